This is an optimization exercise on Yosys and OpenROAD, whose aim is small area, not a production implementation. At most, simulation tests tie the RTL to the original design; equivalence was not proved. Runs are listed by start time; runs that overlapped did not see each other's results, and the first one shown may already differ from the original design. Some runs may be left out. An edit can pass the tests and still lose a function that they never use. Only the layout flow was run in run 1; the RTL was not checked for function there.

$ cat design/flow/design.v
module button(Fg_CLK,RESETn,ExtBTN,IntBTN);
    input Fg_CLK;
    input RESETn;
    input  ExtBTN;
    output reg IntBTN;
    reg D1;
    reg D2;
    reg D3;
    reg [25:0] counter;
    reg enable_counter;
      parameter [25:0] time_counter_limit = 300 ;  
always @(posedge Fg_CLK or negedge RESETn) begin
    if(~RESETn)begin
            D1 <= 0;
            D2 <= 0;
            D3 <= 0;
            IntBTN <= 0;
    end
    else begin
        D1 <= ExtBTN;
        D2 <= D1;
        D3 <= D2;
        if(~enable_counter) IntBTN <= (~D2 & D3 &(counter == 0));
    end
end
always @(posedge Fg_CLK or negedge RESETn) begin
    if(~RESETn)begin
        counter <= 0;
    end
    else if(counter < time_counter_limit && (enable_counter == 1))begin
        counter <= counter + 1;
    end
    else begin  
        counter <= 0;
    end
end
always @(posedge Fg_CLK or negedge RESETn) begin
    if(~RESETn)begin
        enable_counter <= 0 ;
    end
    else if(IntBTN)begin
        enable_counter <= 1;
    end
    else if(~(counter < time_counter_limit && (enable_counter == 1)))begin
        enable_counter <= 0;
    end
end
endmodule
module sampling_control(Fg_CLK,RESETn,IntBTN,Ready,Enable,Mode);
    input Fg_CLK;
    input RESETn;
    input IntBTN;
    output reg Ready;
    output reg Enable;
    output reg [3:0] Mode;  
    reg [14:0] counter_Enable;
    reg [6:0] counter_Ready;
    reg reg_pulse; 
    function automatic signed [31:0] pow10(input [3:0] e);
        case (e)
            4'd0: pow10 = 32'h00000001;
            4'd1: pow10 = 32'h0000000A;
            4'd2: pow10 = 32'h00000064;
            4'd3: pow10 = 32'h000003E8;
            4'd4: pow10 = 32'h00002710;
            4'd5: pow10 = 32'h000186A0;
            4'd6: pow10 = 32'h000F4240;
            4'd7: pow10 = 32'h00989680;
            4'd8: pow10 = 32'h05F5E100;
            4'd9: pow10 = 32'h3B9ACA00;
            4'd10: pow10 = 32'h540BE400;
            4'd11: pow10 = 32'h4876E800;
            4'd12: pow10 = 32'hD4A51000;
            4'd13: pow10 = 32'h4E72A000;
            4'd14: pow10 = 32'h107A4000;
            4'd15: pow10 = 32'hA4C68000;
            default: pow10 = 32'h00000001;
        endcase
    endfunction
    always @(posedge Fg_CLK or negedge RESETn)begin 
        if(~RESETn)begin
            Mode <= 0;
        end
        else if (reg_pulse && Enable)begin
            if(Mode < 4 )begin
                Mode <= Mode +1;
            end
            else begin
                Mode <= 0;
            end
        end
    end
    always @(posedge Fg_CLK or negedge RESETn)begin 
        if(~RESETn)begin
            Enable <= 1;
            counter_Enable <= 0;
        end
        else begin
            counter_Enable <= counter_Enable + 1;
            if(counter_Enable >= pow10(Mode)-1) begin
                Enable <= 1;
                counter_Enable <= 0;
            end
            else begin
                Enable <= 0;
            end
        end
    end
    always @(posedge Fg_CLK or negedge RESETn)begin
        if(~RESETn)counter_Ready <= 0;
        else if (counter_Ready < 80) counter_Ready <= counter_Ready + 1;
    end
    always @(posedge Fg_CLK or negedge RESETn)begin
        if(~RESETn) Ready <= 0;
        else if(counter_Ready == 79) Ready <= 1;
        else Ready <= 0;
    end
    always @(posedge Fg_CLK or negedge RESETn)begin
        if(~RESETn)begin
            reg_pulse <= 0;
        end
        else if (reg_pulse && Enable)begin
            reg_pulse <= 0;
        end
        else if (IntBTN) begin
            reg_pulse <= 1;
        end
    end
endmodule
module rotary(Fg_CLK, RESETn, Rot_A, Rot_B, Rot_C, Address, FreqChng);
    input Fg_CLK;
    input RESETn;
    input Rot_A;
    input Rot_B;
    input Rot_C;
    output reg [10:0] Address;  
    output reg FreqChng;
    reg [11:0] count;  
    reg [1:0] step_exp;  
    reg [1:0] state;  
    reg A1;
    reg A2;
    reg A3;
    reg A_pulse;
    reg B1;
    reg B2;
    reg B3;
    reg B_pulse;
    reg [21:0] counter;
    reg counter_pulse;
      parameter counter_100ms = 3000; 
    function automatic signed [31:0] pow10(input [1:0] e);
        case (e)
            2'd0: pow10 = 32'h00000001;
            2'd1: pow10 = 32'h0000000A;
            2'd2: pow10 = 32'h00000064;
            2'd3: pow10 = 32'h000003E8;
            default: pow10 = 32'h00000001;
        endcase
    endfunction
    always @(posedge Fg_CLK or negedge RESETn) begin
        if(~RESETn) begin
            A1 <= 0;
            A2 <= 0;
            A3 <= 0;
            A_pulse <= 0;
        end
        else begin 
            A1 <= Rot_A;
            A2 <= A1;
            A3 <= A2;
            A_pulse <= (~A2 & A3);
        end
    end 
    always @(posedge Fg_CLK or negedge RESETn) begin
        if(~RESETn) begin
            B1 <= 0;
            B2 <= 0;
            B3 <= 0;
            B_pulse <= 0;
        end
        else begin 
            B1 <= Rot_B;
            B2 <= B1;
            B3 <= B2;
            B_pulse <= (~B2 & B3);
        end
    end 
    always @(posedge Fg_CLK or negedge RESETn) begin
        if(~RESETn) begin
            state <= 2'b00;
            count <= 0;
        end
        else begin
            case (state)
                2'b10 : begin  
                    if (B_pulse) begin 
                        state <= 2'b00;
                        if ($signed(count - pow10(step_exp)) >= 0) count <= count - pow10(step_exp);
                        else                                    count <= 0;
                    end
                end
                2'b00 : begin  
                    if (A_pulse) state <= 2'b10;
                    if (B_pulse) state <= 2'b01;
                end
                2'b01 : begin  
                    if (A_pulse) begin 
                        state <= 2'b00;
                        if (count + pow10(step_exp) <= 1800) count <= count + pow10(step_exp);
                        else count <= 1800; 
                    end
                end
                default : state <= 2'b00;
            endcase
        end
    end
    always @(posedge Fg_CLK or negedge RESETn) begin
        if(~RESETn) step_exp <= 0;
        else if(Rot_C) begin 
            if(step_exp < 2) step_exp <= step_exp + 1;
            else step_exp <= 0;
        end
    end
    always @(posedge Fg_CLK or negedge RESETn) begin
        if(~RESETn) begin 
            counter <= 0;
            counter_pulse <= 0;
        end
        else begin
            counter <= counter + 1; 
            if      (counter == counter_100ms -1)   counter_pulse <= 1;
            else if (counter >= counter_100ms) begin
                counter <= 0;
                counter_pulse <= 0; 
            end
        end
    end
    always @(posedge Fg_CLK or negedge RESETn) begin
        if      (~RESETn)       Address <= 0; 
        else if (counter_pulse) Address <= count[10:0];
    end
    always @(posedge Fg_CLK or negedge RESETn) begin
        if(~RESETn)                                     FreqChng <= 0;
        else if ((Address != count[10:0]) & counter_pulse )   FreqChng <= 1;
        else                                            FreqChng <= 0;
    end
endmodule
module oscillator (Fg_CLK, RESETn, Enable, Ready, init1, init2, Mode, freqchange, out1, out2);
    input Fg_CLK;
    input RESETn;
    input Enable;
    input Ready;
    input [31:0] init1; 
    input [31:0] init2; 
    input [3:0]Mode;
    input freqchange;
    output reg [31:0] out1;
    output reg [31:0] out2;
    reg [31:0] a;
    reg [31:0] b;
    reg [63:0] c;
    reg [31:0] out;
    reg [31:0] out1_a;
    reg zcross;
    reg dir;
    reg do_update;
    reg update_wait;
    always @(*)begin  
        c       <=  $signed(a)*$signed(out1);
        out1_a  <=  c[60:29];
    end
    always @(*)begin  
        out     <= out1_a-out2;
    end
    always @(posedge Fg_CLK or negedge RESETn)begin  
        if      (~RESETn)   out1 <= 0;
        else if (Ready | do_update)     begin
            if (dir) out1 <= init1;
            else     out1 <= ~init1 + 1;
        end
        else if (Enable)    out1 <= out;
    end
    always @(posedge Fg_CLK or negedge RESETn)begin  
        if      (~RESETn)   out2 <= 0;
        else if (Ready | do_update)     out2 <= 32'h000000AB;
        else if (Enable)    out2 <= out1;
    end
    always @(posedge Fg_CLK or negedge RESETn)begin  
        if      (~RESETn)   a <= 0;
        else if (Ready | do_update)     a <= init2;
    end
    always @(*)begin 
            if (Mode == 4) begin  
            if((out1 [31:23] == 9'd0)||(out1 [31:23] == {9{1'b1}})) zcross <= 1;
            else zcross <= 0;
        end
        else begin  
            if((out1 [31:22] == 10'd0)||(out1 [31:22] == {10{1'b1}})) zcross <= 1;
            else zcross <= 0;
        end
    end
    always @(*)begin 
        if (out2[31]) dir <= 1;  
        else          dir <= 0;  
    end
    always @(posedge Fg_CLK or negedge RESETn)begin 
        if      (~RESETn)    update_wait <= 0;
        else if (freqchange) update_wait <= 1;
        else if (do_update)     update_wait <= 0;
    end
    always @(*)begin  
        if(zcross & update_wait) do_update <= 1;
        else do_update <= 0;
    end
endmodule
module interpolator(Fg_CLK, RESETn, out1, out2, Mode, Enable, osc_out);
    input Fg_CLK;
    input RESETn;
    input [31:0] out1;
    input [31:0] out2;
    input [3:0] Mode;
    input Enable;
    output wire [11:0] osc_out;  
    reg Enable_delay;
    reg [31:0] delta_y;
    reg [31:0] interpOut_buffer;
    reg [31:0] delta_y_buffer;
    reg [11:0] interpOut;  
    assign osc_out =  {~interpOut[11], interpOut[10:0]};  
    function automatic signed [31:0] pow10(input [3:0] e);
        case (e)
            4'd0: pow10 = 32'h00000001;
            4'd1: pow10 = 32'h0000000A;
            4'd2: pow10 = 32'h00000064;
            4'd3: pow10 = 32'h000003E8;
            4'd4: pow10 = 32'h00002710;
            4'd5: pow10 = 32'h000186A0;
            4'd6: pow10 = 32'h000F4240;
            4'd7: pow10 = 32'h00989680;
            4'd8: pow10 = 32'h05F5E100;
            4'd9: pow10 = 32'h3B9ACA00;
            4'd10: pow10 = 32'h540BE400;
            4'd11: pow10 = 32'h4876E800;
            4'd12: pow10 = 32'hD4A51000;
            4'd13: pow10 = 32'h4E72A000;
            4'd14: pow10 = 32'h107A4000;
            4'd15: pow10 = 32'hA4C68000;
            default: pow10 = 32'h00000001;
        endcase
    endfunction
    always @(*)begin  
        delta_y_buffer <=  $signed(out1-out2)/$signed(pow10(Mode));
    end
    always@(posedge Fg_CLK or negedge RESETn)begin
        if(~RESETn) Enable_delay <= 0;
        else        Enable_delay <= Enable;
    end
    always@(posedge Fg_CLK or negedge RESETn)begin
        if(~RESETn) delta_y <= 0;
        else        delta_y <= delta_y_buffer; 
    end
    always @(posedge Fg_CLK or negedge RESETn)begin
        if(~RESETn) begin
            interpOut_buffer <= 0;  
            interpOut <= 0;
        end
        else if (Enable_delay) begin
            interpOut_buffer <= out2;
            interpOut <= interpOut_buffer[29:18];
        end
        else begin
            interpOut_buffer <= interpOut_buffer + delta_y;
            interpOut <= interpOut_buffer[29:18]; 
        end
    end
endmodule
module dds_core(
    input  wire        clk,
    input  wire        rst_n,
    input  wire        btn_mode,
    input  wire        rot_a,
    input  wire        rot_b,
    input  wire        btn_step,
    output wire [10:0] rom_addr,
    input  wire [47:0] rom_data,
    output wire [11:0] dac_out
);
    wire wire_rot_c;
    wire [10:0] wire_address;
    wire wire_btn_simp;
    wire wire_ready;
    wire wire_enable;
    wire [3:0] wire_mode;
    wire wire_feqchange;
    wire [31:0] wire_cos2x;
    wire [31:0] wire_sin1x;
    wire [31:0] wire_out1;
    wire [31:0] wire_out2;
    button MODE_BTN_module(
        .Fg_CLK(clk),
        .RESETn(rst_n),
        .ExtBTN(btn_mode),
        .IntBTN(wire_btn_simp)
    );
    sampling_control SAMP_module(
        .Fg_CLK(clk),
        .RESETn(rst_n),
        .IntBTN(wire_btn_simp),
        .Ready(wire_ready),
        .Enable(wire_enable),
        .Mode(wire_mode)
    );
    button STEP_BTN_module(
        .Fg_CLK(clk),
        .RESETn(rst_n),
        .ExtBTN(btn_step),
        .IntBTN(wire_rot_c)
    );
    rotary ROTARY_module (
        .Fg_CLK (clk),
        .RESETn (rst_n),
        .Rot_B  (rot_a),
        .Rot_A  (rot_b),
        .Rot_C  (wire_rot_c),
        .Address    (wire_address),
        .FreqChng   (wire_feqchange)
    );
    assign rom_addr = wire_address;
    assign wire_sin1x = {4'b0000  , rom_data[47:24], 4'b0000};
    assign wire_cos2x = {6'b001111, rom_data[23: 0], 2'b00  };
    oscillator OSC_module(
        .Fg_CLK(clk),
        .RESETn(rst_n),
        .Enable(wire_enable),
        .Ready(wire_ready),
        .init1(wire_sin1x),
        .init2(wire_cos2x),
        .Mode(wire_mode),
        .freqchange(wire_feqchange),
        .out1(wire_out1),
        .out2(wire_out2)
    );
    interpolator INTERPOLATOR_module(
        .Fg_CLK(clk),
        .RESETn(rst_n),
        .out1(wire_out1),
        .out2(wire_out2),
        .Mode(wire_mode),
        .Enable(wire_enable),
        .osc_out(dac_out)
    );
endmodule
$ cat design/flow/run.sh
#!/bin/bash
# synth_recipe.tcl (not shown) runs the flow's synth.tcl, then flattens the netlist and writes it again
# the make line also repeats each setting of config.mk as NAME=value (left out here)
make -C /OpenROAD-flow-scripts/flow DESIGN_CONFIG=/design/flow/config.mk WORK_HOME=/design/flow/orfs CLKGATE_MAP_FILE= SYNTH_SCRIPT=/design/flow/synth_recipe.tcl finish
$ cat design/flow/config.mk
export PLATFORM = sky130hd
export DESIGN_NAME = dds_core
export DESIGN_NICKNAME = dds_core
export VERILOG_FILES = /design/flow/design.v
export SDC_FILE = /design/flow/constraint.sdc
export NUM_CORES = 4
export LEC_CHECK = 0
export CAP_MARGIN = 20
export CORE_MARGIN = 2
export CORE_UTILIZATION = 40
export SLEW_MARGIN = 20
$ cat design/flow/constraint.sdc
create_clock -name core_clock -period 80.0 [get_ports {clk}]
set_input_delay 16.0000 -clock core_clock [delete_from_list [all_inputs] [get_ports {clk}]]
set_output_delay 16.0000 -clock core_clock [all_outputs]
set_load 0.01 [all_outputs]
==> summary.md, run 1 <==
| Metric | Value |
|---|---|
| Status | complete, no violations |
| Fmax | 13.09 MHz |
| CP endpoint kind | register |
| Synth Warn # | 5 |
| Clock tree buffer depth | 3 |
| Reg2Reg Setup Slack | 3.59 ns |
| Post-route minimum period | 76.41 ns |
| Post-synth top area cell | fa_1 |
| Hold Vio Cnt, Final | 0 |
| Die W | 441.2 um |
| Met3 usage | 3.535% |
| Clock H-tree levels | 2 |
| DIE HEIGHT | 441.2 um |
| Top-count cell post-synth | nand2_1 |
| Synth top area share | 24.46% |
| Synth Cell Area | 76,450 sq um |
| Root Buffer Master | clkbuf_16 |
| #FFs+latches synth | 313 |
| Tcrit/Tclk final | 95.51% |
| Worst Setup Path Type | register to register |
| Routed Wire Length | 266,400 um |
| Final Non-Filler Cells | 12,110 |
| Rows | 160 |
| Core area | 190,000 sq um |
| Yosys cell types | 104 |
| Layout net count | 11,400 |
| Largest net degree at the start of global routing | 132 |
| Top Ports | 77 |
| Dpl hpwl | 205,300 um |
| Vias in the first global route | 70,497 |
| Total CTS buffers | 39 |
| Setup crit start kind | register |
| Asr flop ratio synth | 100.0% |
| Post-Syn Instances | 9,369 |
| Post-synth EDFFs | 0 |
| Starting Density | 40.24% |
| Worst skew pair latency | 0.62 ns |
| Slew HR | 20.59% |
| Layout cells sized above 1 | 9.046% |
| Final ANT Viol Nets | 0 |
| Skew final | 0.03342 ns |
| Mean Syn Cell Area | 8.160 sq um |
| Clk sinks | 313 |
| Critical Path RT | 80.47 ns |
| Avg Vias per Cell | 5.735 |
| Buffers on Ports | 76 |
| First-pass GRT wire length | 413,400 um |
| Top post-synthesis cells by area | fa_1 24%, ha_1 14%, dfrtp_1 10% |
| Met2 usage | 45.33% |
| Hold crit path type | register to register |
| Slew Viols, Final | 0 |
| Area Growth Syn to Fin | 11.20% |
| Clock-pin slew on the worst setup and hold paths | 0.06 ns |
| Die area | 194,600 sq um |
| Drt drc | 0 |
| Final Wtd Congestion | 0.9749 |
| Slew @ Worst Pin | 1.182 ns |
| CP peak stage delay | 0.54 ns |
| Commonest cells in the netlist | 1,234 x nand2_1, 1,126 x inv_1, 934 x fa_1 |
| Sequential fraction of the synthesis area | 10.25% |
| CTS tree | yes |
| Crit-path max FO | 31 |
| Top_reg_cell synth | dfrtp_1 |
| Slowest CP cell | or4bb_4 |
| Crit-path most repeated cell | ha_1 |
| Initial antenna violation count | 5 |
| M1 GR Usage | 35.30% |
| Total track usage | 27.26% |
| Fillers | 18,738 |
| Via count | 69,451 |
| Final setup vio count | 0 |
| Crit path DAT | 76.88 ns |
| Iteration-0 DRC Markers | 5,673 |
| Inst Count DP | 11,969 |
| Drt wl/cell | 22.00 um |
| Grt total ovfl | 0 |
| Max cap viols | 0 |
| DRT Pass-1 Iters | 6 |
| Gr busiest metal | met2 |
[metrics by stage]
stage / cell area, sq um / TNS (ns) / utilization (%) / hold WS [ns] / setup WS [ns]
6_report: 85020 / 0 / 44.75 / 0.3471 / 3.590
5_1_grt: 85010 / -4.402 / 44.75 / 0.3666 / -0.3333
4_1_cts: 83610 / 0 / 44.01 / 0.3507 / 0.01451
3_5_place_dp: 82000 / -46.08 / 43.16 / 0.3404 / -2.334
3_3_place_gp: 81990 / -9.462 / 43.16 / 0.3347 / -1.055
2_1_floorplan: 76730 / 0 / - / 0.3312 / 0.01408
[cell type report]
class	count	area (sq um)	share of cell area [%]
Sequential cell	313	7841	9.223
Timing Repair Buffer	495	3979	4.680
Timing Repair inverter	1	7.507	0.008830
Antenna cell	4	10.01	0.01177
Inverter	1129	4245	4.994
Multi-Input combinational cell	7586	64410	75.76
Clock inverter	20	270.3	0.3179
Tap cell	2511	3142	3.695
Clock buffer	51	1111	1.307
[sequential cells by signal (all words and copies together), names as in the netlist, 11 cells and up]
register	count
OSC_module.out1	32
OSC_module.out2	32
INTERPOLATOR_module.delta_y	30
INTERPOLATOR_module.interpOut_buffer	30
MODE_BTN_module.counter	26
STEP_BTN_module.counter	26
OSC_module.a	25
ROTARY_module.counter	22
SAMP_module.counter_Enable	15
INTERPOLATOR_module.interpOut	12
ROTARY_module.count	12
ROTARY_module.Address	11
[path summary, 6_finish.rpt]
check,from,end,cells after the start
max,OSC_module.out2[14]$_DFFE_PN0P_,INTERPOLATOR_module.delta_y[21]$_DFF_PN0_,363
min reg2reg,STEP_BTN_module.D1$_DFF_PN0_,STEP_BTN_module.D2$_DFF_PN0_,0
max in group asynchronous,rst_n,ROTARY_module.count[4]$_DFFE_PN0P_,2
max reg2reg,OSC_module.out2[14]$_DFFE_PN0P_,INTERPOLATOR_module.delta_y[21]$_DFF_PN0_,363
min,STEP_BTN_module.D1$_DFF_PN0_,STEP_BTN_module.D2$_DFF_PN0_,0
min in group asynchronous,rst_n,ROTARY_module.B1$_DFF_PN0_,1
[routing by layer]
| metal | share of wire, % | vias to the layer above |
|---|---|---|
| met5 | 0 | - |
| met4 | 5.3 | 0 |
| met3 | 7.1 | 646 |
| met2 | 47 | 2644 |
| met1 | 41 | 34345 |
| li1 | - | 31816 |
[layout by cell type, fill, tap and decap left out, types with 309 or more instances in the layout]
cell and n:
dfrtp_1 309, ha_1 842, o21ai_0 329, nand2_1 1229, a21oi_1 443, fa_1 933
buf_4 406, xnor2_1 322, inv_1 1124, nor2_1 721
[critical path: cells and delay by family (launching register included)]
family / cells / cell delay [ns]
muxes: 5 / 1.66
and+or+nand+nor: 83 / 14.25
AOI/OAI and AO/OA: 209 / 44.63
xor gates and xnor gates: 1 / 0.23
adders and majority gates: 33 / 9.63
DFF: 1 / 0.45
buffers and inverters: 32 / 5.22
[logic make-up after synthesis]
kind of cell,after synthesis,share of synthesized area (%)
buf+inv,1513,7.535
xor+xnor,540,6.186
other cells,2,0.009823
simple gates,3126,18.76
mux,157,2.203
flops,313,10.25
compound gates,1937,16.74
fa+ha+maj,1781,38.32
[timing repair]
item	in CTS	in global routing
hold buffers	0	0
setup endpoints to repair	30	30
resized for setup	36	227
pin swaps	2	71
setup buffers	6	58
cloned	1	1
Power of run 1 is not shown: default switching activity piles up to over one toggle a cycle in this logic, so the estimate is an artifact.
## Run 2: large edit since run 1, in outline
design/flow/design.v: 453 -> 2139 lines; modules unchanged: 0
  button: edited, 48 -> 37 lines
  sampling_control: edited, 81 -> 46 lines
  rotary: edited, 119 -> 80 lines
  oscillator: edited, 68 -> 70 lines
  rca: new, 9 lines
  inc: new, 9 lines
  booth_mul: new, 1808 lines, shown in part
  interpolator: edited, 61 -> 40 lines
  dds_core: edited, 76 -> 40 lines
==> module button as of run 2 <==
module button(Fg_CLK,RESETn,ExtBTN,IntBTN);
    input Fg_CLK;
    input RESETn;
    input  ExtBTN;
    output reg IntBTN;
    reg D1;
    reg D2;
    reg D3;
    reg [8:0] counter;
    reg enable_counter;
    localparam [8:0] time_counter_limit = 300;
    wire counting = (counter < time_counter_limit) & enable_counter;
    always @(posedge Fg_CLK or negedge RESETn) begin
        if(~RESETn)begin
            D1 <= 0;
            D2 <= 0;
            D3 <= 0;
            IntBTN <= 0;
        end
        else begin
            D1 <= ExtBTN;
            D2 <= D1;
            D3 <= D2;
            if(~enable_counter) IntBTN <= (~D2 & D3 &(counter == 0));
        end
    end
    always @(posedge Fg_CLK or negedge RESETn) begin
        if(~RESETn)        counter <= 0;
        else if (counting) counter <= counter + 1'b1;
        else               counter <= 0;
    end
    always @(posedge Fg_CLK or negedge RESETn) begin
        if(~RESETn)         enable_counter <= 0;
        else if(IntBTN)     enable_counter <= 1;
        else if(~counting)  enable_counter <= 0;
    end
endmodule
==> module sampling_control as of run 2 <==
module sampling_control(Fg_CLK,RESETn,IntBTN,Tick,Ready,Enable,Mode);
    input Fg_CLK;
    input RESETn;
    input IntBTN;
    input Tick;             
    output wire Ready;
    output reg Enable;
    output reg [2:0] Mode;  
    reg [13:0] counter_Enable;  
    reg reg_pulse;
    reg ready_done;
    assign Ready = Tick & ~ready_done;
    always @(posedge Fg_CLK or negedge RESETn)begin
        if(~RESETn)    ready_done <= 0;
        else if (Tick) ready_done <= 1;
    end
    always @(posedge Fg_CLK or negedge RESETn)begin
        if(~RESETn) Mode <= 0;
        else if (reg_pulse && Enable) Mode <= (Mode == 3'd4) ? 3'd0 : Mode + 1'b1;
    end
    reg last;
    always @(*) begin
        case (Mode)
            3'd1:    last = (counter_Enable == 14'd9);
            3'd2:    last = (counter_Enable == 14'd99);
            3'd3:    last = (counter_Enable == 14'd999);
            3'd4:    last = (counter_Enable == 14'd9999);
            default: last = 1'b1;
        endcase
    end
    always @(posedge Fg_CLK or negedge RESETn)begin
        if(~RESETn)begin
            Enable <= 1;
            counter_Enable <= 0;
        end
        else begin
            Enable <= last;
            counter_Enable <= last ? 14'd0 : counter_Enable + 1'b1;
        end
    end
    always @(posedge Fg_CLK or negedge RESETn)begin
        if(~RESETn)                   reg_pulse <= 0;
        else if (reg_pulse && Enable) reg_pulse <= 0;
        else if (IntBTN)              reg_pulse <= 1;
    end
endmodule
==> module rotary as of run 2 <==
module rotary(Fg_CLK, RESETn, Rot_A, Rot_B, Rot_C, Address, FreqChng, Tick);
    input Fg_CLK;
    input RESETn;
    input Rot_A;
    input Rot_B;
    input Rot_C;
    output reg [10:0] Address;  
    output reg FreqChng;
    output wire Tick;           
    reg [10:0] count;  
    reg [1:0] step_exp;  
    reg [1:0] state;  
    reg A1, A2, A3, A_pulse;
    reg B1, B2, B3, B_pulse;
    reg [11:0] counter;
    wire counter_pulse = (counter == 12'd3000);
    assign Tick = (counter == 12'd80);
    wire [6:0] step = (step_exp == 2'd0) ? 7'd1 : (step_exp == 2'd1) ? 7'd10 : 7'd100;
    wire [11:0] cnt_minus = {1'b0, count} - {5'b0, step};
    wire [11:0] cnt_plus  = {1'b0, count} + {5'b0, step};
    always @(posedge Fg_CLK or negedge RESETn) begin
        if(~RESETn) begin
            A1 <= 0; A2 <= 0; A3 <= 0; A_pulse <= 0;
            B1 <= 0; B2 <= 0; B3 <= 0; B_pulse <= 0;
        end
        else begin
            A1 <= Rot_A; A2 <= A1; A3 <= A2; A_pulse <= (~A2 & A3);
            B1 <= Rot_B; B2 <= B1; B3 <= B2; B_pulse <= (~B2 & B3);
        end
    end
    always @(posedge Fg_CLK or negedge RESETn) begin
        if(~RESETn) begin
            state <= 2'b00;
            count <= 0;
        end
        else begin
            case (state)
                2'b10 : begin  
                    if (B_pulse) begin
                        state <= 2'b00;
                        if (~cnt_minus[11]) count <= cnt_minus[10:0];
                        else                count <= 0;
                    end
                end
                2'b00 : begin  
                    if (A_pulse) state <= 2'b10;
                    if (B_pulse) state <= 2'b01;
                end
                2'b01 : begin  
                    if (A_pulse) begin
                        state <= 2'b00;
                        if (cnt_plus <= 12'd1800) count <= cnt_plus[10:0];
                        else count <= 11'd1800;
                    end
                end
                default : state <= 2'b00;
            endcase
        end
    end
    always @(posedge Fg_CLK or negedge RESETn) begin
        if(~RESETn) step_exp <= 0;
        else if(Rot_C) begin
            if(step_exp < 2) step_exp <= step_exp + 1'b1;
            else step_exp <= 0;
        end
    end
    always @(posedge Fg_CLK or negedge RESETn) begin
        if(~RESETn)             counter <= 0;
        else if (counter_pulse) counter <= 0;
        else                    counter <= counter + 1'b1;
    end
    always @(posedge Fg_CLK or negedge RESETn) begin
        if      (~RESETn)       Address <= 0;
        else if (counter_pulse) Address <= count;
    end
    always @(posedge Fg_CLK or negedge RESETn) begin
        if(~RESETn) FreqChng <= 0;
        else        FreqChng <= (Address != count) & counter_pulse;
    end
endmodule
==> module oscillator as of run 2 <==
module oscillator (Fg_CLK, RESETn, Enable, Ready, rom_data, Mode, freqchange, out1, out2, delta, delta_neg);
    input Fg_CLK;
    input RESETn;
    input Enable;
    input Ready;
    input [47:0] rom_data;
    input [2:0] Mode;
    input freqchange;
    output reg [31:0] out1;
    output reg [31:0] out2;
    output reg [29:0] delta;       
    output wire delta_neg;         
    reg aval;
    reg [23:0] ad;
    reg update_wait;
    wire [31:0] x;
    rca #(32) SUB (.a(out1), .b(~out2), .ci(1'b1), .s(x));
    reg [30:0] magic;
    always @(*) begin
        case (Mode)
            3'd1:    magic = 31'h66666667;
            3'd2:    magic = 31'h51EB851F;
            3'd3:    magic = 31'h10624DD3;
            default: magic = 31'h68DB8BAD;
        endcase
    end
    wire [30:0] mA = Enable ? {1'b0, aval, aval, aval, aval, ad, 2'b00} : magic;
    wire [31:0] mB = Enable ? out1 : x;
    wire [62:29] P;
    booth_mul MUL (.A(mA), .B(mB), .E(~out2 & {32{Enable}}), .e0(Enable), .P(P));
    wire [31:0] out = P[60:29];
    wire sg = P[62];
    always @(*) begin
        case (Mode)
            3'd0:    delta = x[29:0];
            3'd1:    delta = {sg, P[62:34]};
            3'd2:    delta = {{4{sg}}, P[62:37]};
            3'd3:    delta = {{5{sg}}, P[62:38]};
            default: delta = {{11{sg}}, P[62:44]};
        endcase
    end
    assign delta_neg = (Mode != 3'd0) & x[31];
    wire zcross = (Mode == 3'd4) ? ((out1[31:23] == 9'd0) || (out1[31:23] == {9{1'b1}}))
                                 : ((out1[31:22] == 10'd0) || (out1[31:22] == {10{1'b1}}));
    wire dir = out2[31];
    wire do_update = zcross & update_wait;
    wire load = Ready | do_update;
    wire [27:0] init1 = {4'b0000, rom_data[47:24]};
    wire [27:0] ninit1;
    inc #(28) NEG (.a(~init1), .s(ninit1));
    always @(posedge Fg_CLK or negedge RESETn)begin
        if      (~RESETn) out1 <= 0;
        else if (load)    out1 <= {dir ? init1 : ninit1, 4'b0000};
        else if (Enable)  out1 <= out;
    end
    always @(posedge Fg_CLK or negedge RESETn)begin
        if      (~RESETn) out2 <= 0;
        else if (load)    out2 <= 32'h000000AB;
        else if (Enable)  out2 <= out1;
    end
    always @(posedge Fg_CLK or negedge RESETn)begin
        if      (~RESETn) begin aval <= 0; ad <= 0; end
        else if (load)    begin aval <= 1; ad <= rom_data[23:0]; end
    end
    always @(posedge Fg_CLK or negedge RESETn)begin
        if      (~RESETn)    update_wait <= 0;
        else if (freqchange) update_wait <= 1;
        else if (do_update)  update_wait <= 0;
    end
endmodule
==> module rca as of run 2 <==
module rca #(parameter W = 32) (input [W-1:0] a, input [W-1:0] b, input ci, output [W-1:0] s);
    wire [W:0] c;
    assign c[0] = ci;
    genvar i;
    generate for (i = 0; i < W; i = i + 1) begin : g
        assign s[i] = a[i] ^ b[i] ^ c[i];
        assign c[i+1] = (a[i] & b[i]) | (a[i] & c[i]) | (b[i] & c[i]);
    end endgenerate
endmodule
==> module inc as of run 2 <==
module inc #(parameter W = 28) (input [W-1:0] a, output [W-1:0] s);
    wire [W:0] c;
    assign c[0] = 1'b1;
    genvar i;
    generate for (i = 0; i < W; i = i + 1) begin : g
        assign s[i] = a[i] ^ c[i];
        assign c[i+1] = a[i] & c[i];
    end endgenerate
endmodule
==> module booth_mul as of run 2, first 32 of 1808 lines <==
module booth_mul(input [30:0] A, input [31:0] B, input [31:0] E, input e0, output [62:29] P);
    wire [32:0] Ax = {1'b0, A, 1'b0};
    wire one0 = Ax[1] ^ Ax[0];
    wire two0 = (Ax[2] & ~Ax[1] & ~Ax[0]) | (~Ax[2] & Ax[1] & Ax[0]);
    wire neg0 = Ax[2];
    wire n1 = (one0 & B[0]) ^ neg0;
    wire n2 = ((one0 & B[1]) | (two0 & B[0])) ^ neg0;
    wire n3 = ((one0 & B[2]) | (two0 & B[1])) ^ neg0;
    wire n4 = ((one0 & B[3]) | (two0 & B[2])) ^ neg0;
    wire n5 = ((one0 & B[4]) | (two0 & B[3])) ^ neg0;
    wire n6 = ((one0 & B[5]) | (two0 & B[4])) ^ neg0;
    wire n7 = ((one0 & B[6]) | (two0 & B[5])) ^ neg0;
    wire n8 = ((one0 & B[7]) | (two0 & B[6])) ^ neg0;
    wire n9 = ((one0 & B[8]) | (two0 & B[7])) ^ neg0;
    wire n10 = ((one0 & B[9]) | (two0 & B[8])) ^ neg0;
    wire n11 = ((one0 & B[10]) | (two0 & B[9])) ^ neg0;
    wire n12 = ((one0 & B[11]) | (two0 & B[10])) ^ neg0;
    wire n13 = ((one0 & B[12]) | (two0 & B[11])) ^ neg0;
    wire n14 = ((one0 & B[13]) | (two0 & B[12])) ^ neg0;
    wire n15 = ((one0 & B[14]) | (two0 & B[13])) ^ neg0;
    wire n16 = ((one0 & B[15]) | (two0 & B[14])) ^ neg0;
    wire n17 = ((one0 & B[16]) | (two0 & B[15])) ^ neg0;
    wire n18 = ((one0 & B[17]) | (two0 & B[16])) ^ neg0;
    wire n19 = ((one0 & B[18]) | (two0 & B[17])) ^ neg0;
    wire n20 = ((one0 & B[19]) | (two0 & B[18])) ^ neg0;
    wire n21 = ((one0 & B[20]) | (two0 & B[19])) ^ neg0;
    wire n22 = ((one0 & B[21]) | (two0 & B[20])) ^ neg0;
    wire n23 = ((one0 & B[22]) | (two0 & B[21])) ^ neg0;
    wire n24 = ((one0 & B[23]) | (two0 & B[22])) ^ neg0;
    wire n25 = ((one0 & B[24]) | (two0 & B[23])) ^ neg0;
    wire n26 = ((one0 & B[25]) | (two0 & B[24])) ^ neg0;
    wire n27 = ((one0 & B[26]) | (two0 & B[25])) ^ neg0;
==> module interpolator as of run 2 <==
module interpolator(Fg_CLK, RESETn, out2, delta, delta_neg, Enable, osc_out);
    input Fg_CLK;
    input RESETn;
    input [31:0] out2;
    input [29:0] delta;
    input delta_neg;
    input Enable;
    output wire [11:0] osc_out;  
    reg Enable_delay;
    reg [29:0] delta_y;
    reg delta_y_neg;
    reg [29:0] interpOut_buffer;
    reg [11:0] interpOut;
    assign osc_out = {~interpOut[11], interpOut[10:0]};
    wire [29:0] acc;
    rca #(30) ACC (.a(interpOut_buffer), .b(delta_y), .ci(delta_y_neg), .s(acc));
    always@(posedge Fg_CLK or negedge RESETn)begin
        if(~RESETn) begin
            Enable_delay <= 0;
            delta_y <= 0;
            delta_y_neg <= 0;
        end
        else begin
            Enable_delay <= Enable;
            delta_y <= delta;
            delta_y_neg <= delta_neg;
        end
    end
    always @(posedge Fg_CLK or negedge RESETn)begin
        if(~RESETn) begin
            interpOut_buffer <= 0;
            interpOut <= 0;
        end
        else begin
            interpOut <= interpOut_buffer[29:18];
            if (Enable_delay) interpOut_buffer <= out2[29:0];
            else              interpOut_buffer <= acc;
        end
    end
endmodule
==> module dds_core as of run 2 <==
module dds_core(
    input  wire        clk,
    input  wire        rst_n,
    input  wire        btn_mode,
    input  wire        rot_a,
    input  wire        rot_b,
    input  wire        btn_step,
    output wire [10:0] rom_addr,
    input  wire [47:0] rom_data,
    output wire [11:0] dac_out
);
    wire wire_rot_c;
    wire wire_btn_simp;
    wire wire_ready;
    wire wire_enable;
    wire wire_tick;
    wire [2:0] wire_mode;
    wire wire_feqchange;
    wire [31:0] wire_out1;
    wire [31:0] wire_out2;
    wire [29:0] wire_delta;
    wire wire_delta_neg;
    button MODE_BTN_module(
        .Fg_CLK(clk), .RESETn(rst_n), .ExtBTN(btn_mode), .IntBTN(wire_btn_simp));
    sampling_control SAMP_module(
        .Fg_CLK(clk), .RESETn(rst_n), .IntBTN(wire_btn_simp), .Tick(wire_tick),
        .Ready(wire_ready), .Enable(wire_enable), .Mode(wire_mode));
    button STEP_BTN_module(
        .Fg_CLK(clk), .RESETn(rst_n), .ExtBTN(btn_step), .IntBTN(wire_rot_c));
    rotary ROTARY_module (
        .Fg_CLK(clk), .RESETn(rst_n), .Rot_B(rot_a), .Rot_A(rot_b), .Rot_C(wire_rot_c),
        .Address(rom_addr), .FreqChng(wire_feqchange), .Tick(wire_tick));
    oscillator OSC_module(
        .Fg_CLK(clk), .RESETn(rst_n), .Enable(wire_enable), .Ready(wire_ready),
        .rom_data(rom_data), .Mode(wire_mode), .freqchange(wire_feqchange),
        .out1(wire_out1), .out2(wire_out2), .delta(wire_delta), .delta_neg(wire_delta_neg));
    interpolator INTERPOLATOR_module(
        .Fg_CLK(clk), .RESETn(rst_n), .out2(wire_out2), .delta(wire_delta),
        .delta_neg(wire_delta_neg), .Enable(wire_enable), .osc_out(dac_out));
endmodule
--- a/design/flow/config.mk
+++ b/design/flow/config.mk
@@ -5,7 +5,8 @@
 export SDC_FILE = /design/flow/constraint.sdc
 export NUM_CORES = 4
 export LEC_CHECK = 0
+export ABC_AREA = 1
 export CAP_MARGIN = 20
 export CORE_MARGIN = 2
-export CORE_UTILIZATION = 40
+export CORE_UTILIZATION = 60
 export SLEW_MARGIN = 20
==> summary.md, run 2 <==
| Metric | Value |
|---|---|
| Die area | 61,690 sq um |
| Most frequent cells in the layout | 752 x inv_1, 552 x fa_1, 498 x o22ai_1 |
| Top-count cell post-synth | inv_1 |
| Via count | 31,265 |
| Area Growth Syn to Fin | 6.795% |
| Crit-path most repeated cell | fa_1 |
| Sequential fraction of the synthesis area | 18.09% |
| Final Non-Filler Cells | 4,785 |
| Slew @ Worst Pin | 1.232 ns |
| Worst Setup Path Type | register to register |
| Max cap viols | 0 |
| CP peak stage delay | 0.55 ns |
| Total track usage | 44.17% |
| Synth Area in XOR/XNOR | 11.93% |
| Root Buffer Master | clkbuf_16 |
| Hold Vio Cnt, Final | 0 |
| Starting Density | 60.71% |
| Layout net count | 4,705 |
| CP endpoint kind | register |
| Post-synthesis mux area share | 0.05936% |
| Asr flop ratio synth | 100.0% |
| Clock-pin slew on the worst setup and hold paths | 0.07 ns |
| Rows | 89 |
| Buffers on Ports | 76 |
| Post-route minimum period | 31.48 ns |
| Dpl hpwl | 92,520 um |
| Crit path DAT | 31.99 ns |
| First-pass GRT wire length | 200,500 um |
| Biggest regs | OSC_module.out1 x32, OSC_module.out2 x32 |
| Post-CTS Resized | 0 |
| Slowest CP cell | fa_1 |
| Post-Synth Adder-Cell Area | 34.68% |
| Setup crit start kind | register |
| Final setup vio count | 0 |
| Unrepaired setup endpoints after global routing | no |
| Total CTS buffers | 28 |
| Post-Syn Instances | 4,096 |
| Commonest non-fill, non-tap cell in the layout | inv_1 |
| Largest family of logic cells by synthesized area | adder cells |
| Final ANT Viol Nets | 0 |
| Hold crit path type | register to register |
| Slew Viols, Final | 0 |
| Clock H-tree levels | 1 |
| Tcrit/Tclk final | 39.35% |
| Clock tree buffer depth | 3 |
| Top_reg_cell synth | dfrtp_1 |
| Synth Cell Area | 35,830 sq um |
| #FFs+latches synth | 259 |
| Final Hold Slack | 0.3465 ns |
| DIE HEIGHT | 248.4 um |
| Die W | 248.4 um |
| Yosys cell types | 59 |
| Core area | 59,020 sq um |
| Top post-synthesis cells by area | fa_1 31%, dfrtp_1 18%, xor2_1 10% |
| Inst Count DP | 4,731 |
| Final Wtd Congestion | 1.066 |
| Crit-path max FO | 31 |
| Layout cells sized above 1 | 5.935% |
| Commonest cells in the netlist | 752 x inv_1, 552 x fa_1, 498 x o22ai_1 |
| Post-synth EDFFs | 0 |
| Setup_tns | 0 ns |
| Compound-cell area share of the yosys netlist | 15.38% |
| Iteration-0 DRC Markers | 3,638 |
| Fmax | 31.77 MHz |
| DRT Pass-1 Iters | 6 |
| Mean Syn Cell Area | 8.748 sq um |
| Top Ports | 77 |
| Avg Vias per Cell | 6.534 |
| Status | complete, no violations |
| CTS tree | yes |
| Simple-Gate Fraction of Synth Area | 8.325% |
| Clk sinks | 259 |
| Drt drc | 0 |
| Synth Warn # | 5 |
| Largest net degree at the start of global routing | 135 |
| Setup Fix Bufs, Post-CTS | 0 |
| Worst skew pair latency | 0.58 ns |
| Vias in the first global route | 32,440 |
| Hold buffers post-CTS | 0 |
| Critical Path RT | 80.51 ns |
| Skew final | 0.03830 ns |
| Synth top area share | 30.84% |
| Initial antenna violation count | 1 |
| Routed Wire Length | 133,400 um |
| Slew HR | 17.87% |
| Grt total ovfl | 0 |
| Drt wl/cell | 27.89 um |
| Post-synth top area cell | fa_1 |
-- run 2: changes by cell type in the layout (fill, tap and decap cells not counted), moves of 372 or more --
cell / before / now
ha_1: 842 / 110
nor2_1: 721 / 170
o22ai_1: 21 / 498
fa_1: 933 / 552
nand2_1: 1229 / 389
inv_1: 1124 / 752
-- run 2: through the flow --
| step | area (sq um) | util [%] | setup slack (ns) |
|---|---|---|---|
| final | 38270 | 64.84 | 48.52 |
| after global routing | 38260 | 64.83 | 47.54 |
| after CTS | 38230 | 64.77 | 48.64 |
| after detailed placement | 37280 | 63.17 | 48.66 |
| after global placement | 37280 | 63.17 | 48.88 |
| after floorplan | 35830 | - | 50.26 |
-- run 2: cell type report --
| type | instances | area [sq um] |
|---|---|---|
| timing repair buffer | 172 | 1519 |
| sequential | 259 | 6486 |
| inverter | 773 | 2907 |
| clock inverter | 12 | 157.7 |
| clock buffer | 39 | 792.0 |
| antenna | 2 | 5.005 |
| multi-input combinational | 2755 | 25430 |
| tap | 773 | 967.2 |
| fill | 5039 | 20750 |
-- run 2: path summary, 6_finish.rpt --
| kind | start | to | slack, ns | cells past startpoint |
|---|---|---|---|---|
| max reg2reg | OSC_module.out1[0]$_DFFE_PN0P_ | INTERPOLATOR_module.delta_y[27]$_DFF_PN0_ | 48.52 | 86 |
| max | OSC_module.out1[0]$_DFFE_PN0P_ | INTERPOLATOR_module.delta_y[27]$_DFF_PN0_ | 48.52 | 86 |
| max in group asynchronous | rst_n | OSC_module.ad[16]$_DFFE_PN0N_ | 63.57 | 2 |
| min reg2reg | STEP_BTN_module.D1$_DFF_PN0_ | STEP_BTN_module.D2$_DFF_PN0_ | 0.35 | 0 |
| min | STEP_BTN_module.D1$_DFF_PN0_ | STEP_BTN_module.D2$_DFF_PN0_ | 0.35 | 0 |
| min in group asynchronous | rst_n | ROTARY_module.count[10]$_DFFE_PN0P_ | 15.37 | 1 |
-- run 2: layer usage --
metal | share of wire [%] | vias to the layer above | GRT usage (%)
li1 | - | 12930 | -
met1 | 36 | 15384 | 56.10
met2 | 42 | 2286 | 64.66
met3 | 14 | 665 | 14.52
met4 | 8.4 | 0 | 29.20
met5 | 0 | - | 0
-- run 2: cell families (layout without fill, tap and decap cells) --
logic type | Yosys count | count (layout)
other cells | 0 | 2
flops | 259 | 259
buf+inv | 1082 | 996
fa+ha+maj | 662 | 662
xor+xnor | 488 | 488
simple gates | 712 | 712
mux | 2 | 2
compound gates | 891 | 891
-- run 2: worst max-delay path, delay by kind of cell, from the launching register on --
kind / cells / cell delay [ns]
buf+inv: 9 / 1.08
fa+ha+maj: 67 / 28.28
compound gates: 3 / 0.32
simple gates: 5 / 0.86
xor+xnor: 2 / 0.49
flops: 1 / 0.39
Power of run 2 is left out for the same reason.
==> run 3: changes to the inputs <==
--- a/design/flow/config.mk
+++ b/design/flow/config.mk
@@ -6,7 +6,8 @@
 export NUM_CORES = 4
 export LEC_CHECK = 0
 export ABC_AREA = 1
-export CAP_MARGIN = 20
+export CAP_MARGIN = 0
 export CORE_MARGIN = 2
 export CORE_UTILIZATION = 60
-export SLEW_MARGIN = 20
+export CTS_BUF_LIST = sky130_fd_sc_hd__clkbuf_4
+export SLEW_MARGIN = 0
==> summary.md, run 3 <==
| Metric | Value |
|---|---|
| Status | complete, no violations |
| Worst R2R End | INTERPOLATOR_module.delta_y[27]$_DFF_PN0_ |
| Via count | 31,615 |
| Slew HR | 18.44% |
| Initial antenna violation count | 3 |
| Clk sinks | 259 |
| Vias in the first global route | 32,650 |
| Drt wl/cell | 27.52 um |
| Synth Cell Area | 35,830 sq um |
| Inst Count DP | 4,731 |
| CP startpoint | OSC_module.out1[0]$_DFFE_PN0P_ |
| Top post-synthesis cells by area | fa_1 31%, dfrtp_1 18%, xor2_1 10% |
| Top Ports | 77 |
| Layout cells sized above 1 | 7.187% |
| Yosys cell types | 59 |
| Top_reg_cell synth | dfrtp_1 |
| Final Wtd Congestion | 1.066 |
| CP peak stage delay | 0.55 ns |
| Clock-pin slew on the worst setup and hold paths | 0.08 ns |
| Final core utilization | 64.65% |
| Crit path DAT | 32.11 ns |
| Setup Fix Bufs, Post-CTS | 0 |
| Buf+Inv Stages, Crit Path | 9 |
| Slew Viols, Final | 0 |
| Post-route minimum period | 31.43 ns |
| Largest net degree at the start of global routing | 135 |
| Crit-path max FO | 31 |
| Area Growth Syn to Fin | 6.485% |
| Layout net count | 4,745 |
| Post-Syn Instances | 4,096 |
| Commonest non-fill, non-tap cell in the layout | inv_1 |
| Post-synth EDFFs | 0 |
| Top delay family on crit path | adder cells |
| Avg Vias per Cell | 6.517 |
| Grt total ovfl | 0 |
| Clock tree buffer depth | 3 |
| Reg2reg start | OSC_module.out1[0]$_DFFE_PN0P_ |
| Setup_tns | 0 ns |
| Setup crit start kind | register |
| #FFs+latches synth | 259 |
| CTS tree | yes |
| Hold Vio Cnt, Final | 0 |
| Post-Place Cell Area | 37,280 sq um |
| Mean Syn Cell Area | 8.748 sq um |
| Reg2Reg Setup Slack | 48.57 ns |
| Hold Path Stages | 0 |
| Hold buffers post-CTS | 0 |
| Starting Density | 60.71% |
| DIE HEIGHT | 248.4 um |
| Clock H-tree levels | 3 |
| Asr flop ratio synth | 100.0% |
| Slowest CP cell | fa_1 |
| Root Buffer Master | clkbuf_4 |
| Hold crit path type | register to register |
| Total CTS buffers | 69 |
| Sequential fraction of the synthesis area | 18.09% |
| Routed Wire Length | 133,500 um |
| Start point of the worst min-delay path | STEP_BTN_module.D1$_DFF_PN0_ |
| Post-synth top area cell | fa_1 |
| Die W | 248.4 um |
| R2R cell count | 86 |
| Skew final | 0.06816 ns |
| Worst Setup Path Type | register to register |
| Max cap viols | 0 |
| Synth top area share | 30.84% |
| Dpl hpwl | 92,520 um |
| Die area | 61,690 sq um |
| Drt drc | 0 |
| Critical Path RT | 80.68 ns |
| Final setup vio count | 0 |
| Fmax | 31.82 MHz |
| Worst skew pair latency | 0.75 ns |
| Crit-path most repeated cell | fa_1 |
| Post-CTS Resized | 0 |
| Hold EP | STEP_BTN_module.D2$_DFF_PN0_ |
| Commonest cells in the netlist | 752 x inv_1, 552 x fa_1, 498 x o22ai_1 |
| Core area | 59,020 sq um |
| Top-count cell post-synth | inv_1 |
| Unrepaired setup endpoints after global routing | no |
| Slew @ Worst Pin | 1.223 ns |
| Synth Warn # | 5 |
| Final Non-Filler Cells | 4,851 |
| DRT Pass-1 Iters | 7 |
| Buffers on Ports | 76 |
| Tcrit/Tclk final | 39.28% |
| CP endpoint kind | register |
| Rows | 89 |
| Total track usage | 44.28% |
| Final instance area | 38,150 sq um |
| Most frequent cells in the layout | 752 x inv_1, 552 x fa_1, 498 x o22ai_1 |
| Biggest regs | OSC_module.out1 x32, OSC_module.out2 x32 |
| First-pass GRT wire length | 200,300 um |
| Iteration-0 DRC Markers | 3,622 |
| Final ANT Viol Nets | 0 |
## run 3: cell counts after synthesis
Identical to the previous run, type by type.
## run 3: worst max path at each step
stage	cells after the start	endpoint	slack, ns
6_report	86	INTERPOLATOR_module.delta_y[27]$_DFF_PN0_	48.57
2_1_floorplan	86	INTERPOLATOR_module.delta_y[27]$_DFF_PN0_	50.26
3_5_place_dp	86	INTERPOLATOR_module.delta_y[27]$_DFF_PN0_	48.66
5_1_grt	86	INTERPOLATOR_module.delta_y[28]$_DFF_PN0_	47.57
4_1_cts	86	INTERPOLATOR_module.delta_y[27]$_DFF_PN0_	48.66
3_3_place_gp	86	INTERPOLATOR_module.delta_y[27]$_DFF_PN0_	48.88
## run 3: cell type report
type / count / area [sq um]
clock buffer: 96 / 720.7
fill: 5082 / 20870
sequential: 259 / 6486
multi-input combinational: 2755 / 25430
inverter: 773 / 2907
antenna: 1 / 2.502
tap: 773 / 967.2
timing repair buffer: 171 / 1491
clock inverter: 23 / 151.4
## run 3: logic make-up after synthesis
logic type,after synthesis,share of synthesized area (%)
mux,2,0.05936
compound gates,891,15.38
flops,259,18.09
buf+inv,1082,11.53
simple gates,712,8.325
xor+xnor,488,11.93
fa+ha+maj,662,34.68
## run 3: through the flow
step	worst slack (ns)	hold slack [ns]
2_1_floorplan	50.26	0.3312
3_3_place_gp	48.88	0.3365
4_1_cts	48.66	0.3582
6_report	48.57	0.3484
5_1_grt	47.57	0.3673
3_5_place_dp	48.66	0.3402
## run 3: metal layers
layer	global-route usage (%)	wire, um	vias up
li1	-	-	13042
met1	56.88	47840	15546
met2	64.08	56370	2367
met3	13.79	18010	658
met4	30.51	11280	2
met5	0	13	-
Power of run 3 is left out for the same reason.
--- run 4: outline of the changes from run 3 ---
design/flow/design.v: 2139 -> 2009 lines; modules unchanged: 0
  fadd: new, 4 lines
  hadd: new, 4 lines
  dds_core: edited, 40 -> 2001 lines, shown in part
  removed: button, sampling_control, rotary, oscillator, rca, inc, booth_mul, interpolator
==> module fadd as of run 4 <==
module fadd(input a, input b, input c, output s, output co);
    assign s = a ^ b ^ c;
    assign co = (a & b) | (a & c) | (b & c);
endmodule
==> module hadd as of run 4 <==
module hadd(input a, input b, output s, output co);
    assign s = a ^ b;
    assign co = a & b;
endmodule
==> module dds_core, changes in run 4, first 38 of 2022 lines <==
@@ -9,32 +9,1993 @@
     input  wire [47:0] rom_data,
     output wire [11:0] dac_out
 );
-    wire wire_rot_c;
-    wire wire_btn_simp;
-    wire wire_ready;
-    wire wire_enable;
-    wire wire_tick;
-    wire [2:0] wire_mode;
-    wire wire_feqchange;
-    wire [31:0] wire_out1;
-    wire [31:0] wire_out2;
-    wire [29:0] wire_delta;
-    wire wire_delta_neg;
-    button MODE_BTN_module(
-        .Fg_CLK(clk), .RESETn(rst_n), .ExtBTN(btn_mode), .IntBTN(wire_btn_simp));
-    sampling_control SAMP_module(
-        .Fg_CLK(clk), .RESETn(rst_n), .IntBTN(wire_btn_simp), .Tick(wire_tick),
-        .Ready(wire_ready), .Enable(wire_enable), .Mode(wire_mode));
-    button STEP_BTN_module(
-        .Fg_CLK(clk), .RESETn(rst_n), .ExtBTN(btn_step), .IntBTN(wire_rot_c));
-    rotary ROTARY_module (
-        .Fg_CLK(clk), .RESETn(rst_n), .Rot_B(rot_a), .Rot_A(rot_b), .Rot_C(wire_rot_c),
-        .Address(rom_addr), .FreqChng(wire_feqchange), .Tick(wire_tick));
-    oscillator OSC_module(
-        .Fg_CLK(clk), .RESETn(rst_n), .Enable(wire_enable), .Ready(wire_ready),
-        .rom_data(rom_data), .Mode(wire_mode), .freqchange(wire_feqchange),
-        .out1(wire_out1), .out2(wire_out2), .delta(wire_delta), .delta_neg(wire_delta_neg));
-    interpolator INTERPOLATOR_module(
-        .Fg_CLK(clk), .RESETn(rst_n), .out2(wire_out2), .delta(wire_delta),
-        .delta_neg(wire_delta_neg), .Enable(wire_enable), .osc_out(dac_out));
+    localparam [8:0] time_counter_limit = 300;
+    reg       mb_D1, mb_D2, mb_D3, mb_IntBTN, mb_enable_counter;
+    reg [8:0] mb_counter;
+    wire      mb_counting = (mb_counter < time_counter_limit) & mb_enable_counter;
+    always @(posedge clk or negedge rst_n) begin
+        if (~rst_n) begin
--- a/design/flow/config.mk
+++ b/design/flow/config.mk
@@ -11,3 +11,4 @@
 export CORE_UTILIZATION = 60
 export CTS_BUF_LIST = sky130_fd_sc_hd__clkbuf_4
 export SLEW_MARGIN = 0
+export SYNTH_HIERARCHICAL = 1
==> summary.md, run 4 <==
| Metric | Value |
|---|---|
| CTS tree | yes |
| Worst skew pair latency | 0.81 ns |
| Die area | 58,930 sq um |
| Starting Density | 60.66% |
| Post-synth top area cell | fa_1 |
| Fmax | 32.13 MHz |
| Sequential fraction of the synthesis area | 18.95% |
| Commonest non-fill, non-tap cell in the layout | fa_1 |
| Max cap viols | 0 |
| Layout net count | 4,262 |
| Dpl hpwl | 81,790 um |
| Skew final | 0.07596 ns |
| Mean Syn Cell Area | 9.540 sq um |
| Slew Viols, Final | 0 |
| Post-synth EDFFs | 0 |
| Setup crit start kind | register |
| Reg2Reg Setup Slack | 48.88 ns |
| Initial antenna violation count | 3 |
| Setup Fix Bufs, Post-CTS | 0 |
| Iteration-0 DRC Markers | 3,708 |
| Clock-pin slew on the worst setup and hold paths | 0.06 ns |
| CP endpoint kind | register |
| DRT Pass-1 Iters | 14 |
| Layout cells sized above 1 | 8.536% |
| Status | complete, no violations |
| Most frequent cells in the layout | 564 x fa_1, 500 x o22ai_1, 471 x xor2_1 |
| Slew @ Worst Pin | 1.180 ns |
| Worst R2R End | delta_y[25]$_DFF_PN0_ |
| Hold buffers post-CTS | 0 |
| Post-CTS Resized | 0 |
| Vias in the first global route | 31,016 |
| #FFs+latches synth | 259 |
| Via count | 29,114 |
| Synth Cell Area | 34,200 sq um |
| Hold Vio Cnt, Final | 0 |
| Final ANT Viol Nets | 0 |
| Clock H-tree levels | 3 |
| Routed Wire Length | 120,700 um |
| Top post-synthesis cells by area | fa_1 33%, dfrtp_1 19%, xor2_1 12% |
| Slowest CP cell | fa_1 |
| Commonest cells in the netlist | 564 x fa_1, 500 x o22ai_1, 471 x xor2_1 |
| Hold crit path type | register to register |
| Top-count cell post-synth | fa_1 |
| Post-Syn Instances | 3,585 |
| R2R cell count | 75 |
| Drt wl/cell | 27.79 um |
| Total CTS buffers | 75 |
| Largest net degree at the start of global routing | 115 |
| Slew HR | 20.47% |
| Clock tree buffer depth | 3 |
| Hold EP | sb_D2$_DFF_PN0_ |
| Biggest regs | out1 x32, out2 x32 |
| First-pass GRT wire length | 185,800 um |
| CP peak stage delay | 1.02 ns |
| Yosys cell types | 57 |
| DP Worst Slack | 48.97 ns |
| Core area | 56,390 sq um |
| Total track usage | 41.85% |
| Die W | 242.8 um |
| Setup_tns | 0 ns |
| Unrepaired setup endpoints after global routing | no |
| Crit-path most repeated cell | fa_1 |
| Worst Setup Path Type | register to register |
| Area Growth Syn to Fin | 6.457% |
| Post-route minimum period | 31.12 ns |
| Synth Warn # | 7 |
| Start point of the worst min-delay path | sb_D1$_DFF_PN0_ |
| Buffers on Ports | 76 |
| Top_reg_cell synth | dfrtp_1 |
| Final setup vio count | 0 |
| Final Non-Filler Cells | 4,344 |
| Synth top area share | 33.01% |
| DIE HEIGHT | 242.8 um |
| Avg Vias per Cell | 6.702 |
| Tcrit/Tclk final | 38.90% |
| Asr flop ratio synth | 100.0% |
| Clk sinks | 259 |
| Critical Path RT | 80.66 ns |
| Drt drc | 0 |
| Reg2reg start | Enable$_DFF_PN1_ |
| Crit path DAT | 31.78 ns |
| Top Ports | 77 |
| Rows | 87 |
| Hold Path Stages | 0 |
| PnR worst setup slack | 48.88 ns |
| Inst Count DP | 4,209 |
| Crit-path max FO | 30 |
| Root Buffer Master | clkbuf_4 |
| Grt total ovfl | 0 |
| Final Wtd Congestion | 0.9567 |
==> run 4: cell count changes in the layout (fill, tap and decap cells not counted), moves of 8 or more <==
cell | previous run | this run
clkbuf_4 | 96 | 110
fa_1 | 552 | 564
o21bai_2 | 18 | 0
mux2_2 | 1 | 30
inv_1 | 752 | 291
a21oi_1 | 91 | 45
o311ai_0 | 8 | 0
nand2_1 | 389 | 365
o211ai_1 | 18 | 8
o221ai_1 | 8 | 24
xnor2_1 | 67 | 9
o21ai_0 | 134 | 126
nor2_1 | 170 | 187
xor2_1 | 421 | 471
==> run 4: worst max-delay path, delay by kind of cell, from the launching register on <==
family,cells,cell delay (ns)
AOI/OAI and AO/OA,3,0.96
buffers and inverters,2,0.58
DFF,1,0.85
and+or+nand+nor,1,0.13
adders and majority gates,68,28.10
xor gates and xnor gates,1,0.31
==> run 4: worst max path at each step <==
| stage | start | endpoint | slack (ns) |
|---|---|---|---|
| 2_1_floorplan | Enable$_DFF_PN1_ | delta_y[27]$_DFF_PN0_ | 50.22 |
| 3_3_place_gp | Enable$_DFF_PN1_ | delta_y[27]$_DFF_PN0_ | 49.67 |
| 3_5_place_dp | Enable$_DFF_PN1_ | delta_y[27]$_DFF_PN0_ | 48.97 |
| 4_1_cts | Enable$_DFF_PN1_ | delta_y[25]$_DFF_PN0_ | 48.94 |
| 5_1_grt | Enable$_DFF_PN1_ | delta_y[27]$_DFF_PN0_ | 48.10 |
| 6_report | Enable$_DFF_PN1_ | delta_y[25]$_DFF_PN0_ | 48.88 |
==> run 4: cell families after synthesis <==
family	count (synthesis)	synth area share (%)
and+or+nand+nor	707	8.641
other	2	0.02196
AOI/OAI and AO/OA	808	14.79
DFF	259	18.95
adders and majority gates	677	37.15
xor gates and xnor gates	480	12.29
muxes	30	0.9877
buffers and inverters	622	7.167
==> run 4: through the flow <==
stage | area (sq um) | hold slack [ns] | utilization [%]
after detailed placement | 35450 | 0.3355 | 62.87
after floorplan | 34220 | 0.3312 | -
final | 36410 | 0.3431 | 64.57
after CTS | 36390 | 0.3453 | 64.55
after global placement | 35450 | 0.3383 | 62.87
after global routing | 36410 | 0.3539 | 64.57
==> run 4: final cells by class <==
class	count	area, sq um
multi-input combinational	2708	25350
inverter	312	1174
tap	756	945.9
fill	4721	19980
timing repair buffer	175	1509
clock inverter	21	116.4
antenna	3	7.507
sequential	259	6486
clock buffer	110	825.8
==> run 4: Yosys stat by module, one instance, submodules excluded <==
module	cells inside	flops+latches
fadd	1	0
dds_core	2935	259
hadd	1	0
==> run 4: routing by layer <==
| metal | up-vias | global-route usage, % | part of all wire (%) |
|---|---|---|---|
| met5 | - | 0 | 0 |
| met4 | 0 | 24.29 | 7.1 |
| met3 | 614 | 14.25 | 13 |
| met2 | 2126 | 63.75 | 45 |
| met1 | 14426 | 52.15 | 35 |
| li1 | 11948 | - | - |
Power of run 4 is left out for the same reason.
==> run 5: changes to the inputs <==
--- a/design/flow/config.mk
+++ b/design/flow/config.mk
@@ -8,7 +8,7 @@
 export ABC_AREA = 1
 export CAP_MARGIN = 0
 export CORE_MARGIN = 2
-export CORE_UTILIZATION = 60
-export CTS_BUF_LIST = sky130_fd_sc_hd__clkbuf_4
+export CORE_UTILIZATION = 75
+export CTS_BUF_LIST = sky130_fd_sc_hd__clkbuf_2
 export SLEW_MARGIN = 0
 export SYNTH_HIERARCHICAL = 1
==> summary.md, run 5 <==
| Metric | Value |
|---|---|
| Status | complete, no violations |
| Top post-synthesis cells by area | fa_1 33%, dfrtp_1 19%, xor2_1 12% |
| Routed Wire Length | 117,600 um |
| Via count | 30,317 |
| Final setup vio count | 0 |
| Iteration-0 DRC Markers | 5,218 |
| Post-Place Cell Area | 35,210 sq um |
| Post-CTS Resized | 0 |
| Critical Path RT | 80.99 ns |
| Clk sinks | 259 |
| Hold crit path type | register to register |
| Total CTS buffers | 67 |
| PnR worst setup slack | 48.97 ns |
| Total track usage | 51.68% |
| Post-synth top area cell | fa_1 |
| Final instance area | 35,820 sq um |
| Clock H-tree levels | 3 |
| Skew final | 0.1114 ns |
| Setup crit start kind | register |
| Slew @ Worst Pin | 1.394 ns |
| Slew Viols, Final | 0 |
| Vias in the first global route | 32,420 |
| Post-route minimum period | 31.03 ns |
| Reg2Reg Setup Slack | 48.97 ns |
| Most frequent cells in the layout | 564 x fa_1, 499 x o22ai_1, 471 x xor2_1 |
| Starting Density | 75.69% |
| Dpl hpwl | 77,700 um |
| First-pass GRT wire length | 182,500 um |
| DRT Pass-1 Iters | 15 |
| Final ANT Viol Nets | 0 |
| Clock-pin slew on the worst setup and hold paths | 0.12 ns |
| Final Wtd Congestion | 1.036 |
| Die area | 47,330 sq um |
| Hold buffers post-CTS | 0 |
| Top delay family on crit path | adder cells |
| Final core utilization | 79.28% |
| #FFs+latches synth | 259 |
| CP endpoint kind | register |
| Rows | 78 |
| DIE HEIGHT | 217.5 um |
| Mean Syn Cell Area | 9.540 sq um |
| Initial antenna violation count | 4 |
| Post-Syn Instances | 3,585 |
| Synth Warn # | 7 |
| Sequential fraction of the synthesis area | 18.95% |
| Top_reg_cell synth | dfrtp_1 |
| Area Growth Syn to Fin | 4.738% |
| CTS tree | yes |
| Unrepaired setup endpoints after global routing | no |
| Crit path DAT | 32.02 ns |
| Root Buffer Master | clkbuf_2 |
| Crit-path most repeated cell | fa_1 |
| Grt total ovfl | 0 |
| Clock tree buffer depth | 3 |
| Drt wl/cell | 28.21 um |
| Crit-path max FO | 53 |
| Buf+Inv Stages, Crit Path | 2 |
| Avg Vias per Cell | 7.270 |
| Layout net count | 4,247 |
| Top-count cell post-synth | fa_1 |
| Slowest CP cell | fa_1 |
| Buffers on Ports | 76 |
| Asr flop ratio synth | 100.0% |
| Tcrit/Tclk final | 38.78% |
| Setup_tns | 0 ns |
| Synth Cell Area | 34,200 sq um |
| Layout cells sized above 1 | 7.878% |
| Reg2reg start | Enable$_DFF_PN1_ |
| Die W | 217.5 um |
| Worst skew pair latency | 1.10 ns |
| Post-synth EDFFs | 0 |
| Synth top area share | 33.01% |
| Worst Setup Path Type | register to register |
| Drt drc | 0 |
| DP Worst Slack | 49.14 ns |
| Commonest non-fill, non-tap cell in the layout | fa_1 |
| Start point of the worst min-delay path | A1$_DFF_PN0_ |
| CP peak stage delay | 1.01 ns |
| Core area | 45,190 sq um |
| Hold Vio Cnt, Final | 0 |
| Yosys cell types | 57 |
| Top Ports | 77 |
| CP startpoint | Enable$_DFF_PN1_ |
| Biggest regs | out1 x32, out2 x32 |
| Fmax | 32.23 MHz |
| Largest net degree at the start of global routing | 125 |
| Slew HR | 6.063% |
| Max cap viols | 0 |
| Commonest cells in the netlist | 564 x fa_1, 500 x o22ai_1, 471 x xor2_1 |
| Setup Fix Bufs, Post-CTS | 0 |
==> run 5: cell counts after synthesis <==
No cell type changed its count.
==> run 5: Yosys stat by module, one instance, submodules excluded <==
module / area, sq um / copies in the design / cells inside
fadd: 20.02 / 562 / 1
hadd: 12.51 / 88 / 1
dds_core: 21850 / 1 / 2935
==> run 5: layout make-up <==
class / count / area [sq um]
Antenna cell: 3 / 7.507
Clock buffer: 91 / 455.4
Clock inverter: 29 / 147.6
Fill cell: 2926 / 9364
Inverter: 312 / 1174
Multi-Input combinational cell: 2708 / 25340
Sequential cell: 259 / 6486
Tap cell: 600 / 750.7
Timing Repair Buffer: 168 / 1456
==> run 5: metal layers <==
metal / share of wire, % / up-vias / global-route usage, % / routed length, um
met2: 42 / 2870 / 73.25 / 49170
met1: 32 / 14535 / 61.16 / 37730
met4: 9.1 / 6 / 36.69 / 10710
li1: - / 11909 / - / -
met5: 0.064 / - / 1.458 / 75
met3: 17 / 997 / 25.63 / 19970
==> run 5: worst paths after layout <==
path | endpoint | cells after the start
max | delta_y[27]$_DFF_PN0_ | 75
min | A2$_DFF_PN0_ | 0
max reg2reg | delta_y[27]$_DFF_PN0_ | 75
min reg2reg | A2$_DFF_PN0_ | 0
max in group asynchronous | interpOut_buffer[2]$_DFF_PN0_ | 2
min in group asynchronous | count[7]$_DFFE_PN0P_ | 1
==> run 5: kinds of logic (layout without fill, tap and decap cells) <==
family	count (synthesis)	after routing	synth area share (%)
other	2	9	0.02196
and+or+nand+nor	707	707	8.641
xor gates and xnor gates	480	480	12.29
AOI/OAI and AO/OA	808	808	14.79
adders and majority gates	677	677	37.15
muxes	30	30	0.9877
buffers and inverters	622	600	7.167
DFF	259	259	18.95
==> run 5: per-stage QoR <==
step / std cells / hold slack (ns)
3_3_place_gp: 4047 / 0.3356
6_report: 4170 / 0.3486
2_1_floorplan: 3589 / 0.3312
4_1_cts: 4167 / 0.3518
5_1_grt: 4170 / 0.3441
3_5_place_dp: 4047 / 0.3401
Power of run 5 is left out for the same reason.
==> run 6: changes to the inputs <==
--- a/design/flow/design.v
+++ b/design/flow/design.v
@@ -17,33 +17,33 @@
     input  wire [47:0] rom_data,
     output wire [11:0] dac_out
 );
-    localparam [8:0] time_counter_limit = 300;
+    localparam [8:0] L0 = 9'h001, L300 = 9'h0e9;
     reg       mb_D1, mb_D2, mb_D3, mb_IntBTN, mb_enable_counter;
     reg [8:0] mb_counter;
-    wire      mb_counting = (mb_counter < time_counter_limit) & mb_enable_counter;
+    wire      mb_counting = (mb_counter != L300) & mb_enable_counter;
     always @(posedge clk or negedge rst_n) begin
         if (~rst_n) begin
             mb_D1 <= 0; mb_D2 <= 0; mb_D3 <= 0; mb_IntBTN <= 0;
-            mb_counter <= 0; mb_enable_counter <= 0;
+            mb_counter <= L0; mb_enable_counter <= 0;
         end else begin
             mb_D1 <= btn_mode; mb_D2 <= mb_D1; mb_D3 <= mb_D2;
-            if (~mb_enable_counter) mb_IntBTN <= ~mb_D2 & mb_D3 & (mb_counter == 0);
-            mb_counter <= mb_counting ? mb_counter + 1'b1 : 9'd0;
+            if (~mb_enable_counter) mb_IntBTN <= ~mb_D2 & mb_D3 & (mb_counter == L0);
+            mb_counter <= mb_counting ? {mb_counter[7:0], mb_counter[8] ^ mb_counter[4]} : L0;
             if (mb_IntBTN)          mb_enable_counter <= 1;
             else if (~mb_counting)  mb_enable_counter <= 0;
         end
     end
     reg       sb_D1, sb_D2, sb_D3, sb_IntBTN, sb_enable_counter;
     reg [8:0] sb_counter;
-    wire      sb_counting = (sb_counter < time_counter_limit) & sb_enable_counter;
+    wire      sb_counting = (sb_counter != L300) & sb_enable_counter;
     always @(posedge clk or negedge rst_n) begin
         if (~rst_n) begin
             sb_D1 <= 0; sb_D2 <= 0; sb_D3 <= 0; sb_IntBTN <= 0;
-            sb_counter <= 0; sb_enable_counter <= 0;
+            sb_counter <= L0; sb_enable_counter <= 0;
         end else begin
             sb_D1 <= btn_step; sb_D2 <= sb_D1; sb_D3 <= sb_D2;
-            if (~sb_enable_counter) sb_IntBTN <= ~sb_D2 & sb_D3 & (sb_counter == 0);
-            sb_counter <= sb_counting ? sb_counter + 1'b1 : 9'd0;
+            if (~sb_enable_counter) sb_IntBTN <= ~sb_D2 & sb_D3 & (sb_counter == L0);
+            sb_counter <= sb_counting ? {sb_counter[7:0], sb_counter[8] ^ sb_counter[4]} : L0;
             if (sb_IntBTN)          sb_enable_counter <= 1;
             else if (~sb_counting)  sb_enable_counter <= 0;
         end
@@ -55,69 +55,68 @@
     reg [1:0]  state;        
     reg        A1, A2, A3, A_pulse;
     reg        B1, B2, B3, B_pulse;
-    reg [11:0] counter;      
-    wire       counter_pulse = (counter == 12'd3000);
-    wire       tick80 = (counter == 12'd80);
+    reg [11:0] counter;
+    wire       counter_pulse = (counter == 12'hb35);
+    wire       tick80 = (counter == 12'h3ba);
     assign rom_addr = Address;
-    wire [6:0]  step = (step_exp == 2'd0) ? 7'd1 : (step_exp == 2'd1) ? 7'd10 : 7'd100;
-    wire [11:0] cnt_minus = {1'b0, count} - {5'b0, step};
-    wire [11:0] cnt_plus  = {1'b0, count} + {5'b0, step};
+    wire        minus  = state[1];
+    wire [6:0]  step   = (step_exp == 2'd0) ? 7'd1 : (step_exp == 2'd1) ? 7'd10 : 7'd100;
+    wire [11:0] addend = minus ? ~{5'b0, step} : {5'b0, step};
+    wire [11:0] r      = {1'b0, count} + addend + {11'd0, minus};
+    wire        under  = minus & r[11];                
+    wire        over   = ~minus & (r > 12'd1800);
+    wire [10:0] nxt    = under ? 11'd0 : over ? 11'd1800 : r[10:0];
+    wire        fire   = minus ? B_pulse : A_pulse;    
     always @(posedge clk or negedge rst_n) begin
         if (~rst_n) begin
             A1 <= 0; A2 <= 0; A3 <= 0; A_pulse <= 0;
             B1 <= 0; B2 <= 0; B3 <= 0; B_pulse <= 0;
             state <= 2'b00; count <= 0; step_exp <= 0;
-            counter <= 0; Address <= 0; FreqChng <= 0;
+            counter <= 12'h001; Address <= 0; FreqChng <= 0;
         end else begin
             A1 <= rot_b; A2 <= A1; A3 <= A2; A_pulse <= ~A2 & A3;
             B1 <= rot_a; B2 <= B1; B3 <= B2; B_pulse <= ~B2 & B3;
             case (state)
-                2'b10: begin  
-                    if (B_pulse) begin
-                        state <= 2'b00;
-                        count <= cnt_minus[11] ? 11'd0 : cnt_minus[10:0];
-                    end
-                end
                 2'b00: begin  
                     if (A_pulse) state <= 2'b10;
                     if (B_pulse) state <= 2'b01;
                 end
-                2'b01: begin  
-                    if (A_pulse) begin
+                2'b10, 2'b01: begin  
+                    if (fire) begin
                         state <= 2'b00;
-                        count <= (cnt_plus <= 12'd1800) ? cnt_plus[10:0] : 11'd1800;
+                        count <= nxt;
                     end
                 end
                 default: state <= 2'b00;
             endcase
-            if (sb_IntBTN) step_exp <= (step_exp < 2) ? step_exp + 1'b1 : 2'd0;
-            counter <= counter_pulse ? 12'd0 : counter + 1'b1;
+            if (sb_IntBTN) step_exp <= step_exp[1] ? 2'd0 : step_exp + 1'b1;
+            counter <= counter_pulse ? 12'h001 : {counter[10:0], counter[11] ^ counter[10] ^ counter[9] ^ counter[3]};
             if (counter_pulse) Address <= count;
             FreqChng <= (Address != count) & counter_pulse;
         end
     end
     reg        Enable;
     reg [2:0]  Mode;
-    reg [13:0] counter_Enable;   
+    reg [13:0] counter_Enable;
     reg        reg_pulse;
     reg        ready_done;
     wire       Ready = tick80 & ~ready_done;
     reg last;
     always @(*) begin
         case (Mode)
-            3'd1:    last = (counter_Enable == 14'd9);
-            3'd2:    last = (counter_Enable == 14'd99);
-            3'd3:    last = (counter_Enable == 14'd999);
-            3'd4:    last = (counter_Enable == 14'd9999);
+            3'd1:    last = (counter_Enable == 14'h02aa);
+            3'd2:    last = (counter_Enable == 14'h07e6);
+            3'd3:    last = (counter_Enable == 14'h2e6d);
+            3'd4:    last = (counter_Enable == 14'h22df);
             default: last = 1'b1;
         endcase
     end
     always @(posedge clk or negedge rst_n) begin
         if (~rst_n) begin
-            Enable <= 1; counter_Enable <= 0; Mode <= 0; reg_pulse <= 0; ready_done <= 0;
+            Enable <= 1; counter_Enable <= 14'h0001; Mode <= 0; reg_pulse <= 0; ready_done <= 0;
         end else begin
             Enable <= last;
-            counter_Enable <= last ? 14'd0 : counter_Enable + 1'b1;
+            counter_Enable <= last ? 14'h0001 : {counter_Enable[12:0], counter_Enable[13] ^ counter_Enable[12] ^ counter_Enable[11] ^ counter_Enable[1]};
             if (reg_pulse && Enable) Mode <= (Mode == 3'd4) ? 3'd0 : Mode + 1'b1;
             if (reg_pulse && Enable) reg_pulse <= 0;
             else if (mb_IntBTN)      reg_pulse <= 1;
@@ -126,7 +125,6 @@
     end
     reg [31:0] out1;
     reg [31:0] out2;
-    reg        aval;             
     reg [23:0] ad;
     reg        update_wait;
     wire [31:0] x;
@@ -146,7 +144,7 @@
             default: magic = 31'h68DB8BAD;
         endcase
     end
-    wire [30:0] mA = Enable ? {1'b0, aval, aval, aval, aval, ad, 2'b00} : magic;
+    wire [30:0] mA = Enable ? {5'b01111, ad, 2'b00} : magic;
     wire [31:0] mB = x;
     wire [31:0] mE = ~out2 & {32{Enable}};
     wire [62:29] P;
@@ -1971,13 +1969,13 @@
     end endgenerate
     always @(posedge clk or negedge rst_n) begin
         if (~rst_n) begin
-            out1 <= 0; out2 <= 0; aval <= 0; ad <= 0; update_wait <= 0;
+            out1 <= 0; out2 <= 0; ad <= 0; update_wait <= 0;
         end else begin
             if (load)        out1 <= {dir ? init1 : ninit1, 4'b0000};
             else if (Enable) out1 <= out;
             if (load)        out2 <= 32'h000000AB;
             else if (Enable) out2 <= out1;
-            if (load) begin aval <= 1; ad <= rom_data[23:0]; end
+            if (load)        ad <= rom_data[23:0];
             if (FreqChng)       update_wait <= 1;
             else if (do_update) update_wait <= 0;
         end
--- a/design/flow/config.mk
+++ b/design/flow/config.mk
@@ -8,7 +8,7 @@
 export ABC_AREA = 1
 export CAP_MARGIN = 0
 export CORE_MARGIN = 2
-export CORE_UTILIZATION = 75
-export CTS_BUF_LIST = sky130_fd_sc_hd__clkbuf_2
+export CORE_UTILIZATION = 60
+export CTS_BUF_LIST = sky130_fd_sc_hd__clkbuf_4
 export SLEW_MARGIN = 0
 export SYNTH_HIERARCHICAL = 1
==> summary.md, run 6 <==
| Metric | Value |
|---|---|
| Post-synth EDFFs | 0 |
| Drt drc | 0 |
| Worst Setup Path Type | register to register |
| DIE HEIGHT | 240.2 um |
| Crit path DAT | 31.76 ns |
| DRT Pass-1 Iters | 8 |
| Slew @ Worst Pin | 1.017 ns |
| Via count | 28,247 |
| Tcrit/Tclk final | 38.90% |
| Root Buffer Master | clkbuf_4 |
| Fillers | 4,665 |
| CP peak stage delay | 0.98 ns |
| Fmax | 32.14 MHz |
| Buffers on Ports | 76 |
| Clk sinks | 258 |
| Clock tree buffer depth | 3 |
| Crit-path max FO | 56 |
| Setup crit start kind | register |
| First-pass GRT wire length | 181,200 um |
| Post-route minimum period | 31.12 ns |
| CTS tree | yes |
| Top-count cell post-synth | fa_1 |
| Crit-path most repeated cell | fa_1 |
| Total CTS buffers | 69 |
| Layout net count | 4,106 |
| Slew HR | 32.06% |
| Critical Path RT | 80.64 ns |
| Max cap viols | 0 |
| Clock H-tree levels | 3 |
| Synth Cell Area | 33,470 sq um |
| Die W | 240.2 um |
| CP endpoint kind | register |
| Dpl hpwl | 79,240 um |
| Mean Syn Cell Area | 9.687 sq um |
| Setup Fix Bufs, Post-CTS | 0 |
| Clock-pin slew on the worst setup and hold paths | 0.07 ns |
| Synth top area share | 33.68% |
| Final ANT Viol Nets | 0 |
| Iteration-0 DRC Markers | 3,797 |
| Slowest CP cell | dfstp_4 |
| Unrepaired setup endpoints after global routing | no |
| Commonest cells in the netlist | 563 x fa_1, 504 x o22ai_1, 474 x xor2_1 |
| Biggest regs | out1 x32, out2 x32 |
| Post-Syn Instances | 3,455 |
| Top_reg_cell synth | dfrtp_1 |
| Largest net degree at the start of global routing | 124 |
| Hold buffers post-CTS | 0 |
| Rows | 86 |
| Skew final | 0.05784 ns |
| Die area | 57,690 sq um |
| Most frequent cells in the layout | 563 x fa_1, 504 x o22ai_1, 474 x xor2_1 |
| Final Wtd Congestion | 0.9973 |
| Commonest non-fill, non-tap cell in the layout | fa_1 |
| Starting Density | 60.75% |
| Drt wl/cell | 28.63 um |
| #FFs+latches synth | 258 |
| Vias in the first global route | 29,813 |
| Layout cells sized above 1 | 8.547% |
| Yosys cell types | 49 |
| Asr flop ratio synth | 100.0% |
| Status | complete, no violations |
| Synth Warn # | 7 |
| Worst skew pair latency | 0.75 ns |
| Slew Viols, Final | 0 |
| Final setup vio count | 0 |
| Post-synth top area cell | fa_1 |
| Top Ports | 77 |
| Hold crit path type | register to register |
| Routed Wire Length | 119,600 um |
| Sequential fraction of the synthesis area | 19.31% |
| Avg Vias per Cell | 6.763 |
| Grt total ovfl | 0 |
| Area Growth Syn to Fin | 6.172% |
| Core area | 55,090 sq um |
| Total track usage | 42.60% |
| Hold Vio Cnt, Final | 0 |
| Setup_tns | 0 ns |
| Initial antenna violation count | 1 |
| Top post-synthesis cells by area | fa_1 34%, dfrtp_1 19%, xor2_1 12% |
| Post-CTS Resized | 0 |
==> run 6: worst max-delay path, delay by kind of cell (launching register included) <==
family | cells | cell delay [ns]
adders and majority gates | 68 | 28.32
xor gates and xnor gates | 1 | 0.30
buffers and inverters | 2 | 0.53
and+or+nand+nor | 2 | 0.28
AOI/OAI and AO/OA | 3 | 0.59
DFF | 1 | 0.98
==> run 6: per-layer routing <==
metal,track usage (%),routed length [um]
met1,55.71,43720
met2,61.67,51410
met3,16.62,17760
met4,21.70,6696
met5,0,0
==> run 6: kinds of logic after synthesis <==
| family | Yosys count | share of synthesized area (%) |
|---|---|---|
| adder cells (fa/ha/maj) | 671 | 37.71 |
| XOR/XNOR | 485 | 12.69 |
| other | 2 | 0.02244 |
| AO/OA/AOI/OAI | 799 | 14.68 |
| flip-flops | 258 | 19.31 |
| AND/OR/NAND/NOR | 606 | 7.488 |
| buffers and inverters | 604 | 7.081 |
| multiplexers | 30 | 1.009 |
==> run 6: cell type report <==
type                            count  area [sq um]  share of cell area (%)
Tap cell                          748         935.9                   2.634
Inverter                          288          1084                   3.049
Multi-Input combinational cell   2597         24730                   69.59
Sequential cell                   258          6466                   18.20
Clock inverter                     22         148.9                  0.4190
Timing Repair Buffer              167          1449                   4.077
Clock buffer                       96         720.7                   2.028
Antenna cell                        1         2.502                0.007042
==> run 6: path summary, 6_finish.rpt <==
kind	from	cells past startpoint	to	slack, ns
min	mb_D1$_DFF_PN0_	0	mb_D2$_DFF_PN0_	0.35
max reg2reg	Enable$_DFF_PN1_	76	delta_y[26]$_DFF_PN0_	48.88
max	Enable$_DFF_PN1_	76	delta_y[26]$_DFF_PN0_	48.88
min in group asynchronous	rst_n	1	mb_D1$_DFF_PN0_	15.34
max in group asynchronous	rst_n	3	out2[8]$_DFFE_PN0P_	62.18
min reg2reg	mb_D1$_DFF_PN0_	0	mb_D2$_DFF_PN0_	0.35
==> run 6: Yosys stat by module, one instance, submodules excluded <==
| module | times used | flip-flops and latches | cells | cell area, sq um |
|---|---|---|---|---|
| dds_core | 1 | 258 | 2805 | 21120 |
| fadd | 562 | 0 | 1 | 20.02 |
| hadd | 88 | 0 | 1 | 12.51 |
==> run 6: metrics by stage <==
| step | utilization (%) | cells | instance area, sq um | setup WS, ns | hold WS [ns] |
|---|---|---|---|---|---|
| 3_3_place_gp | 62.92 | 4058 | 34660 | 49.26 | 0.3354 |
| 2_1_floorplan | - | 3459 | 33480 | 50.68 | 0.3312 |
| 4_1_cts | 64.49 | 4176 | 35530 | 48.96 | 0.3556 |
| 5_1_grt | 64.50 | 4177 | 35530 | 47.94 | 0.3608 |
| 6_report | 64.50 | 4177 | 35530 | 48.88 | 0.3525 |
| 3_5_place_dp | 62.92 | 4058 | 34660 | 48.87 | 0.3357 |
Power of run 6 is left out for the same reason.
==> run 7: changes to the inputs <==
--- a/design/flow/design.v
+++ b/design/flow/design.v
@@ -1960,18 +1960,18 @@
     wire dir = out2[31];
     wire do_update = zcross & update_wait;
     wire load = Ready | do_update;
-    wire [27:0] init1 = {4'b0000, rom_data[47:24]};
-    wire [27:0] ninit1;
-    wire [28:0] nc;
-    assign nc[0] = 1'b1;
-    generate for (gi = 0; gi < 28; gi = gi + 1) begin : gneg
-        hadd u(.a(~init1[gi]), .b(nc[gi]), .s(ninit1[gi]), .co(nc[gi+1]));
+    wire [23:0] rs = rom_data[47:24];
+    wire [24:0] low;             
+    assign low[0] = 1'b0;
+    generate for (gi = 0; gi < 24; gi = gi + 1) begin : gneg
+        assign low[gi+1] = low[gi] | rs[gi];
     end endgenerate
+    wire [27:0] init1 = {4'b0000, rs} ^ ({{4{low[24]}}, low[23:0]} & {28{~dir}});
     always @(posedge clk or negedge rst_n) begin
         if (~rst_n) begin
             out1 <= 0; out2 <= 0; ad <= 0; update_wait <= 0;
         end else begin
-            if (load)        out1 <= {dir ? init1 : ninit1, 4'b0000};
+            if (load)        out1 <= {init1, 4'b0000};
             else if (Enable) out1 <= out;
             if (load)        out2 <= 32'h000000AB;
             else if (Enable) out2 <= out1;
==> design/flow/flow/run.sh (new file) <==
#!/bin/bash
# Layout flow: the standard ORFS flow (standard.sh, standard synthesis
# unchanged) with three changes to how the layout is made:
#  - the port buffers that ORFS inserts at placement are buf_1 cells;
#  - clock tree synthesis uses clkbuf_8 buffers (sink clusters of up to 14) and
#    inserts no dummy loads;
#  - timing-driven global placement does not keep the resizer's buffering
#    (the design has over 40 ns of setup slack); repair_design after
#    placement still fixes every slew, capacitance and fanout violation
#    (with the default 20% slew and capacitance margins).
# The full make output goes to flow_make.log in this folder; ORFS writes each
# step's log under orfs/logs/.
set -euo pipefail
export BUFFER_PORTS_ARGS="-buffer_cell sky130_fd_sc_hd__buf_1"
export CTS_ARGS="-sink_clustering_enable -repair_clock_nets -dont_use_dummy_load -buf_list sky130_fd_sc_hd__clkbuf_8 -sink_clustering_size 14 -sink_clustering_max_diameter 60"
export GPL_KEEP_OVERFLOW=0
bash standard.sh > flow_make.log 2>&1
==> design/flow/standard.sh (new file) <==
#!/bin/bash
# synth_recipe.tcl (not shown) runs the flow's synth.tcl, then flattens the netlist and writes it again
# the make line also repeats each setting of config.mk as NAME=value (left out here)
make -C /OpenROAD-flow-scripts/flow DESIGN_CONFIG=/design/flow/config.mk WORK_HOME=/design/flow/orfs CLKGATE_MAP_FILE= SYNTH_SCRIPT=/design/flow/synth_recipe.tcl "${@:-finish}"
--- a/design/flow/config.mk
+++ b/design/flow/config.mk
@@ -6,9 +6,8 @@
 export NUM_CORES = 4
 export LEC_CHECK = 0
 export ABC_AREA = 1
-export CAP_MARGIN = 0
+export CAP_MARGIN = 20
 export CORE_MARGIN = 2
 export CORE_UTILIZATION = 60
-export CTS_BUF_LIST = sky130_fd_sc_hd__clkbuf_4
-export SLEW_MARGIN = 0
+export SLEW_MARGIN = 20
 export SYNTH_HIERARCHICAL = 1
removed: design/flow/run.sh
==> summary.md, run 7 <==
| Metric | Value |
|---|---|
| Buffers on Ports | 76 |
| Sequential fraction of the synthesis area | 19.38% |
| Routed Wire Length | 119,100 um |
| Post-route minimum period | 33.25 ns |
| Layout cells sized above 1 | 7.091% |
| Post-synth EDFFs | 0 |
| Final ANT Viol Nets | 0 |
| Slew Viols, Final | 0 |
| Max cap viols | 0 |
| Unrepaired setup endpoints after global routing | no |
| Crit-path most repeated cell | fa_1 |
| DRT Pass-1 Iters | 7 |
| #FFs+latches synth | 258 |
| Top Ports | 77 |
| Drt drc | 0 |
| Dpl hpwl | 84,980 um |
| Die area | 57,490 sq um |
| Top post-synthesis cells by area | fa_1 34%, dfrtp_1 19%, xor2_1 13% |
| Clk sinks | 258 |
| Slew HR | 17.64% |
| Fillers | 4,486 |
| Area Growth Syn to Fin | 5.785% |
| Clock-pin slew on the worst setup and hold paths | 0.09 ns |
| Final Wtd Congestion | 0.9463 |
| Simple-Gate Fraction of Synth Area | 7.222% |
| Synth Cell Area | 33,350 sq um |
| Post-CTS Resized | 0 |
| Top_reg_cell synth | dfrtp_1 |
| Status | complete, no violations |
| Worst skew pair latency | 0.64 ns |
| Starting Density | 60.65% |
| Root Buffer Master | clkbuf_8 |
| Grt total ovfl | 0 |
| Critical Path RT | 80.38 ns |
| Setup_tns | 0 ns |
| Synth top area share | 33.79% |
| Vias in the first global route | 29,562 |
| Via count | 27,881 |
| Clock H-tree levels | 1 |
| Hold Vio Cnt, Final | 0 |
| Initial antenna violation count | 1 |
| Clock tree buffer depth | 3 |
| Most frequent cells in the layout | 563 x fa_1, 523 x o22ai_1, 485 x xor2_1 |
| Slew @ Worst Pin | 1.234 ns |
| Commonest non-fill, non-tap cell in the layout | fa_1 |
| Top-count cell post-synth | fa_1 |
| Crit-path max FO | 89 |
| Mean Syn Cell Area | 9.614 sq um |
| Core area | 54,990 sq um |
| CP peak stage delay | 1.05 ns |
| Hold crit path type | register to register |
| Commonest cells in the netlist | 563 x fa_1, 524 x o22ai_1, 485 x xor2_1 |
| Total track usage | 42.51% |
| Post-synthesis mux area share | 1.013% |
| Iteration-0 DRC Markers | 3,551 |
| First-pass GRT wire length | 180,700 um |
| Largest family of logic cells by synthesized area | adder cells |
| Setup crit start kind | register |
| Drt wl/cell | 29.31 um |
| Asr flop ratio synth | 100.0% |
| Skew final | 0.1074 ns |
| Layout net count | 4,013 |
| Post-synth top area cell | fa_1 |
| Buf+Inv Stages, Crit Path | 3 |
| CTS tree | yes |
| Biggest regs | out1 x32, out2 x32 |
| Tcrit/Tclk final | 41.56% |
| Synth Warn # | 7 |
| Top delay family on crit path | adder cells |
| Yosys cell types | 50 |
| Post-Syn Instances | 3,469 |
| Final setup vio count | 0 |
| Worst Setup Path Type | register to register |
| Synth Area in XOR/XNOR | 13.18% |
| Rows | 86 |
| Largest net degree at the start of global routing | 90 |
| Post-Synth Adder-Cell Area | 36.80% |
| Crit path DAT | 33.63 ns |
| Avg Vias per Cell | 6.862 |
| Slowest CP cell | dfstp_4 |
| Total CTS buffers | 25 |
| CP endpoint kind | register |
| Hold buffers post-CTS | 0 |
| Compound-cell area share of the yosys netlist | 15.31% |
| DIE HEIGHT | 239.8 um |
| Fmax | 30.08 MHz |
| Die W | 239.8 um |
| Setup Fix Bufs, Post-CTS | 0 |
-- run 7: cell types whose count changed in the layout (fill, tap and decap cells not counted), sizes merged, moves of 11 or more --
| cell | previous run | this run |
|---|---|---|
| buf | 92 | 133 |
| ha | 108 | 80 |
| xor2 | 474 | 485 |
| o22ai | 504 | 524 |
| a211oi | 11 | 26 |
| o211ai | 22 | 7 |
| nand3 | 72 | 28 |
| clkbuf | 96 | 26 |
| nor2 | 188 | 221 |
| a21oi | 70 | 84 |
| clkdlybuf4s50 | 75 | 0 |
| clkinv | 21 | 10 |
| nor3 | 23 | 8 |
-- run 7: metrics by stage --
stage / util (%) / std cells / cell area, sq um / worst slack, ns / hold slack [ns]
floorplan: - / 3469 / 33350 / 49.71 / 0.3312
global placement: 60.64 / 3979 / 33340 / 43.59 / 0.3337
detailed placement: 63.47 / 4036 / 34900 / 47.03 / 0.3386
CTS: 64.10 / 4061 / 35240 / 46.96 / 0.3513
global route: 64.16 / 4063 / 35280 / 45.77 / 0.3631
finish: 64.16 / 4063 / 35280 / 46.75 / 0.3457
-- run 7: logic make-up (layout without fill, tap and decap cells) --
kind of cell	after synthesis	count (layout)
multiplexers	30	30
XOR/XNOR	502	502
AO/OA/AOI/OAI	836	836
AND/OR/NAND/NOR	582	582
flip-flops	258	258
buffers and inverters	617	462
other	1	2
adder cells (fa/ha/maj)	643	643
-- run 7: worst paths after layout --
check                            startpoint                 endpoint  slack, ns  cells after the start
max                        Enable$_DFF_PN1_    delta_y[29]$_DFF_PN0_      46.75                     79
min                         mb_D1$_DFF_PN0_          mb_D2$_DFF_PN0_       0.35                      0
max reg2reg                Enable$_DFF_PN1_    delta_y[29]$_DFF_PN0_      46.75                     79
min reg2reg                 mb_D1$_DFF_PN0_          mb_D2$_DFF_PN0_       0.35                      0
max in group asynchronous             rst_n  mb_counter[0]$_DFF_PN1_      63.49                      4
min in group asynchronous             rst_n     state[1]$_DFFE_PN0P_      15.40                      1
-- run 7: metal layers --
metal	GRT usage [%]	wire length, um	share of wire, %	up-vias
li1	-	-	-	11244
met4	28.58	9617	8.1	0
met3	10.74	13640	11	597
met1	54.22	43230	36	13903
met5	0.3463	0	0	-
met2	64.25	52600	44	2137
-- run 7: area by class of cell --
class                      count  area, sq um  area share [%]
multi-input combinational   2594        24680           69.95
sequential                   258         6467           18.33
timing repair buffer         134         1695           4.805
inverter                     303         1157           3.280
tap                          748        935.9           2.653
clock buffer                  25        344.1          0.9753
antenna                        1        2.502        0.007093
-- run 7: Yosys stat by module, one instance, submodules excluded --
module    cells  flip-flops and latches
dds_core   2847                     258
fadd          1                       0
hadd          1                       0
Power of run 7 is left out for the same reason.
==> run 8: changes to the inputs <==
==> design/flow/flow/run.sh (replaced) <==
#!/bin/bash
# Layout flow: the standard ORFS flow (standard.sh, standard synthesis
# unchanged) with two changes to how the layout is made:
#  - the port buffers that ORFS inserts at placement are buf_1 cells;
#  - clock tree synthesis uses clkbuf_8 buffers (sink clusters of up to 14) and
#    inserts no dummy loads;
# The full make output goes to flow_make.log in this folder; ORFS writes each
# step's log under orfs/logs/.
set -euo pipefail
export BUFFER_PORTS_ARGS="-buffer_cell sky130_fd_sc_hd__buf_1"
export CTS_ARGS="-sink_clustering_enable -repair_clock_nets -dont_use_dummy_load -buf_list sky130_fd_sc_hd__clkbuf_8 -sink_clustering_size 14 -sink_clustering_max_diameter 60"
bash standard.sh > flow_make.log 2>&1
--- a/design/flow/config.mk
+++ b/design/flow/config.mk
@@ -6,8 +6,8 @@
 export NUM_CORES = 4
 export LEC_CHECK = 0
 export ABC_AREA = 1
-export CAP_MARGIN = 20
+export CAP_MARGIN = 0
 export CORE_MARGIN = 2
 export CORE_UTILIZATION = 60
-export SLEW_MARGIN = 20
+export SLEW_MARGIN = 0
 export SYNTH_HIERARCHICAL = 1
==> summary.md, run 8 <==
| Metric | Value |
|---|---|
| Status | complete, no violations |
| First-pass GRT wire length | 182,400 um |
| Slew @ Worst Pin | 1.243 ns |
| Top post-synthesis cells by area | fa_1 34%, dfrtp_1 19%, xor2_1 13% |
| Synth Warn # | 7 |
| Area Growth Syn to Fin | 3.395% |
| Total track usage | 43.01% |
| Largest net degree at the start of global routing | 76 |
| Hold Vio Cnt, Final | 0 |
| Drt wl/cell | 29.25 um |
| CTS tree | yes |
| Synth top area share | 33.79% |
| Multi-input logic area | 24,570 sq um |
| Reg2reg start | Enable$_DFF_PN1_ |
| CP peak stage delay | 0.82 ns |
| Clock tree buffer depth | 3 |
| Reg2Reg Setup Slack | 48.64 ns |
| Largest family of logic cells by synthesized area | adder cells |
| Slew Viols, Final | 0 |
| Dpl hpwl | 82,350 um |
| Final setup vio count | 0 |
| Top Ports | 77 |
| Compound-cell area share of the yosys netlist | 15.31% |
| CP startpoint | Enable$_DFF_PN1_ |
| Post-Syn Instances | 3,469 |
| Clock H-tree levels | 1 |
| Simple-Gate Fraction of Synth Area | 7.222% |
| R2R cell count | 81 |
| CP endpoint kind | register |
| Top_reg_cell synth | dfrtp_1 |
| Post-route minimum period | 31.36 ns |
| Met2 wire length | 53,070 um |
| Top-count cell post-synth | fa_1 |
| Synth Area in XOR/XNOR | 13.18% |
| Tcrit/Tclk final | 39.20% |
| Asr flop ratio synth | 100.0% |
| Unrepaired setup endpoints after global routing | no |
| Hold buffers post-CTS | 0 |
| Slew HR | 17.13% |
| Post-Synth Adder-Cell Area | 36.80% |
| Commonest non-fill, non-tap cell in the layout | fa_1 |
| Final ANT Viol Nets | 0 |
| Grt total ovfl | 0 |
| Setup Fix Bufs, Post-CTS | 0 |
| Critical Path End | delta_y[26]$_DFF_PN0_ |
| Fillers | 4,648 |
| Sequential standard cell area | 6466 sq um |
| #FFs+latches synth | 258 |
| Critical Path RT | 80.40 ns |
| Vias in the first global route | 29,339 |
| Layout net count | 4,053 |
| Commonest cells in the netlist | 563 x fa_1, 524 x o22ai_1, 485 x xor2_1 |
| Worst skew pair latency | 0.65 ns |
| Biggest regs | out1 x32, out2 x32 |
| Post-synth EDFFs | 0 |
| Layout cells sized above 1 | 6.589% |
| Iteration-0 DRC Markers | 3,354 |
| Crit-path max FO | 34 |
| Met3 WL | 14,190 um |
| Sequential fraction of the synthesis area | 19.38% |
| Post-synthesis mux area share | 1.013% |
| Die W | 239.8 um |
| DRT Pass-1 Iters | 6 |
| Skew final | 0.1199 ns |
| Final Wtd Congestion | 0.9985 |
| Top Layer Used | met4 |
| Worst R2R End | delta_y[26]$_DFF_PN0_ |
| Total CTS buffers | 25 |
| Post-CTS Resized | 0 |
| Setup_tns | 0 ns |
| Setup crit start kind | register |
| Fmax | 31.89 MHz |
| Core area | 54,990 sq um |
| Most frequent cells in the layout | 563 x fa_1, 524 x o22ai_1, 485 x xor2_1 |
| Via count | 27,744 |
| WL met1 | 43,770 um |
| Die area | 57,490 sq um |
| Hold crit path type | register to register |
| Rows | 86 |
| Crit path DAT | 31.76 ns |
| Root Buffer Master | clkbuf_8 |
| Initial antenna violation count | 1 |
| Clk sinks | 258 |
| Mean Syn Cell Area | 9.614 sq um |
| Post-synth top area cell | fa_1 |
| Max cap viols | 0 |
| Slowest CP cell | dfstp_4 |
| Routed Wire Length | 120,000 um |
| Avg Vias per Cell | 6.764 |
| Drt drc | 0 |
| Clock-pin slew on the worst setup and hold paths | 0.10 ns |
| Yosys cell types | 50 |
| Buffers on Ports | 76 |
| Starting Density | 60.65% |
| DIE HEIGHT | 239.8 um |
| Synth Cell Area | 33,350 sq um |
| # diodes | 0 |
| Crit-path most repeated cell | fa_1 |
| Worst Setup Path Type | register to register |
==> run 8: changes by cell type in the layout (fill, tap and decap cells not counted), sizes merged <==
cell    delta
inv        +3
buf       +40
diode      -1
clkinv     -3
==> run 8: routing by layer <==
| metal | track usage, % | vias to the layer above |
|---|---|---|
| met4 | 26.25 | 0 |
| met1 | 55.10 | 13823 |
| met5 | 0 | - |
| met3 | 12.25 | 569 |
| met2 | 64.93 | 2047 |
| li1 | - | 11305 |
==> run 8: final cells by class <==
class,instances,area share [%]
Clock buffer,25,0.9978
Inverter,303,3.298
Multi-Input combinational cell,2594,71.27
Sequential cell,258,18.75
Tap cell,748,2.714
Timing Repair Buffer,174,2.972
==> run 8: through the flow <==
stage	area, sq um	instances	util [%]	hold WS [ns]	setup WS, ns
3_5_place_dp	34140	4077	62.09	0.3347	48.97
3_3_place_gp	34140	4077	62.09	0.3422	49.38
2_1_floorplan	33350	3469	-	0.3312	49.71
5_1_grt	34480	4102	62.71	0.3444	47.80
4_1_cts	34480	4102	62.71	0.3483	48.93
6_report	34480	4102	62.71	0.3425	48.64
==> run 8: cell families after synthesis <==
group           count (synthesis)
flops                         258
mux                            30
other cells                     1
xor+xnor                      502
fa+ha+maj                     643
buf+inv                       617
simple gates                  582
compound gates                836
==> run 8: modules after synthesis (local to each module, per instance) <==
module,times used,flops+latches
dds_core,1,258
fadd,562,0
hadd,60,0
==> run 8: worst min-delay path by stage <==
stage | from | endpoint | cells past startpoint
after CTS | sb_D1$_DFF_PN0_ | sb_D2$_DFF_PN0_ | 0
final | sb_D1$_DFF_PN0_ | sb_D2$_DFF_PN0_ | 0
after floorplan | A1$_DFF_PN0_ | A2$_DFF_PN0_ | 0
after global routing | sb_D1$_DFF_PN0_ | sb_D2$_DFF_PN0_ | 0
after global placement | mb_D1$_DFF_PN0_ | mb_D2$_DFF_PN0_ | 0
after detailed placement | B1$_DFF_PN0_ | B2$_DFF_PN0_ | 0
==> run 8: worst max-delay path: cells and delay by family, from the launching register on <==
kind	cells	cell delay [ns]
AOI/OAI and AO/OA	3	0.47
and+or+nand+nor	3	0.52
xor gates and xnor gates	2	0.33
buffers and inverters	5	1.04
adders and majority gates	68	27.89
DFF	1	0.82
Power of run 8 is left out for the same reason.
==> run 9: changes to the inputs <==
--- a/design/flow/config.mk
+++ b/design/flow/config.mk
@@ -8,6 +8,6 @@
 export ABC_AREA = 1
 export CAP_MARGIN = 0
 export CORE_MARGIN = 2
-export CORE_UTILIZATION = 60
+export CORE_UTILIZATION = 70
 export SLEW_MARGIN = 0
 export SYNTH_HIERARCHICAL = 1
==> summary.md, run 9 <==
| Metric | Value |
|---|---|
| Iteration-0 DRC Markers | 4,619 |
| DRT Pass-1 Iters | 9 |
| Reg2Reg Setup Slack | 48.09 ns |
| Post-Syn Instances | 3,469 |
| Clock-pin slew on the worst setup and hold paths | 0.08 ns |
| Synth Cell Area | 33,350 sq um |
| Setup_tns | 0 ns |
| Grt total ovfl | 0 |
| Setup Fix Bufs, Post-CTS | 0 |
| Worst Setup Path Type | register to register |
| Top Ports | 77 |
| R2R cell count | 80 |
| Vias in the first global route | 30,748 |
| Drt wl/cell | 30.49 um |
| Buf+Inv Stages, Crit Path | 4 |
| Drt drc | 0 |
| Reg2reg start | Enable$_DFF_PN1_ |
| Critical Path RT | 80.49 ns |
| Core area | 46,750 sq um |
| Die W | 222.3 um |
| Commonest non-fill, non-tap cell in the layout | fa_1 |
| Tcrit/Tclk final | 39.88% |
| CP endpoint kind | register |
| Total track usage | 49.68% |
| Layout cells sized above 1 | 6.306% |
| Worst skew pair latency | 0.66 ns |
| Avg Vias per Cell | 7.382 |
| Post-route minimum period | 31.91 ns |
| Post-synth top area cell | fa_1 |
| Post-CTS Resized | 0 |
| Routed Wire Length | 120,600 um |
| Clock H-tree levels | 1 |
| Post-synth EDFFs | 0 |
| Clock tree buffer depth | 3 |
| DIE HEIGHT | 222.3 um |
| Worst R2R End | delta_y[29]$_DFF_PN0_ |
| Slew Viols, Final | 1 |
| Synth Warn # | 7 |
| Most frequent cells in the layout | 563 x fa_1, 524 x o22ai_1, 485 x xor2_1 |
| Inst Count DP | 3,927 |
| Crit-path most repeated cell | fa_1 |
| Via count | 29,197 |
| CTS tree | yes |
| Yosys cell types | 50 |
| Hold Vio Cnt, Final | 0 |
| Final setup vio count | 0 |
| Top_reg_cell synth | dfrtp_1 |
| Hold crit path type | register to register |
| Top post-synthesis cells by area | fa_1 34%, dfrtp_1 19%, xor2_1 13% |
| Crit path DAT | 32.39 ns |
| Top delay family on crit path | adder cells |
| Crit-path max FO | 53 |
| Skew final | 0.1385 ns |
| Root Buffer Master | clkbuf_8 |
| Slowest CP cell | dfstp_4 |
| Sequential fraction of the synthesis area | 19.38% |
| Initial antenna violation count | 2 |
| Commonest cells in the netlist | 563 x fa_1, 524 x o22ai_1, 485 x xor2_1 |
| Biggest regs | out1 x32, out2 x32 |
| Synth top area share | 33.79% |
| Hold buffers post-CTS | 0 |
| CP peak stage delay | 1.04 ns |
| Start point of the worst min-delay path | mb_D1$_DFF_PN0_ |
| Starting Density | 71.33% |
| Dpl hpwl | 77,470 um |
| Asr flop ratio synth | 100.0% |
| Total CTS buffers | 26 |
| Layout net count | 4,045 |
| CP startpoint | Enable$_DFF_PN1_ |
| Fmax | 31.34 MHz |
| Mean Syn Cell Area | 9.614 sq um |
| Area Growth Syn to Fin | 2.713% |
| Rows | 79 |
| Unrepaired setup endpoints after global routing | no |
| Critical Path End | delta_y[29]$_DFF_PN0_ |
| #FFs+latches synth | 258 |
| Largest net degree at the start of global routing | 82 |
| Buffers on Ports | 76 |
| Setup crit start kind | register |
| Final Non-Filler Cells | 3,955 |
| Fillers | 3,470 |
| Slew @ Worst Pin | 1.492 ns |
| Clk sinks | 258 |
| First-pass GRT wire length | 182,500 um |
| Max cap viols | 1 |
| Violated Checks | max-capacitance violations, max-slew violations |
| Die area | 49,410 sq um |
| Slew HR | -0.5411% |
| WP depth | 80 |
| Final ANT Viol Nets | 0 |
| Final Wtd Congestion | 1.014 |
| Top-count cell post-synth | fa_1 |
| Status | failed layout checks |
## run 9: cell counts after synthesis
No cell type changed its count.
## run 9: kinds of logic (layout without fill, tap and decap cells)
| kind of cell | count (synthesis) | after routing | share of synthesized area, % |
|---|---|---|---|
| flops | 258 | 258 | 19.38 |
| mux | 30 | 30 | 1.013 |
| xor+xnor | 502 | 502 | 13.18 |
| compound gates | 836 | 836 | 15.31 |
| buf+inv | 617 | 494 | 7.091 |
| fa+ha+maj | 643 | 643 | 36.80 |
| other cells | 1 | 3 | 0.01124 |
| simple gates | 582 | 582 | 7.222 |
## run 9: worst min path at each step
stage	cells after the start	end	slack, ns
5_1_grt	0	mb_D2$_DFF_PN0_	0.34
3_5_place_dp	0	sb_D2$_DFF_PN0_	0.34
2_1_floorplan	0	A2$_DFF_PN0_	0.33
3_3_place_gp	0	sb_D2$_DFF_PN0_	0.33
6_report	0	mb_D2$_DFF_PN0_	0.34
4_1_cts	0	mb_D2$_DFF_PN0_	0.34
## run 9: Yosys stat by module (local to each module, per instance)
module | copies in the design | cells inside | area (sq um)
dds_core | 1 | 2847 | 21350
fadd | 562 | 1 | 20.02
hadd | 60 | 1 | 12.51
## run 9: per-layer routing
layer	vias up	GRT usage, %	wire length (um)	share of wire, %
li1	11298	-	-	-
met1	14218	61.48	39620	33
met2	2738	72.23	50870	42
met3	939	18.78	18830	16
met4	4	35.05	11240	9.3
met5	-	0	36	0.030
## run 9: through the flow
stage          area, sq um  utilization, %  setup slack [ns]  hold WS, ns
4_1_cts              34250           73.26             48.25       0.3430
3_5_place_dp         33890           72.49             48.14       0.3416
3_3_place_gp         33890           72.49             48.68       0.3348
5_1_grt              34250           73.26             47.28       0.3421
6_report             34260           73.27             48.09       0.3421
2_1_floorplan        33350               -             49.71       0.3312
## run 9: area by class of cell
class / count / area [sq um] / area share (%)
Sequential cell: 258 / 6466 / 18.88
Multi-Input combinational cell: 2594 / 24570 / 71.73
Timing Repair Buffer: 165 / 957.2 / 2.794
Antenna cell: 2 / 5.005 / 0.01461
Inverter: 303 / 1137 / 3.320
Clock buffer: 26 / 357.8 / 1.045
Tap cell: 607 / 759.5 / 2.217
## run 9: worst register-to-register path, delay by kind of cell, from the launching register on
| kind | cells | cell delay (ns) |
|---|---|---|
| buffers and inverters | 4 | 1.50 |
| AND/OR/NAND/NOR | 4 | 0.81 |
| adder cells (fa/ha/maj) | 68 | 27.76 |
| flip-flops | 1 | 1.04 |
| XOR/XNOR | 2 | 0.33 |
| AO/OA/AOI/OAI | 2 | 0.41 |
Power of run 9 is left out for the same reason.
==> run 10: changes to the inputs <==
--- a/design/flow/config.mk
+++ b/design/flow/config.mk
@@ -8,6 +8,6 @@
 export ABC_AREA = 1
 export CAP_MARGIN = 0
 export CORE_MARGIN = 2
-export CORE_UTILIZATION = 70
+export CORE_UTILIZATION = 78
 export SLEW_MARGIN = 0
 export SYNTH_HIERARCHICAL = 1
==> summary.md, run 10 <==
| Metric | Value |
|---|---|
| Biggest regs | out1 x32, out2 x32 |
| Drt drc | 0 |
| Buffers on Ports | 76 |
| Yosys cell types | 50 |
| Final instance area | 34,170 sq um |
| Total track usage | 55.43% |
| Total CTS buffers | 26 |
| Die area | 44,430 sq um |
| Via count | 29,959 |
| Commonest cells in the netlist | 563 x fa_1, 524 x o22ai_1, 485 x xor2_1 |
| Area Growth Syn to Fin | 2.465% |
| Top Ports | 77 |
| Root Buffer Master | clkbuf_8 |
| Core area | 42,040 sq um |
| Avg Vias per Cell | 7.702 |
| Asr flop ratio synth | 100.0% |
| Top delay family on crit path | adder cells |
| Sequential fraction of the synthesis area | 19.38% |
| Drt wl/cell | 30.79 um |
| Post-Syn Instances | 3,469 |
| Final ANT Viol Nets | 0 |
| Post-synth EDFFs | 0 |
| Final setup vio count | 0 |
| Top Layer Used | met5 |
| Commonest non-fill, non-tap cell in the layout | fa_1 |
| Grt total ovfl | 0 |
| WL met1 | 36,710 um |
| First-pass GRT wire length | 181,900 um |
| Hold crit path type | register to register |
| Vias in the first global route | 31,574 |
| Max cap viols | 0 |
| Mean Syn Cell Area | 9.614 sq um |
| Met2 wire length | 49,100 um |
| Tcrit/Tclk final | 39.58% |
| Routed Wire Length | 119,800 um |
| Clock-pin slew on the worst setup and hold paths | 0.09 ns |
| Crit-path max FO | 42 |
| CP endpoint kind | register |
| Worst Setup Path Type | register to register |
| Critical Path RT | 80.48 ns |
| CTS tree | yes |
| Worst skew pair latency | 0.66 ns |
| Hold Vio Cnt, Final | 0 |
| Slew @ Worst Pin | 1.216 ns |
| Fmax | 31.58 MHz |
| Clock tree buffer depth | 3 |
| Post-Place Cell Area | 33,800 sq um |
| #FFs+latches synth | 258 |
| Final Wtd Congestion | 0.9939 |
| Post-synth top area cell | fa_1 |
| Slew HR | 18.96% |
| Top_reg_cell synth | dfrtp_1 |
| Rows | 75 |
| DRT Pass-1 Iters | 17 |
| Top-count cell post-synth | fa_1 |
| Layout cells sized above 1 | 6.278% |
| Setup Fix Bufs, Post-CTS | 0 |
| Initial antenna violation count | 9 |
| Starting Density | 79.33% |
| Unrepaired setup endpoints after global routing | no |
| Most frequent cells in the layout | 563 x fa_1, 524 x o22ai_1, 485 x xor2_1 |
| Synth Warn # | 7 |
| Slowest CP cell | dfstp_4 |
| Status | complete, no violations |
| Synth Cell Area | 33,350 sq um |
| Synth top area share | 33.79% |
| Die W | 210.8 um |
| CP peak stage delay | 0.94 ns |
| Clock H-tree levels | 1 |
| Top post-synthesis cells by area | fa_1 34%, dfrtp_1 19%, xor2_1 13% |
| Post-CTS Resized | 0 |
| Crit path DAT | 32.14 ns |
| Iteration-0 DRC Markers | 5,544 |
| Largest net degree at the start of global routing | 83 |
| Hold buffers post-CTS | 0 |
| Skew final | 0.1349 ns |
| Setup_tns | 0 ns |
| Post-route minimum period | 31.66 ns |
| Crit-path most repeated cell | fa_1 |
| Dpl hpwl | 77,280 um |
| DIE HEIGHT | 210.8 um |
| Slew Viols, Final | 0 |
| Layout net count | 4,044 |
| Clk sinks | 258 |
| Met3 WL | 20,770 um |
| Buf+Inv Stages, Crit Path | 4 |
| Setup crit start kind | register |
run 10: path summary, 6_finish.rpt:
check	slack [ns]	cells after the start	start	to
hold reg to reg	0.35	0	B1$_DFF_PN0_	B2$_DFF_PN0_
setup / recovery	48.34	80	Enable$_DFF_PN1_	delta_y[26]$_DFF_PN0_
hold / removal	0.35	0	B1$_DFF_PN0_	B2$_DFF_PN0_
min in group asynchronous	15.47	1	rst_n	mb_D1$_DFF_PN0_
setup reg to reg	48.34	80	Enable$_DFF_PN1_	delta_y[26]$_DFF_PN0_
max in group asynchronous	62.33	3	rst_n	out1[15]$_DFFE_PN0P_
run 10: area by class of cell:
class | count | area (sq um)
sequential | 258 | 6466
inverter | 303 | 1137
clock buffer | 26 | 357.8
timing repair buffer | 164 | 949.7
antenna | 6 | 15.01
fill | 2669 | 7868
tap | 539 | 674.4
multi-input combinational | 2594 | 24570
run 10: logic make-up after synthesis:
kind of cell | synth area share [%]
multiplexers | 1.013
AO/OA/AOI/OAI | 15.31
other | 0.01124
buffers and inverters | 7.091
AND/OR/NAND/NOR | 7.222
XOR/XNOR | 13.18
flip-flops | 19.38
adder cells (fa/ha/maj) | 36.80
run 10: per-stage QoR:
stage / hold slack, ns / setup WS [ns] / util [%] / std cells
after floorplan: 0.3312 / 49.71 / - / 3469
after global placement: 0.3331 / 49.07 / 80.40 / 3858
after detailed placement: 0.3364 / 48.51 / 80.40 / 3858
after CTS: 0.3565 / 48.60 / 81.25 / 3884
after global routing: 0.3622 / 47.49 / 81.25 / 3884
final: 0.3541 / 48.34 / 81.29 / 3890
run 10: modules after synthesis, one instance, submodules excluded:
module,copies in the design,flops+latches,cells inside
hadd,60,0,1
dds_core,1,258,2847
fadd,562,0,1
run 10: per-layer routing:
metal,GRT usage (%),vias to the layer above
li1,-,11300
met1,65.80,14201
met2,78.25,3232
met3,26.54,1218
met4,41.84,8
met5,0.7786,-
Power of run 10 is left out for the same reason.

static timing again, ports no longer ideal:
No port has a modelled driver above. Below, the same layouts with a new extraction and two added sets of constraints.
Step 1 (the two cells are an assumption about what drives the block):
set clk [get_ports {clk}]
set_driving_cell -lib_cell sky130_fd_sc_hd__clkbuf_16 $clk
set_driving_cell -lib_cell sky130_fd_sc_hd__buf_2 [delete_from_list [all_inputs] $clk]
Step 2 moves the port delays by t, midway between the first and last clock arrival at a register: inputs arrive t later, outputs are due t later. That takes back most of the time a late clock gives input paths.
a / b / c = ideal / step 1 / step 2; a / b = the first two.
run	t, ns	setup WS [ns]	hold slack, ns	worst register clock-pin slew, ns	worst slew at a driven data input, ns
run 1	0.671	3.590 / 3.590 / 3.590	0.347 / 0.347 / 0.347	0.07 / 0.07	0.24
run 2	0.621	48.523 / 48.523 / 48.523	0.346 / 0.346 / 0.346	0.07 / 0.07	0.07
run 3	0.764	48.574 / 48.574 / 48.574	0.348 / 0.348 / 0.348	0.08 / 0.08	0.07
run 4	0.832	48.881 / 48.881 / 48.881	0.343 / 0.343 / 0.343	0.08 / 0.08	0.08
run 5	1.099	48.974 / 48.974 / 48.974	0.349 / 0.349 / 0.349	0.12 / 0.12	0.05
run 6	0.770	48.882 / 48.882 / 48.882	0.352 / 0.352 / 0.352	0.08 / 0.08	0.05
run 7	0.644	46.750 / 46.750 / 46.750	0.346 / 0.346 / 0.346	0.10 / 0.10	0.05
run 8	0.644	48.641 / 48.641 / 48.641	0.342 / 0.342 / 0.342	0.10 / 0.10	0.05
run 9	0.648	48.093 / 48.093 / 48.093	0.342 / 0.342 / 0.342	0.10 / 0.10	0.06
run 10	0.655	48.338 / 48.338 / 48.338	0.354 / 0.354 / 0.354	0.10 / 0.10	0.05
